This design comes from an exercise in tuning for small area on the open sky130 flow, not from production work. Function was checked by simulation only, so behaviour that the tests miss may differ from the original. Runs are listed by start time; runs that overlapped did not see each other's results, and the first one shown may already differ from the original design. Some runs may be left out. An edit can pass the tests and still lose a function that they never use. In runs 6 to 8 the design's own scripts or RTL, not TritonCTS, make the clock network. No driver is modelled on the clock port, so clock power and skew are understated where the tree is cut down; a real chip needs a root buffer or a tree.

==> design.v <==
`timescale 1ns / 1ps
module delay_s (
	input [31:0]delay,
	input reset,clk,
	output timeout
    );
	localparam [31:0]frequency = 50000;
	localparam [31:0]one_ms_value    = frequency/1000;
	reg [31:0] ms_reg;
	wire[31:0] ms_nxt;
	reg [31:0] seconds_reg;
	wire[31:0] seconds_nxt;
	wire one_second_pass_flag;	 
	always @(posedge clk, posedge reset)
		if(reset)
			ms_reg <= 0;
		else 
			ms_reg <= ms_nxt;
	always @(posedge clk, posedge reset)
		if(reset)
			seconds_reg<=0;
		else 
			seconds_reg<=seconds_nxt;
	assign one_second_pass_flag = (one_ms_value==ms_reg)? 1'b1: 1'b0;
	assign timeout = (seconds_reg == delay);
	assign ms_nxt = ((seconds_reg == delay || one_ms_value == ms_reg )? 0 : ( ms_reg + 1));
	assign seconds_nxt = (seconds_reg == delay)? 0 : ((one_second_pass_flag == 1)? seconds_reg+1: seconds_reg);
endmodule
`timescale 1ns / 1ps
module debounce(
	input button_bressed, clk, reset,
	output button_state
    );
	reg [1:0]state_reg, state_nxt;
	reg button;
	reg [31:0]delay;
	wire timeout;
	delay_s uut (
		.delay(delay), 
		.reset(reset), 
		.clk(clk), 
		.timeout(timeout)
	);
	always @(posedge clk, posedge reset)
		if(reset)
			state_reg<=2'b00;
		else if(timeout)
			state_reg<=state_nxt; 
	always @*
		case(state_reg)
			2'b00:
			begin
				delay<=0;
				button<=0;
			end
			2'b01:
			begin
				delay<=20;
				button<=0;
			end
			2'b10:
			begin
				delay<=0;
				button<=1;
			end
			2'b11:
			begin
				delay<=20;
				button<=1;
			end
		endcase
	always @*
		if(state_reg==2'b00 && button_bressed)
			state_nxt<=2'b01;
		else if(state_reg==2'b01 && !button_bressed && timeout)
			state_nxt<=2'b00;
		else if(state_reg==2'b01 && button_bressed && timeout)
			state_nxt<=2'b10;
		else if(state_reg==2'b10 && !button_bressed)
			state_nxt<=2'b11;
		else if(state_reg==2'b11 && button_bressed && timeout)
			state_nxt<=2'b10;
		else if(state_reg==2'b11 && !button_bressed && timeout)
			state_nxt<=2'b00;
		else 
			state_nxt<=state_reg;
	assign button_state= button;
endmodule
`timescale 1ns / 1ps
module Traffic_light(
	input button_bressed, clk, reset,
	output green_led, yellow_led, red_led
    );
	reg [2:0]state_reg, state_nxt;
	reg [31:0]delay;
	wire timeout;
	delay_s uut (
		.delay(delay), 
		.reset(reset), 
		.clk(clk), 
		.timeout(timeout)
	);
	wire button_state;
	debounce uut1 (
		.button_bressed(button_bressed), 
		.clk(clk), 
		.reset(reset), 
		.button_state(button_state)
	);
	always @(posedge clk, posedge reset)
		if(reset)
			state_reg<=3'b000;
		else if(timeout|| state_nxt == 3'b011)
			state_reg<=state_nxt; 
	reg Green, Red, Yellow;
	always @*
		case(state_reg)
			3'b000:
			begin
				delay<=0;
				Green <= 1'b1;
				Yellow <= 1'b0;
				Red <= 1'b0;
			end
			3'b001:
			begin
				delay<=15000;
				Green <= 1'b0;
				Yellow <= 1'b1;
				Red <= 1'b0;
			end
			3'b010:
			begin
				delay<=30000;
				Green <= 1'b0;
				Yellow <= 1'b0;
				Red <= 1'b1;
			end
			3'b011:
			begin
				delay<=30000;
				Green <= 1'b0;
				Yellow <= 1'b0;
				Red <= 1'b1;
			end
			3'b100:
			begin
				delay<=30000;
				Green <= 1'b0;
				Yellow <= 1'b0;
				Red <= 1'b1;
			end
			default:
			begin
				delay<=0;
				Green <= 1'b0;
				Yellow <= 1'b0;
				Red <= 1'b0;
			end
		endcase
	always @*
		if(state_reg == 3'b000 &&  button_state)
			state_nxt<=3'b001;
		else if(state_reg == 3'b001)
			state_nxt<=3'b010;
		else if(state_reg == 3'b010 &&  button_state)
		begin
			state_nxt<=3'b011;
		end
		else if(state_reg == 3'b010)
			state_nxt<=3'b000;
		else if(state_reg == 3'b011)
			state_nxt<=3'b100;
		else if(state_reg == 3'b100)
			state_nxt<=3'b000;
		else state_nxt <= state_reg;
	assign green_led = Green;
	assign yellow_led = Yellow;
	assign red_led = Red;
endmodule
==> run.sh <==
#!/bin/bash
# synth_recipe.tcl (not shown) runs the flow's synth.tcl, then flattens the netlist and writes it again
# the make line also repeats each setting of config.mk as NAME=value (left out here)
make -C /OpenROAD-flow-scripts/flow DESIGN_CONFIG=/design/flow/config.mk WORK_HOME=/design/flow/orfs CLKGATE_MAP_FILE= SYNTH_SCRIPT=/design/flow/synth_recipe.tcl finish
==> config.mk <==
export PLATFORM = sky130hd
export DESIGN_NAME = Traffic_light
export DESIGN_NICKNAME = Traffic_light
export VERILOG_FILES = /design/flow/design.v
export SDC_FILE = /design/flow/constraint.sdc
export NUM_CORES = 4
export LEC_CHECK = 0
export CAP_MARGIN = 20
export CORE_MARGIN = 2
export CORE_UTILIZATION = 40
export SLEW_MARGIN = 20
==> constraint.sdc <==
create_clock -name core_clock -period 10.0 [get_ports {clk}]
set_input_delay 2.0000 -clock core_clock [delete_from_list [all_inputs] [get_ports {clk}]]
set_output_delay 2.0000 -clock core_clock [all_outputs]
set_load 0.01 [all_outputs]
==> results of run 1 <==
[cell usage after synthesis, types with 5 or more instances]
cell / number
a21oi_1: 7
and2_1: 10
and3_1: 19
and4_1: 13
buf_2: 9
buf_4: 8
clkbuf_1: 6
dfrtp_1: 133
ha_1: 8
inv_1: 20
nand2_1: 42
nand3_1: 49
nand4_1: 60
nor2_1: 99
nor3_1: 25
nor4_1: 26
nor4_2: 9
o21ai_0: 5
xnor2_1: 71
xor2_1: 49
[final timing paths]
path / to / cells after the start
setup reg to reg: uut.ms_reg[2] / 7
min in group asynchronous: uut1.uut.ms_reg[28] / 2
setup / recovery: red_led / 3
max in group asynchronous: uut.seconds_reg[15] / 3
hold reg to reg: uut1.uut.seconds_reg[31] / 1
hold / removal: uut1.uut.seconds_reg[31] / 1
[final cells by class]
class                           instances  area (µm²)  area share [%]
Clock buffer                           24         502            6.45
Tap cell                              225         282            3.62
Inverter                               20        77.6           0.997
Sequential cell                       133        3330            42.8
Clock inverter                          8        96.3            1.24
Multi-Input combinational cell        525        3420            44.0
Timing Repair Buffer                    8        72.6           0.933
[critical path, cell delays in order (launching register included)]
cell             delay (ns)
dfrtp_1                0.44
or3b_1                 0.44
nand2_1                0.08
clkdlybuf4s50_1        0.53
[routing by layer]
metal	track usage, %	up-vias	share of wire [%]
met2	25.9	79	47
met5	0	-	0
met4	6.54	0	1.7
met3	3.69	22	3.2
met1	22.2	2522	48
li1	-	2486	-
[cells by family (layout without fill, tap and decap cells)]
logic type / after synthesis / count (layout) / share of synthesized area (%)
compound gates: 25 / 25 / 2.91
xor+xnor: 120 / 120 / 15.1
fa+ha+maj: 8 / 8 / 1.44
buf+inv: 45 / 60 / 3.23
flops: 133 / 133 / 47.8
mux: 2 / 2 / 0.323
simple gates: 370 / 370 / 29.2
[stage by stage]
stage,std cells,utilization (%),setup WS [ns],hold WS [ns],area [µm²]
2_1_floorplan,703,-,4.45,0.447,6960
4_1_cts,943,45.2,6.07,0.482,7770
3_3_place_gp,911,41.7,6.06,0.464,7170
5_1_grt,943,45.3,5.99,0.507,7780
6_report,943,45.3,6.09,0.476,7780
3_5_place_dp,911,41.7,6.01,0.468,7170
==> flow_summary_export.csv, run 1 <==
group,metric,value,unit
clock_tree,ctsHoldBuffers,0,
timing,relSlewSlack,32.3,%
run,max-cap-violations,0,
die,die_x,136,µm
logic_synthesis,syn_avg_cell_area,9.90,µm²
logic_synthesis,yosysTopAreaCellShare,47.8,%
timing,tns,0,ns
logic_synthesis,ys_ff_latch,133,
die,die_h,136,µm
grt,grt_max_degree,76,
final_layout,drive_above_1_share,8.08,%
route,postRouteAntennaNets,0,
die,start_util,40.5,%
logic_synthesis,synthCells,703,
critical_path,required,8.00,ns
final_layout,n_antenna_cell,0,
clock_tree,numCtsBuffers,17,
clock_tree,cts_max_level,4,
grt,grt_pass1_wl,24300,µm
route,first_iter_violations,308,
logic_synthesis,synth_cell_type_count,44,
grt,grt_pass1_vias,4942,
clock_tree,cts.sinks,133,
critical_path,worstReg2RegStart,"uut.seconds_reg[0]",
die,io_pins,6,
timing,clock_skew,0.00804,ns
timing,period_share,39.1,%
logic_synthesis,ys.flop_type,"dfrtp_1",
final_layout,final_common_cell,"dfrtp_1",
clock_tree,post-cts-setup-buffers,0,
clock_tree,cts_resized,0,
die,num_rows,48,
route,remaining_drc_errors,0,
clock_tree,cts_tree,"done",
timing,fin_crit,3.91,ns
placement,io_buffers,5,
grt,track_usage,16.5,%
critical_path,cp.arrival,1.91,ns
route,wl_per_cell,14.8,µm
critical_path,worstPathMaxFanout,8,
grt,grt_antenna_before_repair,0,
placement,gp_congestion,0.815,
route,vias,5109,
timing,worstMarginPinSlew,1.01,ns
timing,hold_viol_final,0,
critical_path,cp-end-kind,"primary output",
logic_synthesis,ys_top_cells_by_area,"dfrtp_1 48%, xnor2_1 8.9%, xor2_1 6.2%",
clock_tree,clkTransAtPathRegs,0.05,ns
die,die_area,18500,µm²
final_layout,nFillCells,1645,
placement,hpwl,9230,µm
timing,slew_violations,0,
critical_path,crit_path_start,"state_reg[1]",
run_status,status,"no timing/DRC/antenna violations",
logic_synthesis,synth_top_area_cell,"dfrtp_1",
critical_path,start_kind,"flip-flop",
die,core,17200,µm²
logic_synthesis,syn_area,6960,µm²
route,dr.pass1.iters,5,
timing,rsz0062_at_grt,"no",
clock_tree,worstSkewPairLatency,0.42,ns
logic_synthesis,yosys_warnings,3,
critical_path,critical_path_class,"flip-flop to primary output",
worst_hold_path,hold_start,"uut1.uut.seconds_reg[31]",
route,vias_per_cell,5.42,
critical_path,worst-r2r-setup-slack,7.22,ns
timing,fmax,256,MHz
logic_synthesis,synth_fp_nets,714,
logic_synthesis,async_reset_ff_share,100,%
final_layout,syn2layout_area_growth,11.8,%
final_layout,layout_common_cells,"133 x dfrtp_1, 99 x nor2_1, 71 x xnor2_1, 60 x nand4_1",
final_layout,fin_nets,716,
logic_synthesis,synth_edf_count,0,
worst_hold_path,min_path_type,"flip-flop to flip-flop",
grt,grt-ovfl-total,0,
clock_tree,cts.path.max_buffers,2,
route,routed_wl,14000,µm
timing,setup_viol,0,
logic_synthesis,yosysSeqAreaShare,47.8,%
clock_tree,cts_root_buffer,"clkbuf_16",
Power of run 1 is not shown: the default activity estimate is doubtful for this run.
==> inputs of run 2 (changes only) <==
==> design.v (replaced) <==
module delay_s (
	input clk,
	input load,
	output timeout
    );
	localparam [20:0] P  = 21'haaaaa;
	localparam [20:0] T  = 21'h1893c9;
	localparam [20:0] C1 = 21'h5bc56;
	reg  [20:0] q;
	wire [20:0] c = q ^ P;
	assign timeout = (c == T);
	wire fb = c[20] ^ c[1] ^ timeout;
	always @(posedge clk)
		q <= (load ? C1 : {c[19:0], fb}) ^ P;
endmodule
module debounce(
	input button_bressed, clk, reset,
	output button_state
    );
	localparam [9:0] P    = 10'h2aa;
	localparam [9:0] S0   = 10'h3ff;
	localparam [9:0] TERM = 10'h7f;
	reg b, cnt;
	reg  [9:0] q;
	wire [9:0] d = q ^ P;
	wire timeout = (d == TERM);
	always @(posedge clk, posedge reset)
		if (reset) begin
			b <= 1'b0;
			cnt <= 1'b0;
		end else if (cnt) begin
			if (timeout) begin
				cnt <= 1'b0;
				b <= button_bressed;
			end
		end else
			cnt <= button_bressed ^ b;
	always @(posedge clk)
		q <= (cnt ? {d[8:0], d[9] ^ d[6]} : S0) ^ P;
	assign button_state = b;
endmodule
module Traffic_light(
	input button_bressed, clk, reset,
	output green_led, yellow_led, red_led
    );
	reg [2:0] s;
	wire b, timeout;
	debounce db (
		.button_bressed(button_bressed),
		.clk(clk),
		.reset(reset),
		.button_state(b)
	);
	wire t0 = (s == 3'b000);
	delay_s tm (
		.clk(clk),
		.load(t0),
		.timeout(timeout)
	);
	always @(posedge clk, posedge reset)
		if (reset)
			s <= 3'b000;
		else case (s)
			3'b000: if (b) s <= 3'b100;
			3'b100: if (timeout) s <= 3'b010;
			3'b010: if (b) s <= 3'b011; else if (timeout) s <= 3'b000;
			3'b011: if (timeout) s <= 3'b001;
			3'b001: if (timeout) s <= 3'b000;
			default: s <= 3'b000;
		endcase
	assign green_led = t0;
	assign yellow_led = s[2];
	assign red_led = s[1] | s[0];
endmodule
--- a/config.mk
+++ b/config.mk
@@ -7,5 +7,8 @@
 export LEC_CHECK = 0
 export CAP_MARGIN = 20
 export CORE_MARGIN = 2
-export CORE_UTILIZATION = 40
+export CORE_UTILIZATION = 25
+export CTS_BUF_LIST = sky130_fd_sc_hd__clkbuf_8
+export CTS_CLUSTER_DIAMETER = 200
+export CTS_CLUSTER_SIZE = 40
 export SLEW_MARGIN = 20
==> run 2 against run 1 <==
Largest cell class is now flip-flops and latches. Wire length decreased by 87%. Still clean on timing, DRC and antenna. Final area decreased by 82%. Count of clock-buffer cells in the layout decreased by 19. Flip-flop and latch count decreased by 97.
==> flow_summary_export.csv, run 2 <==
group,metric,value,unit
final_layout,top_register,"tm.q",
critical_path,critical_path_class,"flip-flop to primary output",
die,die_x,72.1,µm
route,vias,732,
timing,clock_skew,0.00451,ns
timing,slew_violations,0,
timing,period_share,40.9,%
logic_synthesis,synth_xor_area_share,1.51,%
logic_synthesis,synth_top_area_cell,"dfxtp_1",
critical_path,cp.arrival,2.09,ns
timing,hold_viol_final,0,
critical_path,critPathBufInv,2,
clock_tree,numCtsBuffers,5,
logic_synthesis,syn_avg_cell_area,10.9,µm²
placement,gp_congestion,0.714,
clock_tree,cts_max_level,2,
route,remaining_drc_errors,0,
timing,fin_crit,4.09,ns
grt,grt-ovfl-total,0,
placement,io_buffers,5,
grt,grt_pass1_wl,3150,µm
logic_synthesis,async_reset_ff_share,13.9,%
grt,track_usage,7.99,%
logic_synthesis,synthCells,106,
logic_synthesis,synth-adder-area-share,0,%
logic_synthesis,yosys.area_share.simple,25.5,%
clock_tree,cts_resized,0,
critical_path,r2r_cells,3,
timing,setup_viol,0,
logic_synthesis,synth_fp_nets,109,
run_status,status,"no timing/DRC/antenna violations",
logic_synthesis,yosysSeqAreaShare,64.3,%
final_layout,drive_above_1_share,13.8,%
die,num_rows,24,
logic_synthesis,yosys_warnings,3,
critical_path,slowest_delay,0.59,ns
logic_synthesis,synth_edf_count,0,
run,max-cap-violations,0,
clock_tree,cts.sinks,36,
grt,grt_max_degree,15,
die,die_h,72.1,µm
final_layout,syn2layout_area_growth,18.4,%
clock_tree,cts_tree,"done",
grt,grt_antenna_before_repair,0,
logic_synthesis,synthMuxAreaShare,0.971,%
logic_synthesis,syn_area,1160,µm²
logic_synthesis,yosysTopAreaCellShare,53.5,%
logic_synthesis,synth.most_common_cell,"dfxtp_1",
clock_tree,post-cts-setup-buffers,0,
final_layout,fin_nets,118,
final_layout,n_antenna_cell,0,
timing,rsz0062_at_grt,"no",
die,core,4410,µm²
die,die_area,5200,µm²
clock_tree,clkTransAtPathRegs,0.07,ns
timing,relSlewSlack,71.4,%
logic_synthesis,synth.cells.most_frequent,"31 x dfxtp_1, 20 x nand2_1, 14 x nor2_1, 5 x dfrtp_1, 5 x nor2b_1",
timing,worstMarginPinSlew,0.430,ns
route,dr.pass1.iters,4,
grt,grt_pass1_vias,715,
logic_synthesis,synth_cell_type_count,30,
route,wl_per_cell,11.0,µm
timing,fmax,245,MHz
logic_synthesis,ys_ff_latch,36,
critical_path,cp-end-kind,"primary output",
logic_synthesis,ys_top_cells_by_area,"dfxtp_1 54%, dfrtp_1 11%, nand2_1 6.5%",
clock_tree,cts.path.max_buffers,2,
critical_path,worstPathMaxFanout,14,
final_layout,layout_top_registers,"tm.q (21), db.q (10), s (3)",
clock_tree,ctsHoldBuffers,0,
route,routed_wl,1840,µm
critical_path,required,8.00,ns
final_layout,final_common_cell,"dfxtp_1",
logic_synthesis,synth-compound-area-share,5.39,%
final_layout,largest_register_ffs,21,
critical_path,start_kind,"flip-flop",
critical_path,slowest_stage,"or3_1",
worst_hold_path,min_path_type,"flip-flop to flip-flop",
route,first_iter_violations,59,
final_layout,layout_common_cells,"31 x dfxtp_1, 20 x nand2_1, 14 x nor2_1",
clock_tree,worstSkewPairLatency,0.28,ns
logic_synthesis,synth_top_family_by_area,"simple AND/OR/NAND/NOR gates",
critical_path,path_cells,"or3_1 > inv_2 > clkdlybuf4s50_1",
route,vias_per_cell,4.36,
worst_hold_path,hold_depth,1,
route,postRouteAntennaNets,0,
placement,hpwl,1360,µm
die,io_pins,6,
critical_path,crit_cells,3,
logic_synthesis,ys.flop_type,"dfxtp_1",
critical_path,cp_top_family,"buffers and inverters",
timing,tns,0,ns
clock_tree,cts_root_buffer,"clkbuf_8",
die,start_util,26.3,%
run 2: cell type report:
cell class | instances | area, µm²
Tap cell | 52 | 65.1
Multi-Input combinational cell | 63 | 387
Clock buffer | 5 | 68.8
Clock inverter | 3 | 42.5
Inverter | 4 | 15.0
Fill cell | 436 | 3040
Sequential cell | 36 | 746
Timing Repair Buffer | 5 | 50.0
run 2: worst reg2reg max path, delay by kind of cell (launching register included):
family	cells	cell delay, ns
flip-flops	1	0.50
multiplexers	1	0.35
AND/OR/NAND/NOR	2	0.48
run 2: through the flow:
step / hold WS, ns / utilization, % / cell area (µm²) / setup slack [ns] / instances
2_1_floorplan: 0.353 / - / 1160 / 6.92 / 106
3_3_place_gp: 0.355 / 28.6 / 1260 / 6.23 / 160
3_5_place_dp: 0.364 / 28.6 / 1260 / 6.21 / 160
4_1_cts: 0.379 / 31.1 / 1370 / 5.88 / 168
5_1_grt: 0.397 / 31.1 / 1370 / 5.79 / 168
6_report: 0.374 / 31.1 / 1370 / 5.91 / 168
run 2: cells by family after synthesis:
family / count (synthesis)
compound gates: 8
mux: 1
xor+xnor: 2
buf+inv: 7
simple gates: 52
flops: 36
run 2: worst paths after layout:
path | startpoint | to | slack, ns
min | tm.q[6] | tm.q[7] | 0.37
min in group asynchronous | reset | s[2] | 1.91
max in group asynchronous | reset | s[0] | 7.90
max | s[2] | green_led | 5.91
min reg2reg | tm.q[6] | tm.q[7] | 0.37
max reg2reg | db.cnt | db.b | 8.55
run 2: layer usage:
layer | GRT usage (%) | routed length, µm | up-vias
met2 | 12.0 | 876 | 22
met1 | 9.36 | 785 | 341
met3 | 3.06 | 128 | 6
li1 | - | - | 363
met4 | 5.45 | 51 | 0
met5 | 0 | 0 | -
Power of run 2 is not shown: the default activity estimate is doubtful for this run.
==> inputs of run 3 (changes only) <==
--- a/config.mk
+++ b/config.mk
@@ -8,7 +8,4 @@
 export CAP_MARGIN = 20
 export CORE_MARGIN = 2
 export CORE_UTILIZATION = 25
-export CTS_BUF_LIST = sky130_fd_sc_hd__clkbuf_8
-export CTS_CLUSTER_DIAMETER = 200
-export CTS_CLUSTER_SIZE = 40
 export SLEW_MARGIN = 20
==> run 3 against run 2 <==
Global-route usage unchanged. Maximum frequency unchanged. Count of clock-buffer cells in the layout unchanged. Final cell count unchanged. Worst setup slack unchanged. Worst hold slack unchanged. Core utilization unchanged. Final area unchanged. Area after synthesis unchanged. Still clean on timing, DRC and antenna.
==> flow_summary_export.csv, run 3 <==
group,metric,value,unit
final_layout,drive_above_1_share,13.8,%
die,die_h,72.1,µm
worst_hold_path,hold_depth,1,
clock_tree,cts.sinks,36,
critical_path,worstReg2RegStart,"db.cnt",
run,max-cap-violations,0,
logic_synthesis,syn_avg_cell_area,10.9,µm²
critical_path,cp_top_family,"buffers and inverters",
critical_path,reg2reg_to,"db.b",
route,dr.pass1.iters,4,
timing,period_share,40.9,%
clock_tree,post-cts-setup-buffers,0,
route,vias_per_cell,4.36,
worst_hold_path,min_path_type,"flip-flop to flip-flop",
worst_hold_path,hold_start,"tm.q[6]",
clock_tree,cts_resized,0,
critical_path,slowest_delay,0.59,ns
timing,worstMarginPinSlew,0.430,ns
clock_tree,clkTransAtPathRegs,0.07,ns
die,start_util,26.3,%
logic_synthesis,syn_area,1160,µm²
clock_tree,ctsHoldBuffers,0,
logic_synthesis,synth_edf_count,0,
final_layout,n_antenna_cell,0,
grt,track_usage,7.99,%
logic_synthesis,synth_cell_type_count,30,
timing,hold_viol_final,0,
logic_synthesis,ys.flop_type,"dfxtp_1",
grt,grt-ovfl-total,0,
logic_synthesis,synthCells,106,
logic_synthesis,synth_top_area_cell,"dfxtp_1",
grt,grt_pass1_wl,3150,µm
critical_path,slowest_stage,"or3_1",
grt,grt_util_met3,3.06,%
logic_synthesis,synth.most_common_cell,"dfxtp_1",
run_status,status,"no timing/DRC/antenna violations",
logic_synthesis,yosys_warnings,3,
critical_path,cp.arrival,2.09,ns
critical_path,required,8.00,ns
final_layout,syn2layout_area_growth,18.4,%
critical_path,critical_path_class,"flip-flop to primary output",
timing,fmax,245,MHz
critical_path,path_cells,"or3_1 > inv_2 > clkdlybuf4s50_1",
placement,io_buffers,5,
grt,grt_antenna_before_repair,0,
logic_synthesis,ys_top_cells_by_area,"dfxtp_1 54%, dfrtp_1 11%, nand2_1 6.5%",
clock_tree,worstSkewPairLatency,0.28,ns
grt,grt_pass1_vias,715,
grt,grt_max_degree,15,
die,core,4410,µm²
logic_synthesis,ys_ff_latch,36,
critical_path,worstPathMaxFanout,14,
route,wl_per_cell,11.0,µm
critical_path,worst-r2r-setup-slack,8.55,ns
logic_synthesis,synth.cells.most_frequent,"31 x dfxtp_1, 20 x nand2_1, 14 x nor2_1, 5 x dfrtp_1, 5 x nor2b_1",
logic_synthesis,synth_fp_nets,109,
grt,use_met2,12.0,%
die,io_pins,6,
worst_hold_path,hold_end,"tm.q[7]",
timing,slew_violations,0,
clock_tree,cts_root_buffer,"clkbuf_8",
timing,rsz0062_at_grt,"no",
final_layout,top_register,"tm.q",
final_layout,fin_nets,118,
route,vias,732,
clock_tree,numCtsBuffers,5,
die,num_rows,24,
final_layout,largest_register_ffs,21,
final_layout,final_common_cell,"dfxtp_1",
logic_synthesis,async_reset_ff_share,13.9,%
timing,fin_crit,4.09,ns
placement,placed_cell_area,1260,µm²
logic_synthesis,yosysTopAreaCellShare,53.5,%
clock_tree,cts_max_level,2,
die,die_area,5200,µm²
critical_path,r2r_cells,3,
critical_path,cp-end-kind,"primary output",
grt,met1_usage,9.36,%
critical_path,start_kind,"flip-flop",
final_layout,layout_common_cells,"31 x dfxtp_1, 20 x nand2_1, 14 x nor2_1",
clock_tree,cts.path.max_buffers,2,
final_layout,layout_top_registers,"tm.q (21), db.q (10), s (3)",
timing,setup_viol,0,
route,routed_wl,1840,µm
route,remaining_drc_errors,0,
final_layout,nFillCells,436,
final_layout,design_area,1370,µm²
grt,busiest_layer,"met2",
clock_tree,cts_tree,"done",
critical_path,critPathBufInv,2,
placement,gp_congestion,0.714,
logic_synthesis,yosysSeqAreaShare,64.3,%
die,die_x,72.1,µm
route,first_iter_violations,59,
timing,relSlewSlack,71.4,%
placement,hpwl,1360,µm
timing,tns,0,ns
timing,clock_skew,0.00451,ns
route,postRouteAntennaNets,0,
==> run 3: cell counts after synthesis <==
No cell type changed its count.
==> run 3: logic make-up (layout without fill, tap and decap cells) <==
logic type | after synthesis | count (layout) | synth area share, %
AOI/OAI and AO/OA | 8 | 8 | 5.39
DFF | 36 | 36 | 64.3
xor gates and xnor gates | 2 | 2 | 1.51
buffers and inverters | 7 | 17 | 2.37
and+or+nand+nor | 52 | 52 | 25.5
muxes | 1 | 1 | 0.971
==> run 3: cell type report <==
class                      count  area (µm²)  share of cell area (%)
clock buffer                   5        68.8                    5.01
clock inverter                 3        42.5                    3.10
inverter                       4        15.0                    1.09
multi-input combinational     63         387                    28.1
sequential                    36         746                    54.3
tap                           52        65.1                    4.74
timing repair buffer           5        50.0                    3.64
==> run 3: worst register-to-register path: cells and delay by family, from the launching register on <==
| kind | cells | cell delay [ns] |
|---|---|---|
| DFF | 1 | 0.50 |
| muxes | 1 | 0.35 |
| and+or+nand+nor | 2 | 0.48 |
==> run 3: worst max-delay path by stage <==
stage | startpoint | end | slack (ns) | cells after the start
after global placement | s[2] | green_led | 6.23 | 3
after floorplan | s[2] | green_led | 6.92 | 3
after global routing | s[2] | green_led | 5.79 | 3
after CTS | s[2] | green_led | 5.88 | 3
final | s[2] | green_led | 5.91 | 3
after detailed placement | s[2] | green_led | 6.21 | 3
==> run 3: layer usage <==
metal  vias to the layer above  wire (µm)  part of all wire [%]
li1                        363          -                     -
met1                       341        785                    43
met2                        22        876                    48
met3                         6        128                   7.0
met4                         0         51                   2.8
met5                         -          0                     0
==> run 3: through the flow <==
stage	util (%)	std cells	hold WS, ns	setup WS (ns)
3_5_place_dp	28.6	160	0.364	6.21
5_1_grt	31.1	168	0.397	5.79
4_1_cts	31.1	168	0.379	5.88
3_3_place_gp	28.6	160	0.355	6.23
2_1_floorplan	-	106	0.353	6.92
6_report	31.1	168	0.374	5.91
Power of run 3 is not shown: the default activity estimate is doubtful for this run.
==> inputs of run 4 (changes only) <==
--- a/design.v
+++ b/design.v
@@ -4,26 +4,25 @@
 	output timeout
     );
 	localparam [20:0] P  = 21'haaaaa;
-	localparam [20:0] T  = 21'h1893c9;
 	localparam [20:0] C1 = 21'h5bc56;
 	reg  [20:0] q;
 	wire [20:0] c = q ^ P;
-	assign timeout = (c == T);
-	wire fb = c[20] ^ c[1] ^ timeout;
-	always @(posedge clk)
-		q <= (load ? C1 : {c[19:0], fb}) ^ P;
+	assign timeout = ((c & 21'h1ffbfb) == 21'h1893c9);
+	always @(posedge clk) begin
+		q[20:1] <= (load ? C1[20:1] : c[19:0]) ^ P[20:1];
+		q[0] <= ~(load | timeout) & (c[20] ^ c[1]);
+	end
 endmodule
 module debounce(
 	input button_bressed, clk, reset,
 	output button_state
     );
-	localparam [9:0] P    = 10'h2aa;
-	localparam [9:0] S0   = 10'h3ff;
-	localparam [9:0] TERM = 10'h7f;
+	localparam [9:0] P  = 10'h2aa;
+	localparam [9:0] S0 = 10'h155;
 	reg b, cnt;
 	reg  [9:0] q;
 	wire [9:0] d = q ^ P;
-	wire timeout = (d == TERM);
+	wire timeout = ((d & 10'h2ff) == 10'h2aa);
 	always @(posedge clk, posedge reset)
 		if (reset) begin
 			b <= 1'b0;
==> flow/run.sh (new file) <==
#!/bin/bash
# Own layout flow: the standard ORFS flow (standard.sh) with
#  - the standard synthesis script, except that ABC maps with an area script,
#  - unit-size port buffers,
#  - a clock tree of one cluster without dummy loads,
#  - power recovery (downsizing of gates off the critical path).
# Each step's full output stays in orfs/logs; make's output goes to flow_make.log.
set -euo pipefail
W=$PWD
export MY_ABC_SCRIPT=$W/flow/area.script
bash standard.sh \
  SYNTH_SCRIPT=$W/flow/my_synth.tcl \
  BUFFER_PORTS_ARGS="-buffer_cell sky130_fd_sc_hd__buf_1" \
  CTS_ARGS="-buf_list sky130_fd_sc_hd__clkbuf_8 -root_buf sky130_fd_sc_hd__clkbuf_8 -dont_use_dummy_load -sink_clustering_enable -sink_clustering_size 50 -sink_clustering_max_diameter 500 -repair_clock_nets" \
  RECOVER_POWER=100 \
  finish > $W/flow_make.log 2>&1
==> flow/area.script (new file) <==
strash
dch -f
amap
topo
==> flow/my_synth.tcl (new file) <==
proc synth {args} { yosys synth -nofsm -noshare {*}$args }
proc abc {args} {
  set i [lsearch -exact $args -script]
  if {$i >= 0 && [info exists ::env(MY_ABC_SCRIPT)]} { set args [lreplace $args [expr {$i+1}] [expr {$i+1}] $::env(MY_ABC_SCRIPT)] }
  yosys abc {*}$args
}
source $::env(SCRIPTS_DIR)/synth.tcl
# left out here: clear keep_hierarchy, flatten, clean up, hide names made inside functions, write 1_2_yosys.v
==> standard.sh (new file) <==
#!/bin/bash
# synth_recipe.tcl (not shown) runs the flow's synth.tcl, then flattens the netlist and writes it again
# the make line also repeats each setting of config.mk as NAME=value (left out here)
make -C /OpenROAD-flow-scripts/flow DESIGN_CONFIG=/design/flow/config.mk WORK_HOME=/design/flow/orfs CLKGATE_MAP_FILE= SYNTH_SCRIPT=/design/flow/synth_recipe.tcl "${@:-finish}"
removed: run.sh
==> run 4 against run 3 <==
Via count up 1.2%. Maximum frequency up 12%. Area after synthesis down 7.1%. Non-clock buffer count unchanged. Count of clock-buffer cells in the layout unchanged. Final area down 11%. Critical path depth unchanged. Core utilization down 1.1 points. Sequential share of layout area up 6.5 points. Flip-flop and latch count unchanged. Clock skew up 0.0014 ns.
==> flow_summary_export.csv, run 4 <==
group,metric,value,unit
route,postRouteAntennaNets,0,
clock_tree,post-cts-setup-buffers,0,
timing,clock_skew,0.00595,ns
clock_tree,numCtsBuffers,5,
placement,io_buffers,5,
critical_path,required,8.00,ns
worst_hold_path,hold_start,"tm.q[2]",
clock_tree,cts.path.max_buffers,2,
grt,track_usage,8.30,%
final_layout,largest_register_ffs,21,
final_layout,final_common_cell,"dfxtp_1",
clock_tree,cts_tree,"done",
grt,grt_pass1_vias,699,
grt,grt_max_degree,16,
critical_path,cp.arrival,1.66,ns
critical_path,reg2reg_to,"s[1]",
timing,relSlewSlack,57.9,%
logic_synthesis,synth_edf_count,0,
critical_path,crit_path_start,"s[0]",
critical_path,critical_path_class,"flip-flop to primary output",
critical_path,worstReg2RegStart,"s[0]",
grt,grt-ovfl-total,0,
critical_path,start_kind,"flip-flop",
final_layout,n_antenna_cell,0,
route,wl_per_cell,10.4,µm
logic_synthesis,synth_top_area_cell,"dfxtp_1",
grt,grt_pass1_wl,3090,µm
logic_synthesis,yosysTopAreaCellShare,57.6,%
logic_synthesis,ys.flop_type,"dfxtp_1",
die,die_x,69.6,µm
timing,slew_violations,0,
final_layout,syn2layout_area_growth,13.9,%
timing,period_share,36.6,%
timing,fin_crit,3.66,ns
worst_hold_path,hold_end,"tm.q[3]",
worst_hold_path,min_path_type,"flip-flop to flip-flop",
route,remaining_drc_errors,0,
final_layout,layout_common_cells,"31 x dfxtp_1, 27 x nand2_1, 19 x nor2_1, 7 x clkinv_1",
die,num_rows,23,
logic_synthesis,yosysSeqAreaShare,69.2,%
final_layout,top_register,"tm.q",
critical_path,worstPathMaxFanout,10,
critical_path,cp-end-kind,"primary output",
logic_synthesis,async_reset_ff_share,13.9,%
route,first_iter_violations,16,
logic_synthesis,yosys_warnings,3,
die,start_util,26.4,%
logic_synthesis,syn_avg_cell_area,9.88,µm²
logic_synthesis,synth.most_common_cell,"dfxtp_1",
clock_tree,cts.sinks,36,
timing,worstMarginPinSlew,0.629,ns
final_layout,fin_nets,124,
clock_tree,cts_max_level,2,
timing,tns,0,ns
logic_synthesis,ys_top_cells_by_area,"dfxtp_1 58%, dfrtp_1 12%, nand2_1 9.4%",
die,core,4090,µm²
route,routed_wl,1750,µm
die,io_pins,6,
logic_synthesis,synth_cell_type_count,19,
clock_tree,ctsHoldBuffers,0,
grt,grt_antenna_before_repair,0,
clock_tree,clkTransAtPathRegs,0.06,ns
logic_synthesis,synth.cells.most_frequent,"31 x dfxtp_1, 27 x nand2_1, 19 x nor2_1, 7 x clkinv_1, 5 x dfrtp_1",
logic_synthesis,ys_ff_latch,36,
final_layout,layout_top_registers,"tm.q (21), db.q (10), s (3)",
clock_tree,cts_resized,0,
logic_synthesis,synthCells,109,
logic_synthesis,syn_area,1080,µm²
clock_tree,cts_root_buffer,"clkbuf_8",
clock_tree,worstSkewPairLatency,0.28,ns
timing,setup_viol,0,
run,max-cap-violations,0,
route,vias,741,
die,die_area,4850,µm²
timing,rsz0062_at_grt,"no",
worst_hold_path,hold_depth,1,
timing,fmax,273,MHz
critical_path,worst-r2r-setup-slack,7.60,ns
critical_path,r2r_cells,5,
timing,hold_viol_final,0,
placement,hpwl,1290,µm
die,die_h,69.6,µm
route,dr.pass1.iters,4,
final_layout,drive_above_1_share,4.20,%
logic_synthesis,synth_fp_nets,112,
route,vias_per_cell,4.38,
run_status,status,"no timing/DRC/antenna violations",
placement,gp_congestion,0.852,
## run 4: layer usage
layer	vias to the layer above	track usage [%]	wire [µm]
li1	375	-	-
met1	353	8.76	796
met2	7	14.0	852
met3	6	2.62	44
met4	0	5.77	59
met5	-	0	0
## run 4: worst max path at each step
stage | to | slack, ns | cells after the start
after global routing | green_led | 6.22 | 3
after floorplan | green_led | 6.87 | 2
after CTS | green_led | 6.31 | 3
after global placement | green_led | 6.64 | 3
after detailed placement | green_led | 6.62 | 3
final | green_led | 6.34 | 3
## run 4: logic make-up after synthesis
| group | Yosys count | synth area share [%] |
|---|---|---|
| compound gates | 8 | 4.76 |
| buf+inv | 7 | 2.44 |
| flops | 36 | 69.2 |
| simple gates | 58 | 23.6 |
## run 4: critical path: stages, from the launching register on
cell and delay (ns):
dfrtp_1 0.38, or2_0 0.27, nor2_1 0.51, buf_1 0.23
## run 4: metrics by stage
| stage | setup WS [ns] | util (%) | instance area (µm²) | hold slack (ns) | std cells |
|---|---|---|---|---|---|
| finish | 6.34 | 30.0 | 1230 | 0.368 | 169 |
| CTS | 6.31 | 30.0 | 1230 | 0.369 | 169 |
| global placement | 6.64 | 28.4 | 1160 | 0.351 | 164 |
| floorplan | 6.87 | - | 1080 | 0.343 | 109 |
| global route | 6.22 | 30.0 | 1230 | 0.388 | 169 |
| detailed placement | 6.62 | 28.4 | 1160 | 0.355 | 164 |
## run 4: final cells by class
cell class / instances / area, µm²
clock buffer: 5 / 68.8
fill: 435 / 2860
inverter: 7 / 26.3
multi-input combinational: 66 / 305
sequential: 36 / 746
tap: 50 / 62.6
timing repair buffer: 5 / 18.8
Power of run 4 is not shown: the default activity estimate is doubtful for this run.
==> inputs of run 5 (changes only) <==
==> run.sh (new file) <==
#!/bin/bash
# synth_recipe.tcl (not shown) runs the flow's synth.tcl, then flattens the netlist and writes it again
# the make line also repeats each setting of config.mk as NAME=value (left out here)
make -C /OpenROAD-flow-scripts/flow DESIGN_CONFIG=/design/flow/config.mk WORK_HOME=/design/flow/orfs CLKGATE_MAP_FILE= SYNTH_SCRIPT=/design/flow/synth_recipe.tcl finish
removed: flow/run.sh
removed: flow/area.script
removed: flow/my_synth.tcl
removed: standard.sh
==> run 5 against run 4 <==
Worst setup slack got worse by 0.46 ns. Final cell count fell by 5.3%. Critical path depth did not move. Still clean. Global-route usage fell by 0.17 points. Wire length fell by 0.11%. Count of clock-buffer cells in the layout rose by 3. Synthesized cell count fell by 8.3%. Critical endpoint unchanged. Worst hold slack improved by 0.0062 ns. Final area rose by 3.6%. Area after synthesis rose by 0.35%. Core utilization rose by 1.1 points. Flip-flop and latch count did not move.
==> flow_summary_export.csv, run 5 <==
group,metric,value,unit
run_status,status,"no timing/DRC/antenna violations",
placement,dp_slack,6.21,ns
grt,grt_max_degree,15,
clock_tree,cts_resized,0,
clock_tree,cts.path.max_buffers,2,
critical_path,slowest_delay,0.59,ns
critical_path,critical_path_class,"flip-flop to primary output",
critical_path,slowest_stage,"or3_1",
timing,hold_viol_final,0,
critical_path,r2r_cells,3,
logic_synthesis,synth.cells.most_frequent,"31 x dfxtp_1, 24 x nand2_1, 9 x nor2_1, 5 x dfrtp_1, 4 x nor3_1",
final_layout,fin_nets,112,
critical_path,critPathBufInv,2,
route,dr.pass1.iters,4,
grt,grt_util_met3,3.92,%
route,vias,664,
timing,rsz0062_at_grt,"no",
final_layout,top_register,"tm.q",
placement,placed_cell_area,1180,µm²
grt,busiest_layer,"met2",
route,first_iter_violations,18,
logic_synthesis,synth.most_common_cell,"dfxtp_1",
critical_path,crit_cells,3,
logic_synthesis,yosys_warnings,3,
critical_path,crit_path_start,"s[1]",
timing,fin_ws,5.88,ns
clock_tree,post-cts-setup-buffers,0,
final_layout,final_common_cell,"dfxtp_1",
logic_synthesis,ys_top_cells_by_area,"dfxtp_1 57%, dfrtp_1 12%, nand2_1 8.3%",
die,num_rows,23,
route,remaining_drc_errors,0,
placement,numPlacedInstances,152,
clock_tree,numCtsBuffers,5,
final_layout,design_area,1270,µm²
logic_synthesis,syn_avg_cell_area,10.8,µm²
placement,gp_congestion,0.746,
die,die_h,69.8,µm
logic_synthesis,synth_cell_type_count,26,
clock_tree,ctsHoldBuffers,0,
route,wl_per_cell,10.9,µm
route,postRouteAntennaNets,0,
critical_path,cp_top_family,"buffers and inverters",
critical_path,cp-end-kind,"primary output",
final_layout,layout_top_registers,"tm.q (21), db.q (10), s (3)",
logic_synthesis,yosysSeqAreaShare,69.0,%
logic_synthesis,synth_fp_nets,103,
critical_path,crit_end,"green_led",
grt,grt_pass1_wl,2910,µm
timing,slew_violations,0,
critical_path,required,8.00,ns
die,die_x,69.8,µm
critical_path,reg2reg_to,"tm.q[0]",
final_layout,largest_register_ffs,21,
critical_path,start_kind,"flip-flop",
critical_path,worstPathMaxFanout,14,
worst_hold_path,min_path_type,"flip-flop to flip-flop",
route,vias_per_cell,4.15,
final_layout,n_antenna_cell,0,
grt,use_met2,10.5,%
logic_synthesis,synth_top_area_cell,"dfxtp_1",
logic_synthesis,synth_edf_count,0,
die,start_util,26.5,%
final_layout,drive_above_1_share,9.09,%
critical_path,cp.arrival,2.12,ns
critical_path,worst-r2r-setup-slack,8.47,ns
grt,track_usage,8.13,%
critical_path,path_cells,"or3_1 > clkinv_1 > clkdlybuf4s50_1",
grt,grt_pass1_vias,649,
final_layout,syn2layout_area_growth,17.6,%
run,max-cap-violations,0,
logic_synthesis,ys.flop_type,"dfxtp_1",
clock_tree,worstSkewPairLatency,0.28,ns
die,die_area,4870,µm²
timing,fin_crit,4.12,ns
grt,grt-ovfl-total,0,
logic_synthesis,yosysTopAreaCellShare,57.4,%
final_layout,stdcell_count,160,
timing,tns,0,ns
grt,grt_antenna_before_repair,0,
die,io_pins,6,
clock_tree,cts_max_level,2,
clock_tree,cts_root_buffer,"clkbuf_8",
placement,io_buffers,5,
route,routed_wl,1750,µm
timing,period_share,41.2,%
logic_synthesis,async_reset_ff_share,13.9,%
clock_tree,clkTransAtPathRegs,0.07,ns
timing,fmax,243,MHz
placement,hpwl,1260,µm
timing,setup_viol,0,
logic_synthesis,ys_ff_latch,36,
final_layout,layout_common_cells,"31 x dfxtp_1, 24 x nand2_1, 9 x nor2_1, 6 x clkbuf_8",
timing,clock_skew,0.00415,ns
clock_tree,cts_tree,"done",
grt,met1_usage,10.4,%
logic_synthesis,synthCells,100,
critical_path,worstReg2RegStart,"s[1]",
timing,worstMarginPinSlew,0.479,ns
die,core,4090,µm²
logic_synthesis,syn_area,1080,µm²
timing,relSlewSlack,68.1,%
clock_tree,cts.sinks,36,
[run 5: cell families (layout without fill, tap and decap cells)]
family                 Yosys count  count (layout)  share of synthesized area (%)
AO/OA/AOI/OAI                    5               5                           3.47
XOR/XNOR                         3               3                           2.43
AND/OR/NAND/NOR                 49              49                           21.9
flip-flops                      36              36                           69.0
multiplexers                     1               1                           1.04
buffers and inverters            6              16                           2.20
[run 5: worst register-to-register path: stages, from the launching register on]
cell and delay [ns]:
dfrtp_1 0.44, or3_1 0.45, clkinv_1 0.34, nor3_1 0.23
[run 5: area by class of cell]
cell class	count	area, µm²
fill	426	2820
sequential	36	746
multi-input combinational	58	312
clock buffer	8	90.1
tap	50	62.6
timing repair buffer	5	50.0
inverter	3	11.3
[run 5: worst min path at each step]
stage / startpoint / endpoint / slack, ns / cells after the start
after floorplan: tm.q[2] / tm.q[3] / 0.34 / 1
after global placement: tm.q[2] / tm.q[3] / 0.35 / 1
after detailed placement: tm.q[2] / tm.q[3] / 0.37 / 1
after CTS: tm.q[2] / tm.q[3] / 0.38 / 1
after global routing: tm.q[4] / tm.q[5] / 0.40 / 1
final: tm.q[2] / tm.q[3] / 0.37 / 1
[run 5: through the flow]
| step | utilization, % | hold slack [ns] |
|---|---|---|
| 2_1_floorplan | - | 0.343 |
| 3_3_place_gp | 28.9 | 0.348 |
| 3_5_place_dp | 28.9 | 0.367 |
| 4_1_cts | 31.1 | 0.379 |
| 5_1_grt | 31.1 | 0.396 |
| 6_report | 31.1 | 0.374 |
[run 5: per-layer routing]
layer / vias to the layer above / share of wire [%]
met5: - / 0
met4: 0 / 2.6
met3: 4 / 3.5
met2: 9 / 42
met1: 309 / 52
li1: 342 / -
Power of run 5 is not shown: the default activity estimate is doubtful for this run.
==> inputs of run 6 (changes only) <==
==> flow/run.sh (new file) <==
#!/bin/bash
# Own layout flow: the standard ORFS flow (standard.sh) with
#  - the standard synthesis script, except that ABC maps with an area script,
#  - unit-size port buffers,
#  - a one-level clock tree built by flow/cts.tcl (3 buf_4 buffers off the clock port),
#  - power recovery (downsizing of gates off the critical path).
# Each step's full output stays in orfs/logs; make's output goes to flow_make.log.
set -euo pipefail
W=$PWD
export MY_ABC_SCRIPT=$W/flow/area.script
export MY_CTS_N=${MY_CTS_N:-3}
export MY_CTS_BUF=${MY_CTS_BUF:-sky130_fd_sc_hd__buf_4}
bash standard.sh \
  SYNTH_SCRIPT=$W/flow/my_synth.tcl \
  BUFFER_PORTS_ARGS="-buffer_cell sky130_fd_sc_hd__buf_1" \
  PRE_CTS_TCL=$W/flow/cts.tcl \
  RECOVER_POWER=100 \
  finish > $W/flow_make.log 2>&1
==> flow/area.script (new file) <==
strash
dch -f
amap
topo
==> flow/cts.tcl (new file) <==
# PRE_CTS_TCL hook: replaces clock_tree_synthesis with a one-level clock tree.
# The flip-flops are split into MY_CTS_N groups by position (k-means); each group
# gets one MY_CTS_BUF buffer at its centre, driven straight from the clock port.
rename clock_tree_synthesis orig_clock_tree_synthesis
proc clock_tree_synthesis {args} {
  set block [ord::get_db_block]
  set db [ord::get_db]
  set k $::env(MY_CTS_N)
  set master [$db findMaster $::env(MY_CTS_BUF)]
  set clk [$block findNet clk]
  set sinks {}
  foreach it [$clk getITerms] {
    if {[$it isInputSignal] || [[$it getMTerm] getSigType] == "CLOCK" || [$it getMTerm] != ""} {
      lappend sinks $it
    }
  }
  # positions
  set pts {}
  foreach it $sinks {
    set b [[$it getInst] getBBox]
    lappend pts [list [expr {([$b xMin]+[$b xMax])/2.0}] [expr {([$b yMin]+[$b yMax])/2.0}]]
  }
  set n [llength $sinks]
  # k-means, initialised by sorting on x+y
  set order [lsort -real -indices [lmap p $pts {expr {[lindex $p 0]*1.0+[lindex $p 1]}}]]
  set cent {}
  for {set c 0} {$c < $k} {incr c} {
    lappend cent [lindex $pts [lindex $order [expr {int(($c+0.5)*$n/$k)}]]]
  }
  for {set iter 0} {$iter < 50} {incr iter} {
    set asg {}
    foreach p $pts {
      set best 0; set bd 1e30
      for {set c 0} {$c < $k} {incr c} {
        set q [lindex $cent $c]
        set d [expr {abs([lindex $p 0]-[lindex $q 0]) + abs([lindex $p 1]-[lindex $q 1])}]
        if {$d < $bd} { set bd $d; set best $c }
      }
      lappend asg $best
    }
    set newc {}
    for {set c 0} {$c < $k} {incr c} {
      set sx 0; set sy 0; set m 0
      foreach p $pts a $asg { if {$a == $c} { set sx [expr {$sx+[lindex $p 0]}]; set sy [expr {$sy+[lindex $p 1]}]; incr m } }
      if {$m > 0} { lappend newc [list [expr {$sx/$m}] [expr {$sy/$m}]] } else { lappend newc [lindex $cent $c] }
    }
    set cent $newc
  }
  for {set c 0} {$c < $k} {incr c} {
    set inst [odb::dbInst_create $block $master "clkbuf_leaf_$c"]
    set net [odb::dbNet_create $block "clknet_leaf_$c"]
    $net setSigType CLOCK
    [$inst findITerm A] connect $clk
    [$inst findITerm X] connect $net
    set q [lindex $cent $c]
    $inst setLocation [expr {int([lindex $q 0])}] [expr {int([lindex $q 1])}]
    $inst setPlacementStatus PLACED
    set m 0
    foreach it $sinks a $asg {
      if {$a == $c} { $it disconnect; $it connect $net; incr m }
    }
    puts "clock group $c: $m sinks, buffer at $q"
  }
  set_propagated_clock [all_clocks]
}
==> flow/my_synth.tcl (new file) <==
proc synth {args} { yosys synth -nofsm -noshare {*}$args }
proc abc {args} {
  set i [lsearch -exact $args -script]
  if {$i >= 0 && [info exists ::env(MY_ABC_SCRIPT)]} { set args [lreplace $args [expr {$i+1}] [expr {$i+1}] $::env(MY_ABC_SCRIPT)] }
  yosys abc {*}$args
}
source $::env(SCRIPTS_DIR)/synth.tcl
# left out here: clear keep_hierarchy, flatten, clean up, hide names made inside functions, write 1_2_yosys.v
==> standard.sh (new file) <==
#!/bin/bash
# synth_recipe.tcl (not shown) runs the flow's synth.tcl, then flattens the netlist and writes it again
# the make line also repeats each setting of config.mk as NAME=value (left out here)
make -C /OpenROAD-flow-scripts/flow DESIGN_CONFIG=/design/flow/config.mk WORK_HOME=/design/flow/orfs CLKGATE_MAP_FILE= SYNTH_SCRIPT=/design/flow/synth_recipe.tcl "${@:-finish}"
removed: run.sh
==> run 6 against run 5 <==
Still clean on timing, DRC and antenna. Register-to-register slack got worse by 0.89 ns. Final cell count increased by 4.4%. Worst hold slack got worse by 0.0043 ns. First-iteration DRC count decreased by 5.6%. Core utilization decreased by 2.2 points. Area after synthesis decreased by 0.35%. Via count increased by 6.0%. Maximum frequency increased by 16%. Final area decreased by 7.1%. Sequential share of layout area increased by 4.5 points. Flip-flop and latch count unchanged. Largest cell class unchanged.
==> flow_summary_export.csv, run 6 <==
group,metric,value,unit
run_status,status,"no timing/DRC/antenna violations",
route,first_iter_violations,17,
die,io_pins,6,
timing,hold_viol_final,0,
route,vias,704,
critical_path,reg2reg_to,"s[1]",
timing,fin_crit,3.55,ns
route,wl_per_cell,10.2,µm
final_layout,nFillCells,435,
final_layout,drive_above_1_share,2.56,%
critical_path,slowest_stage,"nor2_1",
die,core,4090,µm²
timing,setup_viol,0,
critical_path,worstPathMaxFanout,10,
critical_path,worstReg2RegStart,"s[0]",
timing,worstMarginPinSlew,0.637,ns
final_layout,design_area,1180,µm²
timing,relSlewSlack,57.4,%
grt,grt_max_degree,16,
logic_synthesis,yosys_warnings,3,
critical_path,r2r_cells,5,
final_layout,top_register,"tm.q",
critical_path,critical_path_class,"flip-flop to primary output",
logic_synthesis,synth.cells.most_frequent,"31 x dfxtp_1, 27 x nand2_1, 19 x nor2_1, 7 x clkinv_1, 5 x dfrtp_1",
run,max-cap-violations,0,
logic_synthesis,synth_fp_nets,112,
logic_synthesis,syn_avg_cell_area,9.88,µm²
placement,hpwl,1290,µm
final_layout,layout_top_registers,"tm.q (21), db.q (10), s (3)",
placement,gp_congestion,0.852,
die,die_x,69.6,µm
timing,period_share,35.5,%
timing,slew_violations,0,
placement,placed_cell_area,1160,µm²
die,die_h,69.6,µm
critical_path,start_kind,"flip-flop",
critical_path,slowest_delay,0.51,ns
route,vias_per_cell,4.22,
logic_synthesis,synth_edf_count,0,
critical_path,worst-r2r-setup-slack,7.58,ns
clock_tree,cts_resized,0,
final_layout,largest_register_ffs,21,
grt,grt_antenna_before_repair,0,
logic_synthesis,synth_top_area_cell,"dfxtp_1",
route,dr.pass1.iters,4,
logic_synthesis,synth.most_common_cell,"dfxtp_1",
critical_path,path_cells,"or2_0 > nor2_1 > buf_1",
route,postRouteAntennaNets,0,
timing,tns,0,ns
critical_path,cp-end-kind,"primary output",
clock_tree,post-cts-setup-buffers,0,
timing,rsz0062_at_grt,"no",
grt,grt-ovfl-total,0,
timing,clock_skew,0.0132,ns
logic_synthesis,yosysTopAreaCellShare,57.6,%
critical_path,crit_end,"green_led",
die,die_area,4850,µm²
logic_synthesis,synthCells,109,
final_layout,fin_nets,122,
route,routed_wl,1700,µm
logic_synthesis,syn_area,1080,µm²
timing,fmax,282,MHz
grt,grt_pass1_wl,2980,µm
final_layout,layout_common_cells,"31 x dfxtp_1, 27 x nand2_1, 19 x nor2_1, 7 x clkinv_1",
logic_synthesis,ys_ff_latch,36,
die,num_rows,23,
logic_synthesis,ys_top_cells_by_area,"dfxtp_1 58%, dfrtp_1 12%, nand2_1 9.4%",
route,remaining_drc_errors,0,
grt,track_usage,7.09,%
logic_synthesis,synth_cell_type_count,19,
critical_path,required,8.00,ns
clock_tree,clkTransAtPathRegs,0.11,ns
worst_hold_path,min_path_type,"flip-flop to flip-flop",
grt,grt_pass1_vias,671,
die,start_util,26.4,%
final_layout,seqCellArea,746,µm²
clock_tree,ctsHoldBuffers,0,
clock_tree,worstSkewPairLatency,0.15,ns
final_layout,n_antenna_cell,0,
final_layout,final_common_cell,"dfxtp_1",
logic_synthesis,ys.flop_type,"dfxtp_1",
final_layout,multi_input_area,305,µm²
critical_path,crit_path_start,"s[0]",
logic_synthesis,async_reset_ff_share,13.9,%
final_layout,syn2layout_area_growth,9.64,%
critical_path,cp.arrival,1.55,ns
placement,io_buffers,5,
logic_synthesis,yosysSeqAreaShare,69.2,%
run 6: worst min-delay path by stage:
stage	depth (start not counted)	endpoint	from
2_1_floorplan	1	tm.q[3]	tm.q[2]
3_3_place_gp	1	tm.q[3]	tm.q[2]
3_5_place_dp	1	tm.q[3]	tm.q[2]
4_1_cts	1	tm.q[5]	tm.q[4]
5_1_grt	1	tm.q[5]	tm.q[4]
6_report	1	tm.q[5]	tm.q[4]
run 6: cell type report:
| class | instances | share of cell area (%) |
|---|---|---|
| repair buffers | 5 | 1.59 |
| flip-flops and latches | 36 | 63.1 |
| plain buffers | 3 | 1.91 |
| inverters | 7 | 2.22 |
| well taps | 50 | 5.30 |
| multi-input cells | 66 | 25.8 |
run 6: kinds of logic after synthesis:
kind of cell	synth area share (%)
AND/OR/NAND/NOR	23.6
flip-flops	69.2
AO/OA/AOI/OAI	4.76
buffers and inverters	2.44
run 6: stage by stage:
stage	utilization [%]	worst slack, ns	hold slack (ns)	cells
floorplan	-	6.87	0.343	109
global placement	28.4	6.64	0.351	164
detailed placement	28.4	6.62	0.355	164
CTS	28.9	6.44	0.372	167
global route	28.9	6.34	0.386	167
finish	28.9	6.45	0.370	167
run 6: metal layers:
metal | share of wire (%) | up-vias | track usage [%]
li1 | - | 371 | -
met1 | 48 | 326 | 8.84
met4 | 2.4 | 0 | 1.28
met3 | 1.5 | 3 | 0.436
met5 | 0 | - | 0
met2 | 48 | 4 | 13.5
run 6: critical path, delay by kind of cell, from the launching register on:
family	cells	cell delay, ns
AND/OR/NAND/NOR	2	0.78
buffers and inverters	1	0.23
flip-flops	1	0.40
Power of run 6 is not shown: the default activity estimate is doubtful for this run.
==> inputs of run 7 (changes only) <==
==> design.v (replaced) <==
module delay_s (
	input clk,
	input load,
	output timeout
    );
	reg  [20:0] q;
	wire [20:0] c = q ^ 21'haaaaa;
	assign timeout = ((c & 21'h1fffbe) == 21'h112792);
	always @(posedge clk) begin
		q[0] <= (load ? 1'b1 : (c[20] ^ c[1])) ^ 1'b0;
		q[1] <= ((load | timeout) ? 1'b0 : c[0]) ^ 1'b1;
		q[2] <= (load ? 1'b1 : c[1]) ^ 1'b0;
		q[3] <= (load ? 1'b1 : c[2]) ^ 1'b1;
		q[4] <= (load ? 1'b0 : c[3]) ^ 1'b0;
		q[5] <= (load ? 1'b1 : c[4]) ^ 1'b1;
		q[6] <= (load ? 1'b0 : c[5]) ^ 1'b0;
		q[7] <= (load ? 1'b1 : c[6]) ^ 1'b1;
		q[8] <= (load ? 1'b0 : c[7]) ^ 1'b0;
		q[9] <= (load ? 1'b0 : c[8]) ^ 1'b1;
		q[10] <= (load ? 1'b0 : c[9]) ^ 1'b0;
		q[11] <= (load ? 1'b1 : c[10]) ^ 1'b1;
		q[12] <= (load ? 1'b1 : c[11]) ^ 1'b0;
		q[13] <= (load ? 1'b1 : c[12]) ^ 1'b1;
		q[14] <= (load ? 1'b1 : c[13]) ^ 1'b0;
		q[15] <= (load ? 1'b0 : c[14]) ^ 1'b1;
		q[16] <= (load ? 1'b1 : c[15]) ^ 1'b0;
		q[17] <= (load ? 1'b1 : c[16]) ^ 1'b1;
		q[18] <= (load ? 1'b0 : c[17]) ^ 1'b0;
		q[19] <= (load ? 1'b1 : c[18]) ^ 1'b1;
		q[20] <= (load ? 1'b0 : c[19]) ^ 1'b0;
	end
endmodule
module debounce(
	input button_bressed, clk, reset,
	output button_state
    );
	localparam [9:0] P  = 10'h2aa;
	localparam [9:0] S0 = 10'h155;
	reg b, cnt;
	reg  [9:0] q;
	wire [9:0] d = q ^ P;
	wire timeout = ((d & 10'h2ff) == 10'h2aa);
	always @(posedge clk, posedge reset)
		if (reset) begin
			b <= 1'b0;
			cnt <= 1'b0;
		end else if (cnt) begin
			if (timeout) begin
				cnt <= 1'b0;
				b <= button_bressed;
			end
		end else
			cnt <= button_bressed ^ b;
	always @(posedge clk)
		q <= (cnt ? {d[8:0], d[9] ^ d[6]} : S0) ^ P;
	assign button_state = b;
endmodule
module Traffic_light(
	input button_bressed, clk, reset,
	output green_led, yellow_led, red_led
    );
	reg g, a, x;
	wire b, timeout;
	debounce db (
		.button_bressed(button_bressed),
		.clk(clk),
		.reset(reset),
		.button_state(b)
	);
	delay_s tm (
		.clk(clk),
		.load(g),
		.timeout(timeout)
	);
	always @(posedge clk, posedge reset)
		if (reset) begin
			g <= 1'b1;
			a <= 1'b0;
			x <= 1'b1;
		end else begin
			g <= g ? ~b : (timeout & ((~a & x & ~b) | (a & ~x)));
			a <= g ? (a & ~b) : (a | (x & b));
			x <= (x & ~(g ? b : (a & timeout))) | (~g & ~a & timeout);
		end
	assign green_led = g;
	assign yellow_led = ~(a | x);
	assign red_led = ~(g | yellow_led);
endmodule
==> run 7 against run 6 <==
Synthesized cell count down 6.4%. Final cell count down 4.2%. Critical path depth down 1. Largest cell class unchanged. Clock skew up 0.011 ns. Die area down 2.4%. Area after synthesis down 2.6%. First-iteration DRC count down 24%. Final area down 2.3%. Wire length down 8.2%. Critical endpoint is now red_led.
==> flow_summary_export.csv, run 7 <==
group,metric,value,unit
critical_path,slowest_stage,"dfstp_1",
critical_path,start_kind,"flip-flop",
final_layout,stdcell_count,160,
grt,use_met2,12.4,%
critical_path,critPathBufInv,1,
timing,slew_violations,0,
clock_tree,post-cts-setup-buffers,0,
logic_synthesis,synth_cell_type_count,19,
final_layout,nFillCells,434,
final_layout,layout_top_registers,"tm.q (21), db.q (10)",
route,postRouteAntennaNets,0,
logic_synthesis,syn_area,1050,µm²
critical_path,cp.arrival,1.32,ns
route,wl_per_cell,9.75,µm
die,start_util,26.1,%
final_layout,layout_common_cells,"31 x dfxtp_1, 26 x nor2_1, 19 x nand2_1, 5 x clkinv_1, 5 x buf_1",
final_layout,largest_register_ffs,21,
critical_path,cp_top_family,"flip-flops",
final_layout,n_antenna_cell,0,
grt,grt_pass1_vias,689,
timing,period_share,33.2,%
grt,grt_util_met3,0.812,%
logic_synthesis,synth_top_area_cell,"dfxtp_1",
critical_path,required,8.00,ns
route,first_iter_violations,13,
final_layout,top_register,"tm.q",
logic_synthesis,syn_avg_cell_area,10.3,µm²
timing,setup_viol,0,
placement,numPlacedInstances,157,
die,die_x,68.8,µm
route,routed_wl,1560,µm
timing,fin_ws,6.68,ns
clock_tree,worstSkewPairLatency,0.15,ns
grt,track_usage,7.47,%
placement,gp_congestion,0.712,
critical_path,cp-end-kind,"primary output",
run,max-cap-violations,0,
final_layout,drive_above_1_share,3.64,%
die,die_h,68.8,µm
clock_tree,ctsHoldBuffers,0,
run_status,status,"no timing/DRC/antenna violations",
route,vias_per_cell,4.23,
route,vias,677,
grt,busiest_layer,"met2",
critical_path,slowest_delay,0.87,ns
timing,worstMarginPinSlew,0.547,ns
critical_path,worst-r2r-setup-slack,8.21,ns
logic_synthesis,yosys_warnings,3,
final_layout,final_common_cell,"dfxtp_1",
die,die_area,4730,µm²
die,core,4030,µm²
timing,tns,0,ns
timing,fin_crit,3.32,ns
grt,met1_usage,10.9,%
grt,grt_antenna_before_repair,0,
logic_synthesis,yosysSeqAreaShare,71.3,%
critical_path,reg2reg_to,"x",
timing,fmax,301,MHz
placement,hpwl,1180,µm
timing,rsz0062_at_grt,"no",
final_layout,syn2layout_area_growth,9.89,%
critical_path,crit_path_start,"g",
logic_synthesis,synth.cells.most_frequent,"31 x dfxtp_1, 26 x nor2_1, 19 x nand2_1, 5 x clkinv_1, 3 x dfrtp_1",
clock_tree,cts_resized,0,
critical_path,worstReg2RegStart,"g",
logic_synthesis,synthCells,102,
route,dr.pass1.iters,4,
timing,relSlewSlack,63.5,%
critical_path,crit_cells,2,
grt,grt_max_degree,19,
timing,clock_skew,0.0241,ns
worst_hold_path,hold_start,"tm.q[17]",
critical_path,path_cells,"nor2_1 > buf_1",
die,num_rows,23,
timing,hold_viol_final,0,
critical_path,crit_end,"red_led",
worst_hold_path,min_path_type,"flip-flop to flip-flop",
route,remaining_drc_errors,0,
critical_path,r2r_cells,4,
logic_synthesis,synth.most_common_cell,"dfxtp_1",
logic_synthesis,synth_fp_nets,105,
logic_synthesis,synth_edf_count,0,
clock_tree,clkTransAtPathRegs,0.11,ns
placement,io_buffers,5,
logic_synthesis,yosysTopAreaCellShare,59.1,%
logic_synthesis,ys_top_cells_by_area,"dfxtp_1 59%, nor2_1 9.3%, dfrtp_1 7.2%",
logic_synthesis,async_reset_ff_share,13.9,%
logic_synthesis,ys_ff_latch,36,
grt,grt_pass1_wl,2860,µm
logic_synthesis,ys.flop_type,"dfxtp_1",
placement,dp_slack,7.02,ns
die,io_pins,6,
critical_path,critical_path_class,"flip-flop to primary output",
grt,grt-ovfl-total,0,
critical_path,worstPathMaxFanout,18,
final_layout,fin_nets,115,
-- run 7: worst min-delay path by stage --
stage | to | slack (ns) | depth (start not counted)
2_1_floorplan | tm.q[1] | 0.34 | 1
3_3_place_gp | tm.q[1] | 0.35 | 1
3_5_place_dp | tm.q[1] | 0.36 | 1
4_1_cts | tm.q[18] | 0.38 | 1
5_1_grt | tm.q[1] | 0.39 | 1
6_report | tm.q[18] | 0.38 | 1
-- run 7: cell type report --
| type | count | area (µm²) | area share (%) |
|---|---|---|---|
| inverters | 5 | 18.8 | 1.63 |
| repair buffers | 5 | 18.8 | 1.63 |
| plain buffers | 3 | 22.5 | 1.95 |
| multi-input cells | 61 | 283 | 24.5 |
| well taps | 50 | 62.6 | 5.42 |
| flip-flops and latches | 36 | 748 | 64.9 |
-- run 7: worst register-to-register path: cells and delay by family, from the launching register on --
| family | cells | cell delay, ns |
|---|---|---|
| AO/OA/AOI/OAI | 1 | 0.14 |
| buffers and inverters | 1 | 0.40 |
| flip-flops | 1 | 0.87 |
| AND/OR/NAND/NOR | 2 | 0.29 |
-- run 7: logic make-up (layout without fill, tap and decap cells) --
kind of cell	Yosys count	count (layout)	synth area share [%]
AND/OR/NAND/NOR	54	54	22.4
AO/OA/AOI/OAI	7	7	4.53
buffers and inverters	5	13	1.79
flip-flops	36	36	71.3
-- run 7: metal layers --
layer,wire length (µm),part of all wire (%)
met1,840,54
met2,644,41
met3,59,3.8
met4,16,1.0
met5,0,0
-- run 7: per-stage QoR --
stage               utilization (%)  instance area, µm²  hold slack [ns]
global placement               28.1                1130            0.352
global route                   28.6                1150            0.395
finish                         28.6                1150            0.377
CTS                            28.6                1150            0.383
floorplan                         -                1050            0.343
detailed placement             28.1                1130            0.362
Power of run 7 is not shown: the default activity estimate is doubtful for this run.
==> inputs of run 8 (changes only) <==
--- a/design.v
+++ b/design.v
@@ -78,9 +78,9 @@
 			a <= 1'b0;
 			x <= 1'b1;
 		end else begin
-			g <= g ? ~b : (timeout & ((~a & x & ~b) | (a & ~x)));
-			a <= g ? (a & ~b) : (a | (x & b));
-			x <= (x & ~(g ? b : (a & timeout))) | (~g & ~a & timeout);
+			g <= g ? ~b : (timeout & (((~a & x) & ~b) | (a & x)));
+			a <= g ? (a & ~b) : (((~a & ~x) & (timeout ? 1'b0 : 1'b0)) | ((~a & x) & (b ? 1'b1 : 1'b0)) | ((a & ~x) & (timeout ? 1'b1 : 1'b1)) | ((a & x) & 1'b1));
+			x <= g ? (x & ~b) : (((~a & ~x) & (timeout ? 1'b1 : 1'b0)) | ((~a & x) & (b ? 1'b0 : 1'b1)) | ((a & ~x) & (timeout ? 1'b1 : 1'b0)) | ((a & x) & 1'b1));
 		end
 	assign green_led = g;
 	assign yellow_led = ~(a | x);
--- a/flow/cts.tcl
+++ b/flow/cts.tcl
@@ -1,5 +1,6 @@
 # PRE_CTS_TCL hook: replaces clock_tree_synthesis with a one-level clock tree.
-# The flip-flops are split into MY_CTS_N groups by position (k-means); each group
+# The flip-flops are split into MY_CTS_N groups of near-equal size by position
+# (k-means with a size cap); each group
 # gets one MY_CTS_BUF buffer at its centre, driven straight from the clock port.
 rename clock_tree_synthesis orig_clock_tree_synthesis
 proc clock_tree_synthesis {args} {
@@ -10,9 +11,7 @@
   set clk [$block findNet clk]
   set sinks {}
   foreach it [$clk getITerms] {
-    if {[$it isInputSignal] || [[$it getMTerm] getSigType] == "CLOCK" || [$it getMTerm] != ""} {
-      lappend sinks $it
-    }
+    lappend sinks $it
   }
   # positions
   set pts {}
@@ -28,15 +27,24 @@
     lappend cent [lindex $pts [lindex $order [expr {int(($c+0.5)*$n/$k)}]]]
   }
   for {set iter 0} {$iter < 50} {incr iter} {
-    set asg {}
+    # capacity-limited assignment: nearest pairs first, at most ceil(n/k) per group
+    set cap [expr {($n + $k - 1) / $k}]
+    set pairs {}
+    set i 0
     foreach p $pts {
-      set best 0; set bd 1e30
       for {set c 0} {$c < $k} {incr c} {
         set q [lindex $cent $c]
-        set d [expr {abs([lindex $p 0]-[lindex $q 0]) + abs([lindex $p 1]-[lindex $q 1])}]
-        if {$d < $bd} { set bd $d; set best $c }
+        lappend pairs [list [expr {abs([lindex $p 0]-[lindex $q 0]) + abs([lindex $p 1]-[lindex $q 1])}] $i $c]
       }
-      lappend asg $best
+      incr i
+    }
+    set asg [lrepeat $n -1]
+    set fill [lrepeat $k 0]
+    foreach pr [lsort -real -index 0 $pairs] {
+      lassign $pr d i c
+      if {[lindex $asg $i] >= 0 || [lindex $fill $c] >= $cap} continue
+      lset asg $i $c
+      lset fill $c [expr {[lindex $fill $c] + 1}]
     }
     set newc {}
     for {set c 0} {$c < $k} {incr c} {
==> run 8 against run 7 <==
Still clean on timing, DRC and antenna. Clock skew is 0.017 ns lower. Core utilization hardly changed. Worst setup slack better by 0.070 ns. Global-route usage is 0.20 points lower. Maximum frequency is 2.2% higher. Via count is 4.0% lower. Final cell count is 3.1% lower. Critical endpoint unchanged.
==> flow_summary_export.csv, run 8 <==
group,metric,value,unit
run_status,status,"no timing/DRC/antenna violations",
placement,gp_congestion,0.679,
placement,numPlacedInstances,152,
final_layout,top_register,"tm.q",
timing,slew_violations,0,
timing,hold_viol_final,0,
die,die_area,4700,µm²
clock_tree,ctsHoldBuffers,0,
run,max-cap-violations,0,
final_layout,stdcell_count,155,
final_layout,fin_nets,110,
route,vias_per_cell,4.19,
die,die_h,68.5,µm
worst_hold_path,min_path_type,"flip-flop to flip-flop",
placement,hpwl,1200,µm
final_layout,final_common_cell,"dfxtp_1",
logic_synthesis,synth.most_common_cell,"dfxtp_1",
timing,fin_crit,3.25,ns
logic_synthesis,syn_area,1040,µm²
timing,clock_skew,0.00715,ns
grt,track_usage,7.26,%
logic_synthesis,synthCells,97,
critical_path,crit_path_start,"g",
logic_synthesis,synth_top_area_cell,"dfxtp_1",
final_layout,syn2layout_area_growth,9.98,%
route,wl_per_cell,10.4,µm
die,die_x,68.5,µm
logic_synthesis,synth_cell_type_count,18,
critical_path,worst-r2r-setup-slack,8.00,ns
clock_tree,worstSkewPairLatency,0.15,ns
route,remaining_drc_errors,0,
logic_synthesis,async_reset_ff_share,13.9,%
critical_path,r2r_cells,5,
final_layout,layout_top_registers,"tm.q (21), db.q (10)",
route,routed_wl,1620,µm
timing,tns,0,ns
critical_path,worstPathMaxFanout,18,
die,start_util,26.0,%
critical_path,reg2reg_to,"g",
grt,grt_max_degree,19,
logic_synthesis,ys_top_cells_by_area,"dfxtp_1 60%, nor2_1 7.6%, dfrtp_1 7.2%",
critical_path,critical_path_class,"flip-flop to primary output",
grt,grt_pass1_vias,647,
logic_synthesis,syn_avg_cell_area,10.7,µm²
timing,fmax,308,MHz
logic_synthesis,synth_fp_nets,100,
timing,whs,0.382,ns
final_layout,drive_above_1_share,3.81,%
placement,dp_slack,7.09,ns
critical_path,crit_end,"red_led",
final_layout,layout_common_cells,"31 x dfxtp_1, 21 x nor2_1, 17 x nand2_1, 5 x buf_1, 4 x clkinv_1",
clock_tree,cts_resized,0,
timing,relSlewSlack,63.7,%
timing,setup_viol,0,
clock_tree,post-cts-setup-buffers,0,
critical_path,worstReg2RegStart,"tm.q[1]",
logic_synthesis,yosysSeqAreaShare,71.9,%
timing,fin_ws,6.75,ns
critical_path,cp.arrival,1.25,ns
logic_synthesis,yosysTopAreaCellShare,59.6,%
final_layout,n_antenna_cell,0,
grt,grt_pass1_wl,2750,µm
logic_synthesis,synth.cells.most_frequent,"31 x dfxtp_1, 21 x nor2_1, 17 x nand2_1, 4 x clkinv_1",
placement,io_buffers,5,
die,num_rows,23,
route,dr.pass1.iters,3,
logic_synthesis,ys_ff_latch,36,
die,core,4000,µm²
clock_tree,clkTransAtPathRegs,0.10,ns
timing,rsz0062_at_grt,"no",
grt,grt_antenna_before_repair,0,
logic_synthesis,ys.flop_type,"dfxtp_1",
timing,worstMarginPinSlew,0.545,ns
route,vias,650,
route,first_iter_violations,7,
grt,grt-ovfl-total,0,
critical_path,required,8.00,ns
critical_path,cp-end-kind,"primary output",
logic_synthesis,yosys_warnings,3,
final_layout,largest_register_ffs,21,
timing,period_share,32.5,%
die,io_pins,6,
critical_path,start_kind,"flip-flop",
route,postRouteAntennaNets,0,
final_layout,nFillCells,398,
logic_synthesis,synth_edf_count,0,
==> run 8: final cells by class <==
class | count | area (µm²) | share of cell area (%)
Timing Repair Buffer | 5 | 18.8 | 1.64
Buffer | 3 | 22.5 | 1.97
Tap cell | 50 | 62.6 | 5.46
Multi-Input combinational cell | 57 | 278 | 24.3
Sequential cell | 36 | 748 | 65.4
Inverter | 4 | 15.0 | 1.31
==> run 8: per-stage QoR <==
step                area (µm²)  util, %
floorplan                 1040        -
global placement          1120     28.1
detailed placement        1120     28.1
CTS                       1140     28.6
global route              1140     28.6
finish                    1140     28.6
==> run 8: critical path: stages (launching register included) <==
cell	delay (ns)
dfstp_1	0.87
nor2_1	0.10
buf_1	0.14
==> run 8: worst min-delay path by stage <==
stage | cells after the start | slack [ns] | endpoint | start
2_1_floorplan | 1 | 0.35 | db.q[9] | db.q[8]
3_3_place_gp | 1 | 0.36 | db.q[9] | db.q[8]
3_5_place_dp | 1 | 0.36 | tm.q[1] | tm.q[0]
4_1_cts | 1 | 0.38 | tm.q[7] | tm.q[6]
5_1_grt | 1 | 0.40 | tm.q[15] | tm.q[14]
6_report | 1 | 0.38 | tm.q[7] | tm.q[6]
==> run 8: cells by family after synthesis <==
logic type | synth area share [%]
buffers and inverters | 1.44
AND/OR/NAND/NOR | 21.3
AO/OA/AOI/OAI | 5.41
flip-flops | 71.9
==> run 8: layer usage <==
metal  up-vias  part of all wire [%]  wire (µm)  GRT usage [%]
li1        337                     -          -              -
met1       304                    47        754           8.79
met4         0                   1.5         25           1.25
met2         7                    49        785           13.7
met3         2                   3.3         53          0.974
met5         -                     0          0              0
Power of run 8 is not shown: the default activity estimate is doubtful for this run.

-- separate check: timing with driven ports --
The results above use ideal ports. As a check the final layouts listed here were re-extracted and re-timed, cells and wires unchanged.
Step 1, drivers: a clkbuf_16 drives clk and a buf_2 each remaining input, both assumed.
Step 2, shift: input delay + t, output delay - t, t = (earliest + latest rising clock arrival at the registers) / 2. This alone moves slack from input paths to output paths.
Slacks: no drivers / after step 1 / after step 2; pairs: no drivers / after step 1.
run	t (ns)	setup WS [ns]	worst setup path at the end	slew at the worst register clock pin (ns)	cell pins on the clock port's net
run 1	0.454	6.093 / 6.055 / 6.152	input, reset recovery	0.06 / 0.06	1
run 2	0.303	5.910 / 5.889 / 6.192	register to output	0.07 / 0.07	1
run 3	0.303	5.910 / 5.889 / 6.192	register to output	0.07 / 0.07	1
run 4	0.297	6.336 / 6.313 / 6.610	register to output	0.06 / 0.06	1
run 5	0.304	5.879 / 5.854 / 6.158	register to output	0.07 / 0.07	1
run 6	0.174	6.449 / 6.415 / 6.590	register to output	0.11 / 0.11	3
run 7	0.168	6.678 / 6.646 / 6.814	register to output	0.11 / 0.11	3
run 8	0.178	6.748 / 6.712 / 6.890	register to output	0.11 / 0.11	3
After both steps setup and hold are still met in every run listed. Setup slack includes reset recovery checks.
